From an optimization exercise on the open Yosys and OpenROAD flow, aimed at a short achievable clock period and few clock cycles per item; shortcuts taken in it are not production practice.
At most, simulation tests tie the RTL to the original design; equivalence was not proved.
Order is by start time. A run may have started before the one above it ended, and the first run may already hold edits.
Not every run is shown, and edits may drop behaviour that the tests do not exercise.
For run 5, only the layout was checked, not whether the RTL still works.
Power is estimated from default activity; no workload was simulated.

### flow/design.v
`timescale 1ns / 1ps
module alu(a,b,aluctrl,o_p,zero,shift_amt,flag,shift_ctrl);
input [31:0] a,b;
input [4:0] shift_amt;
input [3:0] aluctrl;
input shift_ctrl;
output reg [31:0]o_p;
output reg zero;
output reg flag;
always@(*)
begin
flag = 1'b0;
case(aluctrl)
default :begin
o_p = 32'b0;
zero = 1'b0;
end 
4'b0000 : begin
{flag,o_p} = a + b;
zero = (o_p==32'b0);
end
4'b0001 : begin
o_p = a-b;
zero = (o_p==32'b0);
end
4'b0010 : begin
o_p = a & b;
end
4'b0011 : begin
o_p = a | b;
end
4'b0100 : begin
if(shift_ctrl==1'b0)
begin
o_p = ($signed(b)>>>shift_amt);
end
else
begin
o_p = ($signed(b)>>>a);
end
end
4'b0101 : begin
o_p = ~(a | b);
end
4'b0110 : begin 
o_p = a^b;
end
4'b0111 : begin
if(shift_ctrl==1'b0)
begin
o_p = (b<<shift_amt);
end
else
begin
o_p = (b<<a);
end
end 
4'b1000 : begin
if(shift_ctrl==1'b0)
begin
o_p = (b>>shift_amt);
end
else
begin
o_p = (b>>a);
end
end
4'b1001 : begin
o_p = ($signed(a) > $signed(b));
end
4'b1010 : begin
o_p= ($signed(a) < $signed(b));
end
4'b1011 : begin
o_p= (a==b);
end
4'b1100 : begin
o_p= (a!=b);
end
4'b1101 : begin
o_p= (a<b);
end
4'b1110 : begin
o_p= ($signed(a) <= $signed(b));
end
endcase
if(o_p==32'b0)
begin
zero = 1'b1;
end
else
begin
zero=1'b0;
end
end
endmodule
`timescale 1ns / 1ps
module decode(instr,immi,rs,rt,rd,aluselect,regdest,memwrite,regwrite,memtoreg,branch,jump,aluctrl,shift,targ_addr,offset,shift_ctrl,immidiate);
input [31:0] instr;
output reg [31:0] immi;
output reg [4:0] rs,rt,rd;
output  reg [4:0] shift;
output reg  [25:0] targ_addr;
output  reg aluselect,regdest,memwrite,regwrite,memtoreg;
output  reg [3:0] aluctrl;
output  reg branch,jump;
output reg [15:0] offset;
output reg shift_ctrl,immidiate;
always@(instr)
begin
 rs = instr[25:21];
 rt =instr[20:16];
 rd =instr[15:11];
 shift=instr[10:6];
targ_addr=instr[25:0];
immi=32'h0000;
branch = 0;
jump=0;
aluselect=1'b0;
regdest=1'b0;
memwrite=0;
regwrite=0;
memtoreg=1'b0;
aluctrl=4'b0000;
immidiate=0;
shift_ctrl=0;
offset=instr[15:0];
if(instr[15]==1)
begin
 immi={16'hFFFF,instr[15:0]};
end
else if(instr[15]==0)
begin
immi={16'h0000,instr[15:0]};
end
if(instr[31:26]==6'b000000)   
begin
branch = 0;
jump=0;
aluselect=0;
regdest=1;
memwrite=0;
regwrite=1;
memtoreg=0;
if(instr[5:0]==6'b100000)	 
begin
aluctrl=4'b0000;
end
else if(instr[5:0]==6'b100010)  
begin
aluctrl=4'b0001;
end
else if(instr[5:0]==6'b101010)  
begin
aluctrl=4'b1010;
end
else if(instr[5:0]==6'b101011)  
begin
aluctrl=4'b1101;
end
else if(instr[5:0]==6'b100100)	 
begin
aluctrl = 4'b0010;
immidiate=1;
end
else if(instr[5:0]==6'b100101)	 
begin
aluctrl = 4'b0011;
immidiate=1;
end
else if(instr[5:0]==6'b100111)		 
begin
aluctrl = 4'b0101;
end
else if(instr[5:0]==6'b100110)		 
begin
aluctrl = 4'b0110;
immidiate=1;
end
else if(instr[5:0]==6'b000000)		 
begin
if(instr[10:6]==5'b00000)				
begin
shift_ctrl=1'b1;
end
aluctrl = 4'b0111;
end
else if(instr[5:0]==6'b000010)		 
begin
if(instr[10:6]==5'b00000)
begin
shift_ctrl=1'b1;
end
aluctrl = 4'b1000;
end
else if(instr[5:0]==6'b000011)		 
begin
if(instr[10:6]==5'b00000)
begin
shift_ctrl=1'b1;
end
aluctrl = 4'b0100;
end
end
else if (instr[31:26]==6'b001000)   
begin
branch=0;
jump=0;
aluctrl=4'b0000;
aluselect=1;
regdest=0;
memwrite=0;
regwrite=1;
memtoreg=0;
end
else if(instr[31:26]==6'b001100)  
begin
branch=0;
jump=0;
aluctrl=4'b0010;
aluselect=1;
regdest=0;
memwrite=0;
regwrite=1;
memtoreg=0;
immidiate=1;
end
else if(instr[31:26]==6'b001101)  
begin
branch=0;
jump=0;
aluctrl=4'b0011;
aluselect=1;
regdest=0;
memwrite=0;
regwrite=1;
memtoreg=0;
immidiate=1;
end
else if(instr[31:26]==6'b001110)  
begin
branch=0;
jump=0;
aluctrl=4'b0110;
aluselect=1;
regdest=0;
memwrite=0;
regwrite=1;
memtoreg=0;
immidiate=1;
end
else if(instr[31:26]==6'b001010)  
begin
branch=0;
jump=0;
aluctrl=4'b1010;
aluselect=1;
regdest=0;
memwrite=0;
regwrite=1;
memtoreg=0;
end
else if(instr[31:26]==6'b001011)  
begin
branch=0;
jump=0;
aluctrl=4'b1101;
aluselect=1;
regdest=0;
memwrite=0;
regwrite=1;
memtoreg=0;
immidiate=1;
end
else if(instr[31:26]==6'b100011)  
begin
branch=0;
jump=0;
aluctrl=4'b0000;
aluselect=1;
regdest=0;
memwrite=0;
regwrite=1;
memtoreg=1;
end
else if(instr[31:26]==6'b101011)  
begin
branch=0;
jump=0;
aluctrl=4'b0000;
aluselect=1;
regdest=0;
memwrite=1;
regwrite=0;
memtoreg=0;
end
else if(instr[31:26]==6'b000100)  
begin
branch=1;
jump=0;
aluctrl=4'b0001;
aluselect=0;
regdest=0;
memwrite=0;
regwrite=0;
memtoreg=0;
end
else if(instr[31:26]==6'b000101)  
begin
branch=1;
jump=0;
aluctrl=4'b1011;
aluselect=0;
regdest=0;
memwrite=0;
regwrite=0;
memtoreg=0;
end
else if(instr[31:26]==6'b000110)  
begin
branch=1;
jump=0;
aluselect=0;
regdest=0;
memwrite=0;
regwrite=0;
memtoreg=0;
aluctrl=4'b1001;
end
else if(instr[31:26]==6'b000111)  
begin
branch=1;
jump=0;
aluselect=0;
regdest=0;
memwrite=0;
regwrite=0;
memtoreg=0;
aluctrl=4'b1110;
end
else if(instr[31:26]==6'b000010)  
begin
branch=0;
jump=1;
aluctrl=4'b0000;
aluselect=0;
regdest=0;
memwrite=0;
regwrite=0;
memtoreg=0;
end
end
endmodule
`timescale 1ns / 1ps
module exe(clk,rst,o_p,instr,retire,imem_addr,imem_data,dmem_addr,dmem_wdata,dmem_we,dmem_re,dmem_rdata);
input clk;
input rst;
output [31:0] instr;
output retire;
output reg [31:0] o_p;
output [31:0] imem_addr;
input [31:0] imem_data;
output [31:0] dmem_addr;
output [31:0] dmem_wdata;
output dmem_we;
output dmem_re;
input [31:0] dmem_rdata;
  wire branch,jump,flag,zero;
 wire [31:0] immi;
 wire [4:0] rs,rt,rd;
  wire [4:0] shift;
 wire  [25:0] targ_addr;
  wire aluselect,regdest,memwrite,regwrite,memtoreg,shift_ctrl,immidiate;
  wire [3:0] aluctrl;
 wire [15:0] offset;
reg [4:0] Rd;
wire [31:0] A;
wire [31:0] o_p_alu,o_p_mem;
wire [31:0] reg_B;
reg [31:0] B;
reg [31:0] reg_file[1:31];    
reg [31:0] pc;
wire [29:0] PC_add;
wire [29:0] PC_jump;
reg [29:0] PC_1;
reg [29:0] PC_2;
reg [31:0] instr_out;
reg valid;      
assign PC_jump = {pc[31:28],targ_addr[25:0]};
assign PC_add = pc[31:2] + 30'd1;
always@(*)
begin
if(branch == 1'b1 & zero == 1'b1)
begin
PC_1 = PC_add + {{14{offset[15]}},offset[15:0]}-1;
end
else
begin
PC_1 = PC_add;
end
end
always@(*)
begin
if(jump == 1'b1)
begin
PC_2 = PC_jump;
end
else
begin
PC_2 = PC_1;
end
end
always@(posedge clk)
begin
if(rst)
begin
instr_out <= 32'b0;
pc <= 32'b0;
valid <= 1'b0;
end
else
begin
instr_out <= imem_data;
valid <= 1'b1;
pc[31:0] <= {PC_2,{2{1'b0}}};
end
end
assign imem_addr = pc;
assign instr = instr_out;
assign retire = valid & ~rst;
decode modu(instr,immi,rs,rt,rd,aluselect,regdest,memwrite,regwrite,memtoreg,branch,jump,aluctrl,shift,targ_addr,offset,shift_ctrl,immidiate);
assign A = (rs == 5'd0) ? 32'b0 : reg_file[rs];
assign reg_B = (rt == 5'd0) ? 32'b0 : reg_file[rt];
always@(*)
begin
if(regdest==1)
begin
Rd=rd;
end
else
begin
Rd=rt;
end
if(aluselect==1)
begin
if(immidiate==0)
begin
B=immi;
end
else
begin
B={16'b0,offset};
end
end
else
begin
B=reg_B;
end
end
alu g1(A,B,aluctrl,o_p_alu,zero,shift,flag,shift_ctrl);
assign o_p_mem = dmem_rdata;
assign dmem_addr = o_p_alu;
assign dmem_wdata = reg_B;
assign dmem_we = memwrite & ~rst;
assign dmem_re = regwrite & memtoreg & ~rst;
always@(posedge clk)
begin
if(rst)
begin
o_p <= 32'b0;
end
else
begin
if(regwrite==1 && memtoreg==0)
begin
o_p <= o_p_alu;
end
if(regwrite==1 && memtoreg==1)
begin
o_p <= o_p_mem;
end
if(memwrite==1)
begin
o_p <= reg_B;
end
end
end
always@(posedge clk)
begin
if(!rst && regwrite==1 && Rd != 5'd0)
begin
if(memtoreg==0)
reg_file[Rd] <= o_p_alu;
else
reg_file[Rd] <= o_p_mem;
end
end
endmodule
### flow/run.sh
#!/bin/bash
# synth_recipe.tcl (not shown) runs the flow's synth.tcl, then flattens the netlist and writes it again
# the make line also repeats each setting of config.mk as NAME=value (left out here)
make -C /OpenROAD-flow-scripts/flow DESIGN_CONFIG=/design/flow/config.mk WORK_HOME=/design/flow/orfs CLKGATE_MAP_FILE= SYNTH_SCRIPT=/design/flow/synth_recipe.tcl finish
### flow/config.mk
export PLATFORM = sky130hd
export DESIGN_NAME = exe
export DESIGN_NICKNAME = exe
export VERILOG_FILES = /design/flow/design.v
export SDC_FILE = /design/flow/constraint.sdc
export NUM_CORES = 8
export LEC_CHECK = 0
export CAP_MARGIN = 20
export CORE_MARGIN = 2
export CORE_UTILIZATION = 40
export SETUP_SLACK_MARGIN = 2.0
export SLEW_MARGIN = 20
### flow/constraint.sdc
create_clock -name core_clock -period 8.5 [get_ports {clk}]
set_input_delay 1.7000 -clock core_clock [delete_from_list [all_inputs] [get_ports {clk}]]
set_output_delay 1.7000 -clock core_clock [all_outputs]
set_load 0.01 [all_outputs]
==> summary.json, run 1 <==
{
  "power": {"value": 18.5, "unit": "mW"},
  "setup.worst_path.class": {"value": "flip-flop to output pin"},
  "cts.clk_slew.worst_paths": {"value": 60, "unit": "ps"},
  "dpl-instance-area": {"value": 74200, "unit": "µm²"},
  "final.period_utilization": {"value": 94.6, "unit": "%"},
  "detail_route.wl_per_cell": {"value": 38.9, "unit": "µm"},
  "areaGrowthSynthToFinish": {"value": 29.8, "unit": "%"},
  "gr_ovfl_total": {"value": 0},
  "mux_share_of_post_synthesis_cell_area": {"value": 19.2, "unit": "%"},
  "nNetsFinal": {"value": 6380},
  "ys_seq_elements": {"value": 1087},
  "finalClockSkew": {"value": 60.9, "unit": "ps"},
  "post_drt_via_cell_ratio": {"value": 6.72},
  "startpoint_class": {"value": "flip-flop"},
  "dp.cells": {"value": 7939},
  "htreeDepth": {"value": 3},
  "status": {"value": "complete, no violations"},
  "fmaxAchievable": {"value": 0.124, "unit": "GHz"},
  "yosys.area.top_type": {"value": "sky130_fd_sc_hd__edfxtp_1"},
  "setup_total_negative_slack": {"value": 0, "unit": "ps"},
  "worst_slew_margin_rel": {"value": 9.48, "unit": "%"},
  "worst_pin_slew": {"value": 1350, "unit": "ps"},
  "die-area": {"value": 165000, "unit": "µm²"},
  "synth_area": {"value": 64600, "unit": "µm²"},
  "final-max-slew-violation-count": {"value": 0},
  "post_synth_xor_area_fraction": {"value": 0.827, "unit": "%"},
  "syn-instance-count": {"value": 5223},
  "place_hpwl": {"value": 228000, "unit": "µm"},
  "fillerInstances": {"value": 13700},
  "cts_buffers": {"value": 116},
  "cts-hold-fix-buffers": {"value": 0},
  "grt_first_pass_wirelength": {"value": 439000, "unit": "µm"},
  "grt_antenna_before_repair": {"value": 16},
  "placement.io_buffers": {"value": 226},
  "synth_simple_gate_area_share": {"value": 8.65, "unit": "%"},
  "critPathMaxStageDelay": {"value": 460, "unit": "ps"},
  "ys.warnings.count": {"value": 3},
  "proportion_of_netlist_area_held_by_the_largest_area_contributor": {"value": 46.1, "unit": "%"},
  "cts_sinks": {"value": 1087},
  "worstHoldPathType": {"value": "flip-flop to flip-flop"},
  "final_weighted_congestion_in_routability_driven_placement": {"value": 1.06},
  "drt-total-wl": {"value": 328000, "unit": "µm"},
  "period_minus_slack": {"value": 8040, "unit": "ps"},
  "drcViolationCount": {"value": 0},
  "top_level_ports": {"value": 229},
  "synth_compound_area_share": {"value": 14.7, "unit": "%"},
  "track_usage": {"value": 38.6, "unit": "%"},
  "clk_latency": {"value": 780, "unit": "ps"},
  "layout.cells.most_common_list": {"value": "sky130_fd_sc_hd__edfxtp_1 (992), sky130_fd_sc_hd__buf_4 (787), sky130_fd_sc_hd__mux2i_1 (383), sky130_fd_sc_hd__mux4_2 (298), sky130_fd_sc_hd__nor2_1 (283)"},
  "detailroute.via_count": {"value": 56600},
  "clock_tree_from_tritoncts": {"value": "yes"},
  "worst_setup_path_end_kind": {"value": "output pin"},
  "largest_net_degree_at_the_start_of_global_routing": {"value": 60},
  "ff_latch_area": {"value": 31700, "unit": "µm²"},
  "post_synth_fa_ha_maj_area_fraction": {"value": 3.08, "unit": "%"},
  "asyncSetResetFlopFracSynth": {"value": 0, "unit": "%"},
  "static-leakage-power": {"value": 29.6, "unit": "nW"},
  "row_count": {"value": 147},
  "die_h": {"value": 406, "unit": "µm"},
  "post_route_cells_drive_above_1_share": {"value": 34.7, "unit": "%"},
  "synth_ff_type": {"value": "sky130_fd_sc_hd__edfxtp_1"},
  "detail-route-antenna-nets": {"value": 0},
  "finalHoldWorstSlack": {"value": 511, "unit": "ps"},
  "cp_data_required_time": {"value": 6800, "unit": "ps"},
  "root_buf_cell": {"value": "sky130_fd_sc_hd__clkbuf_16"},
  "detail_route.first_pass.iterations": {"value": 9},
  "avgSynthCellArea": {"value": 12.4, "unit": "µm²"},
  "finalNonFillerCells": {"value": 8431},
  "initial_utilization": {"value": 40.3, "unit": "%"},
  "critical_path_arrival": {"value": 6340, "unit": "ps"},
  "layout_commonest_cell": {"value": "sky130_fd_sc_hd__edfxtp_1"},
  "worst_path_dominant_cell_family": {"value": "compound AO/OA/AOI/OAI gates"},
  "cell_variety_after_synth": {"value": 115},
  "synth-edff-count": {"value": 992},
  "clockBufferDepth": {"value": 3},
  "design.core.area": {"value": 160000, "unit": "µm²"},
  "die_x": {"value": 406, "unit": "µm"},
  "fin_util": {"value": 52.3, "unit": "%"},
  "timing_hold_violations_final": {"value": 0},
  "layout.cell_area.non_filler": {"value": 83800, "unit": "µm²"},
  "synth.area.top_cells": {"value": "sky130_fd_sc_hd__edfxtp_1 (46%), sky130_fd_sc_hd__mux4_2 (10%), sky130_fd_sc_hd__mux2i_1 (6.1%)"},
  "detailedRoute.firstIterationViolations": {"value": 8489},
  "critical-path-top-cell-by-count": {"value": "sky130_fd_sc_hd__buf_4"},
  "critPathBufInv": {"value": 10},
  "preCtsSetupSlack": {"value": 113, "unit": "ps"},
  "worst-path-max-fanout": {"value": 19},
  "rsz_0062_raised_after_global_routing": {"value": "yes"},
  "power_per_cell_area": {"value": 220, "unit": "nW/µm²"},
  "cpMaxStageDelayCell": {"value": "sky130_fd_sc_hd__dfxtp_2"},
  "setup_violations": {"value": 0},
  "vdd_ir_drop_max": {"value": 0.000181, "unit": "V"},
  "via_count_of_the_first_global_routing_pass": {"value": 54000},
  "dominant_combinational_cell_family_by_area_after_synthesis": {"value": "multiplexers"},
  "timing.max_cap.violations": {"value": 0},
  "multi_input_comb_area": {"value": 33100, "unit": "µm²"},
  "seq_area_frac_synth": {"value": 49.1, "unit": "%"},
  "worst_slack": {"value": 463, "unit": "ps"}
}
[worst paths after layout]
| check | slack (ps) | endpoint | cells past startpoint | from |
|---|---|---|---|---|
| max | 460 | dmem_addr[28] | 26 | instr_out[19] |
| min | 510 | o_p[17] | 2 | o_p[17] |
| max reg2reg | 990 | pc[25] | 34 | instr_out[19] |
| min reg2reg | 510 | o_p[17] | 2 | o_p[17] |
[power breakdown]
group          switching [mW]  internal [mW]  leakage [nW]
Sequential             0.0683           6.59          9.73
Combinational            4.01           2.40          17.9
Clock                    2.28           3.13          1.97
[final cells by class]
type	instances	area share, %
sequential	1087	37.8
inverter	198	0.904
clock inverter	76	1.10
antenna	12	0.0358
clock buffer	144	3.72
tap	2160	3.22
timing repair buffer	1201	13.7
multi-input combinational	3553	39.5
[what timing repair did]
action                                 4_1_cts  5_1_grt
setup endpoints to repair                  701      335
gates cloned                                19        6
resized for setup                          419      385
endpoints found under the hold margin        0        0
buffers inserted                           153       81
pin swaps                                  107      125
[cell usage after synthesis (86+ instances only)]
| cell type | number |
|---|---|
| sky130_fd_sc_hd__edfxtp_1 | 992 |
| sky130_fd_sc_hd__mux2i_1 | 393 |
| sky130_fd_sc_hd__nor2_1 | 336 |
| sky130_fd_sc_hd__mux4_2 | 298 |
| sky130_fd_sc_hd__nand2_1 | 246 |
| sky130_fd_sc_hd__a21oi_1 | 238 |
| sky130_fd_sc_hd__o21ai_0 | 194 |
| sky130_fd_sc_hd__inv_1 | 191 |
| sky130_fd_sc_hd__clkbuf_1 | 163 |
| sky130_fd_sc_hd__ha_1 | 154 |
| sky130_fd_sc_hd__mux2_2 | 138 |
| sky130_fd_sc_hd__o211ai_1 | 112 |
| sky130_fd_sc_hd__buf_2 | 109 |
| sky130_fd_sc_hd__o22ai_1 | 105 |
| sky130_fd_sc_hd__a22oi_1 | 103 |
| sky130_fd_sc_hd__dfxtp_1 | 95 |
| sky130_fd_sc_hd__nand3_1 | 94 |
| sky130_fd_sc_hd__a211oi_1 | 89 |
| sky130_fd_sc_hd__nor3_1 | 87 |
| sky130_fd_sc_hd__a221oi_1 | 86 |
[cells by family after synthesis]
family | Yosys count
AOI/OAI and AO/OA | 1360
xor gates and xnor gates | 61
adders and majority gates | 157
buffers and inverters | 588
DFF | 1087
muxes | 845
other | 1
and+or+nand+nor | 1124
[state kept, by name, summed over array words and instances (netlist names)]
register / flops
instr_out: 32
o_p: 32
valid: 1
reg_file: 992
pc: 30
[metal layers]
| metal | GRT usage [%] | wire length, µm | vias to the layer above |
|---|---|---|---|
| met2 | 58.8 | 143000 | 4297 |
| met4 | 29.9 | 31200 | 10 |
| met3 | 9.79 | 39700 | 1229 |
| met1 | 46.8 | 114000 | 28400 |
| li1 | - | - | 22800 |
| met5 | 0 | 103 | - |
[worst min-delay path, stage by stage (launching register included)]
cell and delay [ps]:
sky130_fd_sc_hd__dfxtp_1 330, sky130_fd_sc_hd__a221oi_1 70, sky130_fd_sc_hd__nor2_1 70
Testbench counts, summed over its fixed seeds: cycles 33,831, instrs 33,735.
==> run 2: changes to the inputs <==
==> flow/design.v (replaced) <==
`timescale 1ns / 1ps
module alu(a, b, sh, sh_reg, op_add, op_sub, op_slt, op_sltu, op_and, op_or, op_xor, op_nor,
           op_sll, op_srl, op_sra, y);
input  [31:0] a, b;
input  [4:0]  sh;
input         sh_reg;
input         op_add, op_sub, op_slt, op_sltu, op_and, op_or, op_xor, op_nor;
input         op_sll, op_srl, op_sra;
output [31:0] y;
wire [31:0] sum  = a + b;
wire [32:0] diff = {1'b0, a} - {1'b0, b};
wire        ltu  = diff[32];
wire        lt   = (a[31] ^ b[31]) ? a[31] : diff[31];
wire [4:0]  amt  = sh_reg ? a[4:0] : sh;
wire        big  = sh_reg & (|a[31:5]);
wire [31:0] sll  = big ? 32'h0 : (b << amt);
wire [31:0] srl  = big ? 32'h0 : (b >> amt);
wire signed [31:0] sb = b;
wire [31:0] sra_r = sb >>> amt;
wire [31:0] sra  = big ? {32{b[31]}} : sra_r;
assign y = ({32{op_add}}  & sum)
         | ({32{op_sub}}  & diff[31:0])
         | ({32{op_slt}}  & {31'h0, lt})
         | ({32{op_sltu}} & {31'h0, ltu})
         | ({32{op_and}}  & (a & b))
         | ({32{op_or}}   & (a | b))
         | ({32{op_xor}}  & (a ^ b))
         | ({32{op_nor}}  & ~(a | b))
         | ({32{op_sll}}  & sll)
         | ({32{op_srl}}  & srl)
         | ({32{op_sra}}  & sra);
endmodule
`timescale 1ns / 1ps
module decode(instr, b_imm, imm, wr, dst, ld, st, beq, bne, ble, bgt, jmp,
              op_add, op_sub, op_slt, op_sltu, op_and, op_or, op_xor, op_nor,
              op_sll, op_srl, op_sra, sh_reg);
input  [31:0] instr;
output reg        b_imm;      
output reg [31:0] imm;        
output reg        wr;         
output reg [4:0]  dst;        
output reg        ld, st, beq, bne, ble, bgt, jmp;
output reg        op_add, op_sub, op_slt, op_sltu, op_and, op_or, op_xor, op_nor;
output reg        op_sll, op_srl, op_sra, sh_reg;
wire [5:0] opc = instr[31:26];
wire [5:0] fn  = instr[5:0];
always @(*) begin
  b_imm = 1'b0; imm = {{16{instr[15]}}, instr[15:0]};
  wr = 1'b0; dst = instr[20:16];
  ld = 1'b0; st = 1'b0; beq = 1'b0; bne = 1'b0; ble = 1'b0; bgt = 1'b0; jmp = 1'b0;
  op_add = 1'b0; op_sub = 1'b0; op_slt = 1'b0; op_sltu = 1'b0;
  op_and = 1'b0; op_or = 1'b0; op_xor = 1'b0; op_nor = 1'b0;
  op_sll = 1'b0; op_srl = 1'b0; op_sra = 1'b0;
  sh_reg = (instr[10:6] == 5'd0);
  case (opc)
    6'b000000: begin
      wr = 1'b1; dst = instr[15:11];
      case (fn)
        6'b100010: op_sub = 1'b1;
        6'b101010: op_slt = 1'b1;
        6'b101011: op_sltu = 1'b1;
        6'b100100: op_and = 1'b1;
        6'b100101: op_or = 1'b1;
        6'b100111: op_nor = 1'b1;
        6'b100110: op_xor = 1'b1;
        6'b000000: op_sll = 1'b1;
        6'b000010: op_srl = 1'b1;
        6'b000011: op_sra = 1'b1;
        default:   op_add = 1'b1;
      endcase
    end
    6'b001000: begin wr = 1'b1; b_imm = 1'b1; op_add = 1'b1; end
    6'b001100: begin wr = 1'b1; b_imm = 1'b1; op_and = 1'b1; imm = {16'h0, instr[15:0]}; end
    6'b001101: begin wr = 1'b1; b_imm = 1'b1; op_or  = 1'b1; imm = {16'h0, instr[15:0]}; end
    6'b001110: begin wr = 1'b1; b_imm = 1'b1; op_xor = 1'b1; imm = {16'h0, instr[15:0]}; end
    6'b001010: begin wr = 1'b1; b_imm = 1'b1; op_slt = 1'b1; end
    6'b001011: begin wr = 1'b1; b_imm = 1'b1; op_sltu = 1'b1; imm = {16'h0, instr[15:0]}; end
    6'b100011: begin wr = 1'b1; b_imm = 1'b1; ld = 1'b1; end
    6'b101011: begin b_imm = 1'b1; st = 1'b1; end
    6'b000100: beq = 1'b1;
    6'b000101: bne = 1'b1;
    6'b000110: ble = 1'b1;
    6'b000111: bgt = 1'b1;
    6'b000010: jmp = 1'b1;
    default: ;
  endcase
end
endmodule
`timescale 1ns / 1ps
module exe(clk,rst,o_p,instr,retire,imem_addr,imem_data,dmem_addr,dmem_wdata,dmem_we,dmem_re,dmem_rdata);
input clk;
input rst;
output [31:0] instr;
output retire;
output reg [31:0] o_p;
output [31:0] imem_addr;
input [31:0] imem_data;
output [31:0] dmem_addr;
output [31:0] dmem_wdata;
output dmem_we;
output dmem_re;
input [31:0] dmem_rdata;
reg [31:0] rf [1:31];
reg [29:0] pc_f;
assign imem_addr = {pc_f, 2'b00};
wire [31:0] fi = imem_data;
wire [4:0]  f_rs = fi[25:21];
wire [4:0]  f_rt = fi[20:16];
wire        d_b_imm, d_wr, d_ld, d_st, d_beq, d_bne, d_ble, d_bgt, d_jmp;
wire [31:0] d_imm;
wire [4:0]  d_dst;
wire        d_add, d_sub, d_slt, d_sltu, d_and, d_or, d_xor, d_nor, d_sll, d_srl, d_sra, d_shr;
decode dec(.instr(fi), .b_imm(d_b_imm), .imm(d_imm), .wr(d_wr), .dst(d_dst),
           .ld(d_ld), .st(d_st), .beq(d_beq), .bne(d_bne), .ble(d_ble), .bgt(d_bgt), .jmp(d_jmp),
           .op_add(d_add), .op_sub(d_sub), .op_slt(d_slt), .op_sltu(d_sltu),
           .op_and(d_and), .op_or(d_or), .op_xor(d_xor), .op_nor(d_nor),
           .op_sll(d_sll), .op_srl(d_srl), .op_sra(d_sra), .sh_reg(d_shr));
reg         ld_m, st_m, opw_m, rfw_m, v_m;
reg  [4:0]  dst_m;
reg  [31:0] res_m, addr_m, ir_m;
wire [31:0] m_res = ld_m ? dmem_rdata : res_m;
reg         v_x, rfw_x, opw_x, ld_x, st_x, beq_x, bne_x, ble_x, bgt_x, jmp_x;
reg  [4:0]  dst_x;
reg  [31:0] ir_x, a_x, b_x, t_x;
reg         fa, fb, ft;
reg         add_x, sub_x, slt_x, sltu_x, and_x, or_x, xor_x, nor_x, sll_x, srl_x, sra_x, shr_x;
wire [31:0] rf_a = (f_rs == 5'd0) ? 32'h0 : rf[f_rs];
wire [31:0] rf_t = (f_rt == 5'd0) ? 32'h0 : rf[f_rt];
wire        fwd_ma = rfw_m & (dst_m == f_rs);
wire        fwd_mt = rfw_m & (dst_m == f_rt);
wire [31:0] f_a = fwd_ma ? m_res : rf_a;
wire [31:0] f_t = fwd_mt ? m_res : rf_t;
wire        f_rfw = d_wr & (d_dst != 5'd0);
always @(posedge clk) begin
  ir_x <= fi;
  a_x  <= f_a;
  t_x  <= f_t;
  b_x  <= d_b_imm ? d_imm : f_t;
  dst_x <= d_dst;
  fa <= rfw_x & (dst_x == f_rs);
  ft <= rfw_x & (dst_x == f_rt);
  fb <= rfw_x & (dst_x == f_rt) & ~d_b_imm;
  add_x <= d_add; sub_x <= d_sub; slt_x <= d_slt; sltu_x <= d_sltu;
  and_x <= d_and; or_x <= d_or; xor_x <= d_xor; nor_x <= d_nor;
  sll_x <= d_sll; srl_x <= d_srl; sra_x <= d_sra; shr_x <= d_shr;
  if (rst) begin
    v_x <= 1'b0; rfw_x <= 1'b0; opw_x <= 1'b0; ld_x <= 1'b0; st_x <= 1'b0;
    beq_x <= 1'b0; bne_x <= 1'b0; ble_x <= 1'b0; bgt_x <= 1'b0; jmp_x <= 1'b0;
  end else begin
    v_x <= 1'b1; rfw_x <= f_rfw; opw_x <= d_wr | d_st; ld_x <= d_ld; st_x <= d_st;
    beq_x <= d_beq; bne_x <= d_bne; ble_x <= d_ble; bgt_x <= d_bgt; jmp_x <= d_jmp;
  end
end
wire [31:0] xa = fa ? m_res : a_x;
wire [31:0] xb = fb ? m_res : b_x;
wire [31:0] xt = ft ? m_res : t_x;
wire [31:0] alu_y;
alu g1(.a(xa), .b(xb), .sh(ir_x[10:6]), .sh_reg(shr_x),
       .op_add(add_x), .op_sub(sub_x), .op_slt(slt_x), .op_sltu(sltu_x),
       .op_and(and_x), .op_or(or_x), .op_xor(xor_x), .op_nor(nor_x),
       .op_sll(sll_x), .op_srl(srl_x), .op_sra(sra_x), .y(alu_y));
wire [31:0] x_addr = xa + xb;
wire eq  = (xa == xt);
wire lts = $signed(xa) < $signed(xt);
wire taken = (beq_x & eq) | (bne_x & ~eq) | (ble_x & (lts | eq)) | (bgt_x & ~(lts | eq));
wire [29:0] pc_seq = pc_f + 30'd1;
wire [29:0] pc_br  = pc_f + {{14{ir_x[15]}}, ir_x[15:0]};
wire [29:0] pc_j   = {pc_f[29:26], ir_x[25:0]};
always @(posedge clk) begin
  if (rst) pc_f <= 30'd0;
  else if (jmp_x) pc_f <= pc_j;
  else if (taken) pc_f <= pc_br;
  else pc_f <= pc_seq;
end
always @(posedge clk) begin
  ir_m   <= ir_x;
  dst_m  <= dst_x;
  addr_m <= x_addr;
  res_m  <= st_x ? xt : alu_y;
  if (rst) begin
    v_m <= 1'b0; ld_m <= 1'b0; st_m <= 1'b0; opw_m <= 1'b0; rfw_m <= 1'b0;
  end else begin
    v_m <= v_x; ld_m <= ld_x; st_m <= st_x; opw_m <= opw_x; rfw_m <= rfw_x;
  end
end
assign dmem_addr  = addr_m;
assign dmem_wdata = res_m;
assign dmem_we    = st_m;
assign dmem_re    = ld_m;
assign instr      = ir_m;
assign retire     = v_m & ~rst;
always @(posedge clk) begin
  if (rst) o_p <= 32'h0;
  else if (opw_m) o_p <= m_res;
end
always @(posedge clk) begin
  if (rfw_m & ~rst) rf[dst_m] <= m_res;
end
endmodule
==> summary.json, run 2 <==
{
  "layout_commonest_cell": {"value": "sky130_fd_sc_hd__edfxtp_1", "change": "unchanged"},
  "final-max-slew-violation-count": {"value": 0, "change": "unchanged"},
  "setup_violations": {"value": 0, "change": "unchanged"},
  "worst_slack": {"value": 2110, "unit": "ps", "change": "was 463 ps"},
  "yosys.cell_count.top_type": {"value": "sky130_fd_sc_hd__edfxtp_1", "change": "unchanged"},
  "post_drt_via_cell_ratio": {"value": 6.31, "change": "was 6.72"},
  "timing.max_cap.violations": {"value": 0, "change": "unchanged"},
  "final_weighted_congestion_in_routability_driven_placement": {"value": 1.01, "change": "was 1.06"},
  "worst_setup_path_end_kind": {"value": "flip-flop", "change": "was output pin"},
  "final.period_utilization": {"value": 75.1, "unit": "%", "change": "was 94.6%"},
  "cp_data_required_time": {"value": 9240, "unit": "ps", "change": "was 6800 ps"},
  "number_of_flip_flops_under_the_largest_register_name": {"value": 992, "change": "unchanged"},
  "gr_ovfl_total": {"value": 0, "change": "unchanged"},
  "placement.io_buffers": {"value": 226, "change": "unchanged"},
  "row_count": {"value": 151, "change": "was 147"},
  "vdd_ir_drop_max": {"value": 0.000202, "unit": "V", "change": "was 0.000181 V"},
  "setup_total_negative_slack": {"value": 0, "unit": "ps", "change": "unchanged"},
  "root_buf_cell": {"value": "sky130_fd_sc_hd__clkbuf_16", "change": "unchanged"},
  "worstHoldPathType": {"value": "flip-flop to flip-flop", "change": "unchanged"},
  "detailedRoute.firstIterationViolations": {"value": 5808, "change": "was 8489"},
  "combPwrFrac": {"value": 19.5, "unit": "%", "change": "was 34.7%"},
  "drcViolationCount": {"value": 0, "change": "unchanged"},
  "avgSynthCellArea": {"value": 13.5, "unit": "µm²", "change": "was 12.4 µm²"},
  "clk_latency": {"value": 840, "unit": "ps", "change": "was 780 ps"},
  "fmaxAchievable": {"value": 0.157, "unit": "GHz", "change": "was 0.124 GHz"},
  "layout.cell_area.non_filler": {"value": 80100, "unit": "µm²", "change": "was 83800 µm²"},
  "clock_tree_from_tritoncts": {"value": "yes", "change": "unchanged"},
  "synth-edff-count": {"value": 992, "change": "unchanged"},
  "dpl-instance-area": {"value": 73600, "unit": "µm²", "change": "was 74200 µm²"},
  "htreeDepth": {"value": 4, "change": "was 3"},
  "top_level_ports": {"value": 229, "change": "unchanged"},
  "die-area": {"value": 173000, "unit": "µm²", "change": "was 165000 µm²"},
  "cpMaxStageDelayCell": {"value": "sky130_fd_sc_hd__or4_1", "change": "was sky130_fd_sc_hd__dfxtp_2"},
  "layout.cells.most_common_list": {"value": "sky130_fd_sc_hd__edfxtp_1 (992), sky130_fd_sc_hd__mux4_2 (478), sky130_fd_sc_hd__mux2i_1 (386), sky130_fd_sc_hd__nor2_1 (366), sky130_fd_sc_hd__dfxtp_1 (319)", "change": "was sky130_fd_sc_hd__edfxtp_1 (992), sky130_fd_sc_hd__buf_4 (787), sky130_fd_sc_hd__mux2i_1 (383), sky130_fd_sc_hd__mux4_2 (298), sky130_fd_sc_hd__nor2_1 (283)"},
  "detail_route.first_pass.iterations": {"value": 7, "change": "was 9"},
  "post_route_cells_drive_above_1_share": {"value": 23.9, "unit": "%", "change": "was 34.7%"},
  "synth_ff_type": {"value": "sky130_fd_sc_hd__edfxtp_1", "change": "unchanged"},
  "preCtsSetupSlack": {"value": 660, "unit": "ps", "change": "was 113 ps"},
  "die_x": {"value": 416, "unit": "µm", "change": "was 406 µm"},
  "power_per_cell_area": {"value": 208, "unit": "nW/µm²", "change": "was 220 nW/µm²"},
  "nNetsFinal": {"value": 5590, "change": "was 6380"},
  "finalHoldWorstSlack": {"value": 327, "unit": "ps", "change": "was 511 ps"},
  "cts.clk_slew.worst_paths": {"value": 60, "unit": "ps", "change": "about the same"},
  "die_h": {"value": 416, "unit": "µm", "change": "was 406 µm"},
  "p_sw": {"value": 4.76, "unit": "mW", "change": "was 6.35 mW"},
  "initial_utilization": {"value": 40.2, "unit": "%", "change": "was 40.3%"},
  "syn-instance-count": {"value": 5039, "change": "was 5223"},
  "period_minus_slack": {"value": 6390, "unit": "ps", "change": "was 8040 ps"},
  "worst-path-max-fanout": {"value": 4, "change": "was 19"},
  "synth.area.top_cells": {"value": "sky130_fd_sc_hd__edfxtp_1 (44%), sky130_fd_sc_hd__mux4_2 (16%), sky130_fd_sc_hd__dfxtp_1 (9.6%)", "change": "was sky130_fd_sc_hd__edfxtp_1 (46%), sky130_fd_sc_hd__mux4_2 (10%), sky130_fd_sc_hd__mux2i_1 (6.1%)"},
  "timing_hold_violations_final": {"value": 0, "change": "unchanged"},
  "seq_area_frac_synth": {"value": 53.4, "unit": "%", "change": "was 49.1%"},
  "p_sw_share": {"value": 28.6, "unit": "%", "change": "was 34.4%"},
  "setup.worst_path.class": {"value": "input port to flip-flop", "change": "was flip-flop to output pin"},
  "grt_first_pass_wirelength": {"value": 349000, "unit": "µm", "change": "was 439000 µm"},
  "grt_antenna_before_repair": {"value": 14, "change": "was 16"},
  "place_hpwl": {"value": 163000, "unit": "µm", "change": "was 228000 µm"},
  "detail-route-antenna-nets": {"value": 0, "change": "unchanged"},
  "worst_slew_margin_rel": {"value": 26.3, "unit": "%", "change": "was 9.48%"},
  "cts-hold-fix-buffers": {"value": 0, "change": "unchanged"},
  "cts_sinks": {"value": 1318, "change": "was 1087"},
  "ys.warnings.count": {"value": 2, "change": "was 3"},
  "detailroute.via_count": {"value": 48600, "change": "was 56600"},
  "clockBufferDepth": {"value": 3, "change": "unchanged"},
  "drt-total-wl": {"value": 248000, "unit": "µm", "change": "was 328000 µm"},
  "clkPwrFrac": {"value": 37.0, "unit": "%", "change": "was 29.3%"},
  "asyncSetResetFlopFracSynth": {"value": 0, "unit": "%", "change": "unchanged"},
  "yosys.area.top_type": {"value": "sky130_fd_sc_hd__edfxtp_1", "change": "unchanged"},
  "proportion_of_netlist_area_held_by_the_largest_area_contributor": {"value": 43.8, "unit": "%", "change": "was 46.1%"},
  "fin_util": {"value": 47.3, "unit": "%", "change": "was 52.3%"},
  "detail_route.wl_per_cell": {"value": 32.2, "unit": "µm", "change": "was 38.9 µm"},
  "static-leakage-power": {"value": 28.6, "unit": "nW", "change": "was 29.6 nW"},
  "status": {"value": "complete, no violations", "change": "unchanged"},
  "worst_pin_slew": {"value": 1100, "unit": "ps", "change": "was 1350 ps"},
  "ys_seq_elements": {"value": 1318, "change": "was 1087"},
  "finalClockSkew": {"value": 44.7, "unit": "ps", "change": "was 60.9 ps"},
  "synth_area": {"value": 68100, "unit": "µm²", "change": "was 64600 µm²"},
  "rsz_0062_raised_after_global_routing": {"value": "yes", "change": "unchanged"},
  "p_seq_share": {"value": 43.5, "unit": "%", "change": "was 36.0%"},
  "track_usage": {"value": 28.0, "unit": "%", "change": "was 38.6%"},
  "critPathMaxStageDelay": {"value": 510, "unit": "ps", "change": "was 460 ps"},
  "via_count_of_the_first_global_routing_pass": {"value": 46900, "change": "was 54000"},
  "power_internal": {"value": 11.9, "unit": "mW", "change": "was 12.1 mW"},
  "netlist_top_cells_count": {"value": "sky130_fd_sc_hd__edfxtp_1 (992), sky130_fd_sc_hd__mux4_2 (478), sky130_fd_sc_hd__nor2_1 (401)", "change": "was sky130_fd_sc_hd__edfxtp_1 (992), sky130_fd_sc_hd__mux2i_1 (393), sky130_fd_sc_hd__nor2_1 (336)"},
  "largest_net_degree_at_the_start_of_global_routing": {"value": 123, "change": "was 60"},
  "cell_variety_after_synth": {"value": 95, "change": "was 115"},
  "startpoint_class": {"value": "input port", "change": "was flip-flop"},
  "areaGrowthSynthToFinish": {"value": 17.6, "unit": "%", "change": "was 29.8%"},
  "cts_buffers": {"value": 141, "change": "was 116"},
  "critical_path_arrival": {"value": 7130, "unit": "ps", "change": "was 6340 ps"},
  "registers.top_by_ff_count": {"value": "rf", "change": "was reg_file"},
  "design.core.area": {"value": 169000, "unit": "µm²", "change": "was 160000 µm²"}
}
==> run 2: per-stage QoR <==
step                      total power [mW]  instances
final                                 16.6       7702
after global routing                  17.1       7698
after CTS                             16.5       7638
after detailed placement              10.4       7320
after global placement                10.4       7319
after floorplan                       9.12       5040
==> run 2: area by class of cell <==
class,instances,area [µm²]
multi-input combinational,3207,30900
tap,2218,2780
antenna,7,17.5
inverter,149,559
clock inverter,80,733
clock buffer,177,3810
fill,14700,89200
sequential,1318,36300
timing repair buffer,546,4930
==> run 2: power groups by stage <==
stage               Combinational [mW]  Sequential (mW)  Clock, mW
finish                            3.25             7.23       6.15
global route                      3.41             7.25       6.47
CTS                               3.07             7.23       6.23
detailed placement                3.00             7.36          0
global placement                  3.01             7.36          0
floorplan                         1.74             7.37          0
==> run 2: logic make-up after synthesis <==
| group | after synthesis | synth area share (%) |
|---|---|---|
| other cells | 1 | 0.00551 |
| flops | 1318 | 53.4 |
| simple gates | 1000 | 6.56 |
| fa+ha+maj | 161 | 3.00 |
| mux | 935 | 23.0 |
| xor+xnor | 92 | 1.18 |
| compound gates | 1017 | 9.78 |
| buf+inv | 515 | 3.10 |
==> run 2: worst paths after layout <==
kind	depth (start not counted)	startpoint	end	slack (ps)
max	27	dmem_rdata[11]	pc_f[28]	2110
min	0	ir_x[28]	ir_m[28]	330
max reg2reg	27	res_m[31]	pc_f[28]	2270
min reg2reg	0	ir_x[28]	ir_m[28]	330
==> run 2: metal layers <==
layer	share of wire, %	up-vias	global-route usage [%]
met5	0.017	-	0
met3	8.4	550	5.11
met2	48	2552	45.9
met1	39	25000	36.3
met4	5.2	6	12.6
li1	-	20500	-
==> run 2: timing repair <==
action                     in CTS  in global routing
setup endpoints to repair      16                 20
gates resized for setup        98                160
buffers inserted               61                 56
pin swaps                      30                 46
==> run 2: worst max-delay path: cells and delay by family <==
family	cells	cell delay (ps)
multiplexers	1	230
adder cells (fa/ha/maj)	3	710
buffers and inverters	2	320
AO/OA/AOI/OAI	11	2400
AND/OR/NAND/NOR	10	1770
Testbench counts for the RTL of run 2, summed over its fixed seeds: cycles 33,927, instrs 33,735.
==> run 3: changes to the inputs <==
--- a/flow/config.mk
+++ b/flow/config.mk
@@ -8,5 +8,5 @@
 export CAP_MARGIN = 20
 export CORE_MARGIN = 2
 export CORE_UTILIZATION = 40
-export SETUP_SLACK_MARGIN = 2.0
+export SETUP_SLACK_MARGIN = 5
 export SLEW_MARGIN = 20
==> summary.json, run 3 <==
{
  "avgSynthCellArea": {"value": 13.5, "unit": "µm²", "change": "unchanged"},
  "fmaxAchievable": {"value": 0.156, "unit": "GHz", "change": "was 0.157 GHz"},
  "worst_slew_margin_rel": {"value": 27.3, "unit": "%", "change": "was 26.3%"},
  "largest_net_degree_at_the_start_of_global_routing": {"value": 72, "change": "was 123"},
  "synth_simple_gate_area_share": {"value": 6.56, "unit": "%", "change": "unchanged"},
  "placement.io_buffers": {"value": 226, "change": "unchanged"},
  "yosys.area.top_type": {"value": "sky130_fd_sc_hd__edfxtp_1", "change": "unchanged"},
  "final_weighted_congestion_in_routability_driven_placement": {"value": 0.993, "change": "was 1.01"},
  "critical_path_arrival": {"value": 7120, "unit": "ps", "change": "was 7130 ps"},
  "die_h": {"value": 416, "unit": "µm", "change": "unchanged"},
  "power": {"value": 17.5, "unit": "mW", "change": "was 16.6 mW"},
  "timing.max_cap.violations": {"value": 0, "change": "unchanged"},
  "seq_area_frac_synth": {"value": 53.4, "unit": "%", "change": "unchanged"},
  "detail-route-antenna-nets": {"value": 0, "change": "unchanged"},
  "period_minus_slack": {"value": 6400, "unit": "ps", "change": "was 6390 ps"},
  "finalHoldWorstSlack": {"value": 324, "unit": "ps", "change": "was 327 ps"},
  "clk_latency": {"value": 820, "unit": "ps", "change": "was 840 ps"},
  "static-leakage-power": {"value": 30.8, "unit": "nW", "change": "was 28.6 nW"},
  "worst_setup_path_end_kind": {"value": "flip-flop", "change": "unchanged"},
  "detail_route.first_pass.iterations": {"value": 6, "change": "was 7"},
  "post_synth_fa_ha_maj_area_fraction": {"value": 3.00, "unit": "%", "change": "unchanged"},
  "detail_route.wl_per_cell": {"value": 33.9, "unit": "µm", "change": "was 32.2 µm"},
  "grt_antenna_before_repair": {"value": 14, "change": "unchanged"},
  "rsz_0062_raised_after_global_routing": {"value": "yes", "change": "unchanged"},
  "post_drt_via_cell_ratio": {"value": 6.39, "change": "was 6.31"},
  "cts-hold-fix-buffers": {"value": 0, "change": "unchanged"},
  "dominant_combinational_cell_family_by_area_after_synthesis": {"value": "multiplexers", "change": "unchanged"},
  "drt-total-wl": {"value": 268000, "unit": "µm", "change": "was 248000 µm"},
  "drcViolationCount": {"value": 0, "change": "unchanged"},
  "ys.warnings.count": {"value": 2, "change": "unchanged"},
  "die-area": {"value": 173000, "unit": "µm²", "change": "unchanged"},
  "setup_total_negative_slack": {"value": 0, "unit": "ps", "change": "unchanged"},
  "final-max-slew-violation-count": {"value": 0, "change": "unchanged"},
  "top_level_ports": {"value": 229, "change": "unchanged"},
  "worst-path-max-fanout": {"value": 13, "change": "was 4"},
  "synth_compound_area_share": {"value": 9.78, "unit": "%", "change": "unchanged"},
  "timing_hold_violations_final": {"value": 0, "change": "unchanged"},
  "initial_utilization": {"value": 40.2, "unit": "%", "change": "unchanged"},
  "fin_util": {"value": 50.6, "unit": "%", "change": "was 47.3%"},
  "finalClockSkew": {"value": 39.2, "unit": "ps", "change": "was 44.7 ps"},
  "synth_area": {"value": 68100, "unit": "µm²", "change": "unchanged"},
  "detailroute.via_count": {"value": 50500, "change": "was 48600"},
  "die_x": {"value": 416, "unit": "µm", "change": "unchanged"},
  "setup.worst_path.class": {"value": "input port to flip-flop", "change": "unchanged"},
  "mux_share_of_post_synthesis_cell_area": {"value": 23.0, "unit": "%", "change": "unchanged"},
  "startpoint_class": {"value": "input port", "change": "unchanged"},
  "cts_sinks": {"value": 1318, "change": "unchanged"},
  "htreeDepth": {"value": 4, "change": "unchanged"},
  "worst_pin_slew": {"value": 1090, "unit": "ps", "change": "was 1100 ps"},
  "synth-edff-count": {"value": 992, "change": "unchanged"},
  "finalNonFillerCells": {"value": 7908, "change": "was 7702"},
  "registers.top_by_ff_count": {"value": "rf", "change": "unchanged"},
  "asyncSetResetFlopFracSynth": {"value": 0, "unit": "%", "change": "unchanged"},
  "cts.clk_slew.worst_paths": {"value": 60, "unit": "ps", "change": "about the same"},
  "worstHoldPathType": {"value": "flip-flop to flip-flop", "change": "unchanged"},
  "power_per_cell_area": {"value": 204, "unit": "nW/µm²", "change": "was 208 nW/µm²"},
  "netlist_top_cells_count": {"value": "sky130_fd_sc_hd__edfxtp_1 (992), sky130_fd_sc_hd__mux4_2 (478), sky130_fd_sc_hd__nor2_1 (401)", "change": "unchanged"},
  "cp_data_required_time": {"value": 9220, "unit": "ps", "change": "was 9240 ps"},
  "layout.cells.most_common_list": {"value": "sky130_fd_sc_hd__edfxtp_1 (992), sky130_fd_sc_hd__mux4_2 (478), sky130_fd_sc_hd__mux2i_1 (364), sky130_fd_sc_hd__nor2_1 (359), sky130_fd_sc_hd__buf_4 (356)", "change": "was sky130_fd_sc_hd__edfxtp_1 (992), sky130_fd_sc_hd__mux4_2 (478), sky130_fd_sc_hd__mux2i_1 (386), sky130_fd_sc_hd__nor2_1 (366), sky130_fd_sc_hd__dfxtp_1 (319)"},
  "nNetsFinal": {"value": 5796, "change": "was 5590"},
  "root_buf_cell": {"value": "sky130_fd_sc_hd__clkbuf_16", "change": "unchanged"},
  "clock_tree_from_tritoncts": {"value": "yes", "change": "unchanged"},
  "post_synth_xor_area_fraction": {"value": 1.18, "unit": "%", "change": "unchanged"},
  "design.core.area": {"value": 169000, "unit": "µm²", "change": "unchanged"},
  "vdd_ir_drop_max": {"value": 0.000178, "unit": "V", "change": "was 0.000202 V"},
  "post_route_cells_drive_above_1_share": {"value": 33.0, "unit": "%", "change": "was 23.9%"},
  "dp.cells": {"value": 7279, "change": "was 7320"},
  "syn-instance-count": {"value": 5039, "change": "unchanged"},
  "cell_variety_after_synth": {"value": 95, "change": "unchanged"},
  "yosys.cell_count.top_type": {"value": "sky130_fd_sc_hd__edfxtp_1", "change": "unchanged"},
  "setup_violations": {"value": 0, "change": "unchanged"},
  "gr_ovfl_total": {"value": 0, "change": "unchanged"},
  "grt_first_pass_wirelength": {"value": 372000, "unit": "µm", "change": "was 349000 µm"},
  "fillerInstances": {"value": 14200, "change": "was 14700"},
  "synth_ff_type": {"value": "sky130_fd_sc_hd__edfxtp_1", "change": "unchanged"},
  "cts_buffers": {"value": 143, "change": "was 141"},
  "final.period_utilization": {"value": 75.3, "unit": "%", "change": "was 75.1%"},
  "detailedRoute.firstIterationViolations": {"value": 6432, "change": "was 5808"},
  "layout_commonest_cell": {"value": "sky130_fd_sc_hd__edfxtp_1", "change": "unchanged"},
  "track_usage": {"value": 30.0, "unit": "%", "change": "was 28.0%"},
  "via_count_of_the_first_global_routing_pass": {"value": 49200, "change": "was 46900"},
  "place_hpwl": {"value": 160000, "unit": "µm", "change": "was 163000 µm"},
  "row_count": {"value": 151, "change": "unchanged"},
  "number_of_flip_flops_under_the_largest_register_name": {"value": 992, "change": "unchanged"},
  "synth.area.top_cells": {"value": "sky130_fd_sc_hd__edfxtp_1 (44%), sky130_fd_sc_hd__mux4_2 (16%), sky130_fd_sc_hd__dfxtp_1 (9.6%)", "change": "unchanged"},
  "areaGrowthSynthToFinish": {"value": 25.8, "unit": "%", "change": "was 17.6%"},
  "status": {"value": "complete, no violations", "change": "unchanged"},
  "proportion_of_netlist_area_held_by_the_largest_area_contributor": {"value": 43.8, "unit": "%", "change": "unchanged"},
  "clockBufferDepth": {"value": 3, "change": "unchanged"},
  "ys_seq_elements": {"value": 1318, "change": "unchanged"}
}
[run 3: cell counts after synthesis]
No cell type changed its count.
[run 3: logic make-up (layout without fill, tap and decap cells)]
family	Yosys count	in the layout
other cells	1	7
compound gates	1017	1018
buf+inv	515	1157
flops	1318	1318
fa+ha+maj	161	161
simple gates	1000	1001
mux	935	936
xor+xnor	92	92
[run 3: critical path, stage by stage]
cell	delay (ps)
sky130_fd_sc_hd__dlygate4sd2_1	270
sky130_fd_sc_hd__mux2i_4	260
sky130_fd_sc_hd__a21o_1	230
sky130_fd_sc_hd__inv_2	80
sky130_fd_sc_hd__ha_4	280
sky130_fd_sc_hd__and4_4	250
sky130_fd_sc_hd__nand4_1	200
sky130_fd_sc_hd__nor2_1	160
sky130_fd_sc_hd__buf_4	170
sky130_fd_sc_hd__o41a_1	180
sky130_fd_sc_hd__buf_4	130
sky130_fd_sc_hd__o21ai_4	70
sky130_fd_sc_hd__and3_4	190
sky130_fd_sc_hd__a211o_1	270
sky130_fd_sc_hd__buf_6	160
sky130_fd_sc_hd__and3_1	200
sky130_fd_sc_hd__ha_4	310
sky130_fd_sc_hd__nand2_1	90
sky130_fd_sc_hd__nor2_2	150
sky130_fd_sc_hd__buf_4	180
sky130_fd_sc_hd__o311ai_2	110
sky130_fd_sc_hd__a21oi_1	180
sky130_fd_sc_hd__o211ai_1	160
sky130_fd_sc_hd__o211ai_1	250
sky130_fd_sc_hd__a31oi_1	130
sky130_fd_sc_hd__o21a_1	150
sky130_fd_sc_hd__or4_4	480
sky130_fd_sc_hd__a21oi_2	110
[run 3: layout make-up]
| cell class | count | area [µm²] | area share [%] |
|---|---|---|---|
| Sequential cell | 1318 | 36400 | 42.5 |
| Tap cell | 2218 | 2780 | 3.24 |
| Multi-Input combinational cell | 3210 | 33600 | 39.2 |
| Clock buffer | 184 | 3880 | 4.53 |
| Antenna cell | 5 | 12.5 | 0.0146 |
| Inverter | 149 | 574 | 0.671 |
| Clock inverter | 77 | 777 | 0.907 |
| Timing Repair Buffer | 747 | 7670 | 8.95 |
[run 3: final timing paths]
kind / start / endpoint / slack [ps] / cells after the start
setup / recovery: dmem_rdata[30] / pc_f[29] / 2100 / 28
hold / removal: ir_x[26] / ir_m[26] / 320 / 0
setup reg to reg: ld_m / pc_f[29] / 2240 / 27
hold reg to reg: ir_x[26] / ir_m[26] / 320 / 0
[run 3: timing repair]
| item | 4_1_cts | 5_1_grt |
|---|---|---|
| buffers inserted | 274 | 61 |
| gates cloned | 23 | 5 |
| setup endpoints to repair | 382 | 147 |
| gates resized for setup | 769 | 171 |
| pin swaps | 191 | 108 |
[run 3: where the power goes]
part,switching [mW],internal [mW],leakage [nW],total (mW)
clock,2.67,3.61,2.27,6.28
sequential,0.100,7.13,11.8,7.23
combinational,2.28,1.67,16.8,3.95
[run 3: per-layer routing]
layer  track usage, %  wire, µm
met1             38.5    102000
met2             49.2    128000
met3             5.17     22600
met4             15.1     15800
met5                0        27
[run 3: through the flow]
stage	instance area, µm²	setup slack, ps
after floorplan	69500	1940
after global placement	73800	85.6
after detailed placement	73900	200
after CTS	84300	2340
after global routing	85600	1910
final	85600	2100
==> run 4: changes to the inputs <==
--- a/flow/config.mk
+++ b/flow/config.mk
@@ -5,6 +5,7 @@
 export SDC_FILE = /design/flow/constraint.sdc
 export NUM_CORES = 8
 export LEC_CHECK = 0
+export ABC_CLOCK_PERIOD_IN_PS = 2500
 export CAP_MARGIN = 20
 export CORE_MARGIN = 2
 export CORE_UTILIZATION = 40
==> summary.json, run 4 <==
{
  "die_h": {"value": 416, "unit": "µm", "change": "unchanged"},
  "via_count_of_the_first_global_routing_pass": {"value": 49200, "change": "unchanged"},
  "worst_pin_slew": {"value": 1090, "unit": "ps", "change": "unchanged"},
  "ys.warnings.count": {"value": 2, "change": "unchanged"},
  "htreeDepth": {"value": 4, "change": "unchanged"},
  "number_of_flip_flops_under_the_largest_register_name": {"value": 992, "change": "unchanged"},
  "post_route_cells_drive_above_1_share": {"value": 33.0, "unit": "%", "change": "unchanged"},
  "avgSynthCellArea": {"value": 13.5, "unit": "µm²", "change": "unchanged"},
  "worstSetupStartpoint": {"value": "dmem_rdata[30]", "change": "unchanged"},
  "nNetsFinal": {"value": 5796, "change": "unchanged"},
  "design.core.area": {"value": 169000, "unit": "µm²", "change": "unchanged"},
  "worst_slack": {"value": 2100, "unit": "ps", "change": "unchanged"},
  "proportion_of_netlist_area_held_by_the_largest_area_contributor": {"value": 43.8, "unit": "%", "change": "unchanged"},
  "ys_seq_elements": {"value": 1318, "change": "unchanged"},
  "yosys.cell_count.top_type": {"value": "sky130_fd_sc_hd__edfxtp_1", "change": "unchanged"},
  "setup_total_negative_slack": {"value": 0, "unit": "ps", "change": "unchanged"},
  "cts_sinks": {"value": 1318, "change": "unchanged"},
  "combPwrFrac": {"value": 22.6, "unit": "%", "change": "about the same"},
  "finalClockSkew": {"value": 39.2, "unit": "ps", "change": "unchanged"},
  "worst-path-max-fanout": {"value": 13, "change": "unchanged"},
  "fmaxAchievable": {"value": 0.156, "unit": "GHz", "change": "unchanged"},
  "preCtsSetupSlack": {"value": 200, "unit": "ps", "change": "unchanged"},
  "worst_setup_path_end_kind": {"value": "flip-flop", "change": "unchanged"},
  "power_internal": {"value": 12.4, "unit": "mW", "change": "unchanged"},
  "startpoint_class": {"value": "input port", "change": "unchanged"},
  "worstHoldPathType": {"value": "flip-flop to flip-flop", "change": "unchanged"},
  "synth_area": {"value": 68100, "unit": "µm²", "change": "unchanged"},
  "p_seq_share": {"value": 41.4, "unit": "%", "change": "about the same"},
  "detailroute.via_count": {"value": 50500, "change": "unchanged"},
  "root_buf_cell": {"value": "sky130_fd_sc_hd__clkbuf_16", "change": "unchanged"},
  "registers.top_by_ff_count": {"value": "rf", "change": "unchanged"},
  "largest_net_degree_at_the_start_of_global_routing": {"value": 72, "change": "unchanged"},
  "timing_hold_violations_final": {"value": 0, "change": "unchanged"},
  "detail-route-antenna-nets": {"value": 0, "change": "unchanged"},
  "p_sw": {"value": 5.05, "unit": "mW", "change": "unchanged"},
  "synth-edff-count": {"value": 992, "change": "unchanged"},
  "static-leakage-power": {"value": 30.8, "unit": "nW", "change": "unchanged"},
  "worst_slew_margin_rel": {"value": 27.3, "unit": "%", "change": "unchanged"},
  "track_usage": {"value": 30.0, "unit": "%", "change": "unchanged"},
  "cell_variety_after_synth": {"value": 95, "change": "unchanged"},
  "status": {"value": "complete, no violations", "change": "unchanged"},
  "clk_latency": {"value": 820, "unit": "ps", "change": "about the same"},
  "syn-instance-count": {"value": 5039, "change": "unchanged"},
  "clock_tree_from_tritoncts": {"value": "yes", "change": "unchanged"},
  "clockBufferDepth": {"value": 3, "change": "unchanged"},
  "row_count": {"value": 151, "change": "unchanged"},
  "drt-total-wl": {"value": 268000, "unit": "µm", "change": "unchanged"},
  "synth_ff_type": {"value": "sky130_fd_sc_hd__edfxtp_1", "change": "unchanged"},
  "r2r-start": {"value": "ld_m", "change": "unchanged"},
  "cp_data_required_time": {"value": 9220, "unit": "ps", "change": "about the same"},
  "power": {"value": 17.5, "unit": "mW", "change": "unchanged"},
  "synth.area.top_cells": {"value": "sky130_fd_sc_hd__edfxtp_1 (44%), sky130_fd_sc_hd__mux4_2 (16%), sky130_fd_sc_hd__dfxtp_1 (9.6%)", "change": "unchanged"},
  "setup_violations": {"value": 0, "change": "unchanged"},
  "grt_antenna_before_repair": {"value": 14, "change": "unchanged"},
  "netlist_top_cells_count": {"value": "sky130_fd_sc_hd__edfxtp_1 (992), sky130_fd_sc_hd__mux4_2 (478), sky130_fd_sc_hd__nor2_1 (401)", "change": "unchanged"},
  "timing.max_cap.violations": {"value": 0, "change": "unchanged"},
  "period_minus_slack": {"value": 6400, "unit": "ps", "change": "unchanged"},
  "layout_commonest_cell": {"value": "sky130_fd_sc_hd__edfxtp_1", "change": "unchanged"},
  "initial_utilization": {"value": 40.2, "unit": "%", "change": "unchanged"},
  "cts_buffers": {"value": 143, "change": "unchanged"},
  "detailedRoute.firstIterationViolations": {"value": 6432, "change": "unchanged"},
  "die-area": {"value": 173000, "unit": "µm²", "change": "unchanged"},
  "final-max-slew-violation-count": {"value": 0, "change": "unchanged"},
  "yosys.area.top_type": {"value": "sky130_fd_sc_hd__edfxtp_1", "change": "unchanged"},
  "rsz_0062_raised_after_global_routing": {"value": "yes", "change": "unchanged"},
  "final_weighted_congestion_in_routability_driven_placement": {"value": 0.993, "change": "unchanged"},
  "final.period_utilization": {"value": 75.3, "unit": "%", "change": "unchanged"},
  "hold_start": {"value": "ir_x[26]", "change": "unchanged"},
  "power_per_cell_area": {"value": 204, "unit": "nW/µm²", "change": "unchanged"},
  "reg2reg_slack": {"value": 2240, "unit": "ps", "change": "about the same"},
  "grt_first_pass_wirelength": {"value": 372000, "unit": "µm", "change": "unchanged"},
  "clkPwrFrac": {"value": 36.0, "unit": "%", "change": "about the same"},
  "dpl-instance-area": {"value": 73900, "unit": "µm²", "change": "unchanged"},
  "top_level_ports": {"value": 229, "change": "unchanged"},
  "vdd_ir_drop_max": {"value": 0.000178, "unit": "V", "change": "unchanged"},
  "layout.cells.most_common_list": {"value": "sky130_fd_sc_hd__edfxtp_1 (992), sky130_fd_sc_hd__mux4_2 (478), sky130_fd_sc_hd__mux2i_1 (364), sky130_fd_sc_hd__nor2_1 (359), sky130_fd_sc_hd__buf_4 (356)", "change": "unchanged"},
  "gr_ovfl_total": {"value": 0, "change": "unchanged"},
  "p_sw_share": {"value": 28.9, "unit": "%", "change": "unchanged"},
  "critical_path_arrival": {"value": 7120, "unit": "ps", "change": "about the same"},
  "seq_area_frac_synth": {"value": 53.4, "unit": "%", "change": "unchanged"},
  "drcViolationCount": {"value": 0, "change": "unchanged"},
  "setup.worst_path.class": {"value": "input port to flip-flop", "change": "unchanged"},
  "layout.cell_area.non_filler": {"value": 85600, "unit": "µm²", "change": "unchanged"},
  "detail_route.first_pass.iterations": {"value": 6, "change": "unchanged"},
  "cts.clk_slew.worst_paths": {"value": 60, "unit": "ps", "change": "about the same"},
  "asyncSetResetFlopFracSynth": {"value": 0, "unit": "%", "change": "unchanged"},
  "post_drt_via_cell_ratio": {"value": 6.39, "change": "unchanged"},
  "die_x": {"value": 416, "unit": "µm", "change": "unchanged"},
  "detail_route.wl_per_cell": {"value": 33.9, "unit": "µm", "change": "unchanged"},
  "areaGrowthSynthToFinish": {"value": 25.8, "unit": "%", "change": "unchanged"},
  "place_hpwl": {"value": 160000, "unit": "µm", "change": "unchanged"},
  "placement.io_buffers": {"value": 226, "change": "unchanged"}
}
## run 4: layer usage
layer | vias to the layer above | GRT usage [%] | part of all wire [%]
li1 | 20900 | - | -
met1 | 26100 | 38.5 | 38
met2 | 2808 | 49.2 | 48
met3 | 680 | 5.17 | 8.4
met4 | 4 | 15.1 | 5.9
met5 | - | 0 | 0.010
## run 4: critical path, cell delays in order
cell and delay, ps:
sky130_fd_sc_hd__dlygate4sd2_1 270, sky130_fd_sc_hd__mux2i_4 260, sky130_fd_sc_hd__a21o_1 230, sky130_fd_sc_hd__inv_2 80, sky130_fd_sc_hd__ha_4 280, sky130_fd_sc_hd__and4_4 250
sky130_fd_sc_hd__nand4_1 200, sky130_fd_sc_hd__nor2_1 160, sky130_fd_sc_hd__buf_4 170, sky130_fd_sc_hd__o41a_1 180, sky130_fd_sc_hd__buf_4 130, sky130_fd_sc_hd__o21ai_4 70
sky130_fd_sc_hd__and3_4 190, sky130_fd_sc_hd__a211o_1 270, sky130_fd_sc_hd__buf_6 160, sky130_fd_sc_hd__and3_1 200, sky130_fd_sc_hd__ha_4 310, sky130_fd_sc_hd__nand2_1 90
sky130_fd_sc_hd__nor2_2 150, sky130_fd_sc_hd__buf_4 180, sky130_fd_sc_hd__o311ai_2 110, sky130_fd_sc_hd__a21oi_1 180, sky130_fd_sc_hd__o211ai_1 160, sky130_fd_sc_hd__o211ai_1 250
sky130_fd_sc_hd__a31oi_1 130, sky130_fd_sc_hd__o21a_1 150, sky130_fd_sc_hd__or4_4 480, sky130_fd_sc_hd__a21oi_2 110
## run 4: cell type report
class | count | area, µm²
tap | 2218 | 2780
clock buffer | 184 | 3880
antenna | 5 | 12.5
sequential | 1318 | 36400
fill | 14200 | 83600
timing repair buffer | 747 | 7670
multi-input combinational | 3210 | 33600
inverter | 149 | 574
clock inverter | 77 | 777
## run 4: metrics by stage
step                hold WS (ps)  utilization, %  cells
global placement             311            43.6   7275
finish                       324            50.6   7908
detailed placement           312            43.7   7279
global route                 326            50.6   7904
CTS                          322            49.8   7837
floorplan                    310               -   5040
## run 4: cells by family after synthesis
kind of cell / count (synthesis) / share of synthesized area, %
flip-flops: 1318 / 53.4
buffers and inverters: 515 / 3.10
adder cells (fa/ha/maj): 161 / 3.00
XOR/XNOR: 92 / 1.18
other: 1 / 0.00551
multiplexers: 935 / 23.0
AO/OA/AOI/OAI: 1017 / 9.78
AND/OR/NAND/NOR: 1000 / 6.56
## run 4: power by group through the flow
| stage | Sequential (mW) | Clock, mW | Combinational, mW |
|---|---|---|---|
| after detailed placement | 7.36 | 0 | 3.05 |
| after global routing | 7.24 | 6.58 | 4.12 |
| after global placement | 7.36 | 0 | 3.05 |
| final | 7.23 | 6.28 | 3.95 |
| after CTS | 7.23 | 6.34 | 3.67 |
| after floorplan | 7.38 | 0 | 1.87 |
## run 4: path summary, 6_finish.rpt
path	endpoint	depth (start not counted)
max reg2reg	pc_f[29]	27
min	ir_m[26]	0
min reg2reg	ir_m[26]	0
max	pc_f[29]	28
## run 4: timing repair
action,in CTS,in global routing
setup endpoints to repair,382,147
pin swaps,191,108
gates cloned,23,5
hold endpoints to repair,0,0
resized for setup,769,171
buffers inserted,274,61
hold buffers,0,0
==> run 5: changes to the inputs <==
--- a/flow/design.v
+++ b/flow/design.v
@@ -101,7 +101,10 @@
 output dmem_re;
 input [31:0] dmem_rdata;
 reg [31:0] rf [1:31];
-reg [29:0] pc_f;
+reg [29:0] pc_seq, pc_br;
+reg [25:0] pc_j;
+reg        sel_br, sel_j;
+wire [29:0] pc_f = sel_br ? pc_br : sel_j ? {pc_seq[29:26], pc_j} : pc_seq;
 assign imem_addr = {pc_f, 2'b00};
 wire [31:0] fi = imem_data;
 wire [4:0]  f_rs = fi[25:21];
@@ -122,7 +125,7 @@
 reg         v_x, rfw_x, opw_x, ld_x, st_x, beq_x, bne_x, ble_x, bgt_x, jmp_x;
 reg  [4:0]  dst_x;
 reg  [31:0] ir_x, a_x, b_x, t_x;
-reg         fa, fb, ft;
+reg         fa_r, fa_l, fb_r, fb_l, ft_r, ft_l;
 reg         add_x, sub_x, slt_x, sltu_x, and_x, or_x, xor_x, nor_x, sll_x, srl_x, sra_x, shr_x;
 wire [31:0] rf_a = (f_rs == 5'd0) ? 32'h0 : rf[f_rs];
 wire [31:0] rf_t = (f_rt == 5'd0) ? 32'h0 : rf[f_rt];
@@ -131,15 +134,20 @@
 wire [31:0] f_a = fwd_ma ? m_res : rf_a;
 wire [31:0] f_t = fwd_mt ? m_res : rf_t;
 wire        f_rfw = d_wr & (d_dst != 5'd0);
+wire        hit_a = rfw_x & (dst_x == f_rs);
+wire        hit_t = rfw_x & (dst_x == f_rt);
 always @(posedge clk) begin
   ir_x <= fi;
   a_x  <= f_a;
   t_x  <= f_t;
   b_x  <= d_b_imm ? d_imm : f_t;
   dst_x <= d_dst;
-  fa <= rfw_x & (dst_x == f_rs);
-  ft <= rfw_x & (dst_x == f_rt);
-  fb <= rfw_x & (dst_x == f_rt) & ~d_b_imm;
+  fa_r <= hit_a & ~ld_x;
+  fa_l <= hit_a & ld_x;
+  ft_r <= hit_t & ~ld_x;
+  ft_l <= hit_t & ld_x;
+  fb_r <= hit_t & ~ld_x & ~d_b_imm;
+  fb_l <= hit_t & ld_x & ~d_b_imm;
   add_x <= d_add; sub_x <= d_sub; slt_x <= d_slt; sltu_x <= d_sltu;
   and_x <= d_and; or_x <= d_or; xor_x <= d_xor; nor_x <= d_nor;
   sll_x <= d_sll; srl_x <= d_srl; sra_x <= d_sra; shr_x <= d_shr;
@@ -151,9 +159,12 @@
     beq_x <= d_beq; bne_x <= d_bne; ble_x <= d_ble; bgt_x <= d_bgt; jmp_x <= d_jmp;
   end
 end
-wire [31:0] xa = fa ? m_res : a_x;
-wire [31:0] xb = fb ? m_res : b_x;
-wire [31:0] xt = ft ? m_res : t_x;
+wire [31:0] xa_r = fa_r ? res_m : a_x;
+wire [31:0] xb_r = fb_r ? res_m : b_x;
+wire [31:0] xt_r = ft_r ? res_m : t_x;
+wire [31:0] xa = fa_l ? dmem_rdata : xa_r;
+wire [31:0] xb = fb_l ? dmem_rdata : xb_r;
+wire [31:0] xt = ft_l ? dmem_rdata : xt_r;
 wire [31:0] alu_y;
 alu g1(.a(xa), .b(xb), .sh(ir_x[10:6]), .sh_reg(shr_x),
        .op_add(add_x), .op_sub(sub_x), .op_slt(slt_x), .op_sltu(sltu_x),
@@ -163,14 +174,14 @@
 wire eq  = (xa == xt);
 wire lts = $signed(xa) < $signed(xt);
 wire taken = (beq_x & eq) | (bne_x & ~eq) | (ble_x & (lts | eq)) | (bgt_x & ~(lts | eq));
-wire [29:0] pc_seq = pc_f + 30'd1;
-wire [29:0] pc_br  = pc_f + {{14{ir_x[15]}}, ir_x[15:0]};
-wire [29:0] pc_j   = {pc_f[29:26], ir_x[25:0]};
-always @(posedge clk) begin
-  if (rst) pc_f <= 30'd0;
-  else if (jmp_x) pc_f <= pc_j;
-  else if (taken) pc_f <= pc_br;
-  else pc_f <= pc_seq;
+always @(posedge clk) begin
+  pc_br <= pc_f + {{14{ir_x[15]}}, ir_x[15:0]};
+  pc_j  <= ir_x[25:0];
+  if (rst) begin
+    pc_seq <= 30'd0; sel_br <= 1'b0; sel_j <= 1'b0;
+  end else begin
+    pc_seq <= pc_f + 30'd1; sel_br <= taken; sel_j <= jmp_x;
+  end
 end
 always @(posedge clk) begin
   ir_m   <= ir_x;
@@ -189,11 +200,12 @@
 assign dmem_re    = ld_m;
 assign instr      = ir_m;
 assign retire     = v_m & ~rst;
+wire [31:0] wb = ld_m ? dmem_rdata : res_m;
 always @(posedge clk) begin
   if (rst) o_p <= 32'h0;
-  else if (opw_m) o_p <= m_res;
-end
-always @(posedge clk) begin
-  if (rfw_m & ~rst) rf[dst_m] <= m_res;
+  else if (opw_m) o_p <= wb;
+end
+always @(posedge clk) begin
+  if (rfw_m & ~rst) rf[dst_m] <= wb;
 end
 endmodule
==> flow/flow/run.sh (new file) <==
#!/bin/bash
# Own layout flow: the ORFS flow with these changes:
#  - synthesis leaves adders to ABC (no fixed full/half-adder cells) and gives ABC a tight
#    delay target; registers are the same as in the standard synthesis;
#  - port buffers are plain buffers, and the resizer may swap any cell footprint;
# Each tool's output is kept in the ORFS log folder (orfs/logs) and in make_*.log here.
set -euo pipefail
W=$PWD
source "$W/flow/knobs.sh"
make -C "$FLOW_HOME" DESIGN_CONFIG="$W/config.mk" WORK_HOME="$W/orfs" CLKGATE_MAP_FILE= \
  SYNTH_SCRIPT="$W/synth_recipe.tcl" "${KNOBS[@]}" finish > "$W/make_finish.log" 2>&1
R="$W/orfs/results/$FLOW_PLATFORM/exe/base"
: # left out here: write the final layout as DEF
==> flow/flow/knobs.sh (new file) <==
KNOBS=(
  ADDER_MAP_FILE=
  MATCH_CELL_FOOTPRINT=0
  "BUFFER_PORTS_ARGS=-buffer_cell sky130_fd_sc_hd__buf_4"
)
==> flow/standard.sh (new file) <==
#!/bin/bash
# synth_recipe.tcl (not shown) runs the flow's synth.tcl, then flattens the netlist and writes it again
# the make line also repeats each setting of config.mk as NAME=value (left out here)
make -C /OpenROAD-flow-scripts/flow DESIGN_CONFIG=/design/flow/config.mk WORK_HOME=/design/flow/orfs CLKGATE_MAP_FILE= SYNTH_SCRIPT=/design/flow/synth_recipe.tcl "${@:-finish}"
==> flow/config.mk (replaced) <==
export PLATFORM = sky130hd
export DESIGN_NAME = exe
export DESIGN_NICKNAME = exe
export VERILOG_FILES = /design/flow/design.v
export SDC_FILE = /design/flow/constraint.sdc
export NUM_CORES = 8
export LEC_CHECK = 0
export ABC_CLOCK_PERIOD_IN_PS = 2000
export CAP_MARGIN = 20
export CORE_MARGIN = 2
export CORE_UTILIZATION = 40
export SETUP_SLACK_MARGIN = 4.9
export SLEW_MARGIN = 20
removed: flow/run.sh
==> summary.json, run 5 <==
{
  "status": {"value": "complete, no violations", "change": "unchanged"},
  "worst_hold_path.endpoint": {"value": "pc_j[16]", "change": "was ir_m[26]"},
  "vdd_ir_drop_max": {"value": 0.000240, "unit": "V", "change": "was 0.000178 V"},
  "htreeDepth": {"value": 4, "change": "unchanged"},
  "proportion_of_netlist_area_held_by_the_largest_area_contributor": {"value": 42.8, "unit": "%", "change": "was 43.8%"},
  "cp_data_required_time": {"value": 9240, "unit": "ps", "change": "was 9220 ps"},
  "synth.area.top_cells": {"value": "sky130_fd_sc_hd__edfxtp_1 (43%), sky130_fd_sc_hd__mux4_2 (15%), sky130_fd_sc_hd__dfxtp_1 (10%)", "change": "was sky130_fd_sc_hd__edfxtp_1 (44%), sky130_fd_sc_hd__mux4_2 (16%), sky130_fd_sc_hd__dfxtp_1 (9.6%)"},
  "finalHoldWorstSlack": {"value": 321, "unit": "ps", "change": "was 324 ps"},
  "layout.cells.most_common_list": {"value": "sky130_fd_sc_hd__edfxtp_1 (992), sky130_fd_sc_hd__buf_4 (555), sky130_fd_sc_hd__mux4_2 (479), sky130_fd_sc_hd__nor2_1 (391), sky130_fd_sc_hd__nand2_1 (359)", "change": "was sky130_fd_sc_hd__edfxtp_1 (992), sky130_fd_sc_hd__mux4_2 (478), sky130_fd_sc_hd__mux2i_1 (364), sky130_fd_sc_hd__nor2_1 (359), sky130_fd_sc_hd__buf_4 (356)"},
  "drt-total-wl": {"value": 276000, "unit": "µm", "change": "was 268000 µm"},
  "detail_route.wl_per_cell": {"value": 33.1, "unit": "µm", "change": "was 33.9 µm"},
  "avgSynthCellArea": {"value": 13.0, "unit": "µm²", "change": "was 13.5 µm²"},
  "via_count_of_the_first_global_routing_pass": {"value": 51900, "change": "was 49200"},
  "syn-instance-count": {"value": 5371, "change": "was 5039"},
  "final_weighted_congestion_in_routability_driven_placement": {"value": 1.01, "change": "was 0.993"},
  "layout_commonest_cell": {"value": "sky130_fd_sc_hd__edfxtp_1", "change": "unchanged"},
  "period_minus_slack": {"value": 4030, "unit": "ps", "change": "was 6400 ps"},
  "preCtsSetupSlack": {"value": 2310, "unit": "ps", "change": "was 200 ps"},
  "netlist_top_cells_count": {"value": "sky130_fd_sc_hd__edfxtp_1 (992), sky130_fd_sc_hd__mux4_2 (479), sky130_fd_sc_hd__nor2_1 (451)", "change": "was sky130_fd_sc_hd__edfxtp_1 (992), sky130_fd_sc_hd__mux4_2 (478), sky130_fd_sc_hd__nor2_1 (401)"},
  "cts.clk_slew.worst_paths": {"value": 70, "unit": "ps", "change": "was 60 ps"},
  "min_delay_path_depth": {"value": 0, "change": "unchanged"},
  "die-area": {"value": 177000, "unit": "µm²", "change": "was 173000 µm²"},
  "startpoint_class": {"value": "input port", "change": "unchanged"},
  "power_per_cell_area": {"value": 209, "unit": "nW/µm²", "change": "was 204 nW/µm²"},
  "initial_utilization": {"value": 40.2, "unit": "%", "change": "about the same"},
  "design.core.area": {"value": 173000, "unit": "µm²", "change": "was 169000 µm²"},
  "detail-route-antenna-nets": {"value": 0, "change": "unchanged"},
  "track_usage": {"value": 29.9, "unit": "%", "change": "was 30.0%"},
  "cts-hold-fix-buffers": {"value": 0, "change": "unchanged"},
  "ys_seq_elements": {"value": 1353, "change": "was 1318"},
  "multi_input_comb_area": {"value": 34300, "unit": "µm²", "change": "was 33600 µm²"},
  "fillerInstances": {"value": 14800, "change": "was 14200"},
  "worstHoldPathType": {"value": "flip-flop to flip-flop", "change": "unchanged"},
  "seq_area_frac_synth": {"value": 53.2, "unit": "%", "change": "was 53.4%"},
  "die_x": {"value": 421, "unit": "µm", "change": "was 416 µm"},
  "root_buf_cell": {"value": "sky130_fd_sc_hd__clkbuf_16", "change": "unchanged"},
  "worstRegToRegCells": {"value": 18, "change": "was 27"},
  "setup_total_negative_slack": {"value": 0, "unit": "ps", "change": "unchanged"},
  "nNetsFinal": {"value": 5973, "change": "was 5796"},
  "yosys.cell_count.top_type": {"value": "sky130_fd_sc_hd__edfxtp_1", "change": "unchanged"},
  "clock_tree_from_tritoncts": {"value": "yes", "change": "unchanged"},
  "rsz_0062_raised_after_global_routing": {"value": "yes", "change": "unchanged"},
  "r2r-start": {"value": "fb_r", "change": "was ld_m"},
  "reg2reg_slack": {"value": 4500, "unit": "ps", "change": "was 2240 ps"},
  "synth-edff-count": {"value": 992, "change": "unchanged"},
  "fmaxAchievable": {"value": 0.248, "unit": "GHz", "change": "was 0.156 GHz"},
  "post_drt_via_cell_ratio": {"value": 6.39, "change": "about the same"},
  "place_hpwl": {"value": 168000, "unit": "µm", "change": "was 160000 µm"},
  "ff_latch_area": {"value": 37000, "unit": "µm²", "change": "was 36400 µm²"},
  "setup_violations": {"value": 0, "change": "unchanged"},
  "ys.warnings.count": {"value": 2, "change": "unchanged"},
  "final.period_utilization": {"value": 47.4, "unit": "%", "change": "was 75.3%"},
  "post_route_cells_drive_above_1_share": {"value": 35.3, "unit": "%", "change": "was 33.0%"},
  "clk_latency": {"value": 830, "unit": "ps", "change": "was 820 ps"},
  "detailedRoute.firstIterationViolations": {"value": 6943, "change": "was 6432"},
  "worst_slew_margin_rel": {"value": 18.1, "unit": "%", "change": "was 27.3%"},
  "top_level_ports": {"value": 229, "change": "unchanged"},
  "synth_ff_type": {"value": "sky130_fd_sc_hd__edfxtp_1", "change": "unchanged"},
  "grt_antenna_before_repair": {"value": 10, "change": "was 14"},
  "largest_net_degree_at_the_start_of_global_routing": {"value": 101, "change": "was 72"},
  "number_of_flip_flops_under_the_largest_register_name": {"value": 992, "change": "unchanged"},
  "worst_slack": {"value": 4470, "unit": "ps", "change": "was 2100 ps"},
  "cts_buffers": {"value": 148, "change": "was 143"},
  "detail_route.first_pass.iterations": {"value": 8, "change": "was 6"},
  "static-leakage-power": {"value": 30.1, "unit": "nW", "change": "was 30.8 nW"},
  "asyncSetResetFlopFracSynth": {"value": 0, "unit": "%", "change": "unchanged"},
  "areaGrowthSynthToFinish": {"value": 25.1, "unit": "%", "change": "was 25.8%"},
  "placement.io_buffers": {"value": 226, "change": "unchanged"},
  "finalClockSkew": {"value": 36.1, "unit": "ps", "change": "was 39.2 ps"},
  "gr_ovfl_total": {"value": 0, "change": "unchanged"},
  "worst-path-max-fanout": {"value": 5, "change": "was 13"},
  "hold_start": {"value": "ir_x[16]", "change": "was ir_x[26]"},
  "yosys.area.top_type": {"value": "sky130_fd_sc_hd__edfxtp_1", "change": "unchanged"},
  "timing_hold_violations_final": {"value": 0, "change": "unchanged"},
  "grt_first_pass_wirelength": {"value": 384000, "unit": "µm", "change": "was 372000 µm"},
  "synth_area": {"value": 69600, "unit": "µm²", "change": "was 68100 µm²"},
  "critical_path_arrival": {"value": 4760, "unit": "ps", "change": "was 7120 ps"},
  "row_count": {"value": 153, "change": "was 151"},
  "die_h": {"value": 421, "unit": "µm", "change": "was 416 µm"},
  "detailroute.via_count": {"value": 53400, "change": "was 50500"},
  "timing.max_cap.violations": {"value": 0, "change": "unchanged"},
  "clockBufferDepth": {"value": 3, "change": "unchanged"},
  "crit-reg2reg-capture": {"value": "res_m[30]", "change": "was pc_f[29]"},
  "worst_pin_slew": {"value": 1220, "unit": "ps", "change": "was 1090 ps"},
  "registers.top_by_ff_count": {"value": "rf", "change": "unchanged"},
  "cts_sinks": {"value": 1353, "change": "was 1318"},
  "setup.worst_path.class": {"value": "input port to flip-flop", "change": "unchanged"},
  "final-max-slew-violation-count": {"value": 0, "change": "unchanged"},
  "cell_variety_after_synth": {"value": 108, "change": "was 95"},
  "worst_setup_path_end_kind": {"value": "flip-flop", "change": "unchanged"},
  "drcViolationCount": {"value": 0, "change": "unchanged"}
}
-- run 5: power by group --
group	internal, mW	total [mW]	switching [mW]
Sequential	7.46	7.65	0.182
Combinational	1.60	4.02	2.43
Clock	3.71	6.50	2.80
-- run 5: routing by layer --
layer | GRT usage (%) | wire length [µm] | vias up
met5 | 0 | 40 | -
met2 | 47.6 | 129000 | 3048
li1 | - | - | 22100
met3 | 5.97 | 23800 | 767
met1 | 38.2 | 105000 | 27500
met4 | 17.1 | 18900 | 6
-- run 5: per-stage QoR --
stage	instances	util [%]	area (µm²)	total power, mW
2_1_floorplan	5372	-	70600	9.68
3_3_place_gp	7660	43.0	74500	11.0
3_5_place_dp	7660	43.0	74500	11.0
4_1_cts	8245	49.0	85000	17.9
5_1_grt	8353	50.2	87100	18.7
6_report	8355	50.2	87100	18.2
-- run 5: cells by family (layout without fill, tap and decap cells) --
family | count (synthesis) | in the layout | synth area share (%)
AO/OA/AOI/OAI | 1174 | 1177 | 10.9
XOR/XNOR | 194 | 194 | 2.49
adder cells (fa/ha/maj) | 53 | 53 | 0.778
buffers and inverters | 475 | 1123 | 2.85
flip-flops | 1353 | 1353 | 53.2
multiplexers | 947 | 951 | 22.4
other | 1 | 5 | 0.00538
AND/OR/NAND/NOR | 1174 | 1174 | 7.44
-- run 5: worst max path at each step --
stage	startpoint	end	depth (start not counted)
after floorplan	dmem_rdata[1]	res_m[24]	14
after global placement	dmem_rdata[30]	res_m[0]	13
after detailed placement	dmem_rdata[30]	res_m[0]	13
after CTS	dmem_rdata[25]	res_m[0]	13
after global routing	sel_j	pc_br[27]	17
final	dmem_rdata[0]	res_m[30]	17
-- run 5: cell type report --
type / count / share of cell area [%]
clock inverter: 76 / 0.905
multi-input combinational: 3551 / 39.4
tap: 2325 / 3.34
timing repair buffer: 781 / 8.82
sequential: 1353 / 42.5
inverter: 72 / 0.323
antenna: 3 / 0.00862
clock buffer: 194 / 4.67
-- run 5: critical path: stages --
cell and delay [ps]:
sky130_fd_sc_hd__buf_12 110, sky130_fd_sc_hd__buf_12 120, sky130_fd_sc_hd__mux2i_4 170, sky130_fd_sc_hd__o21ai_2 90, sky130_fd_sc_hd__a211oi_4 340, sky130_fd_sc_hd__a2111oi_2 70
sky130_fd_sc_hd__or3_4 420, sky130_fd_sc_hd__o41ai_4 370, sky130_fd_sc_hd__buf_6 190, sky130_fd_sc_hd__o21ba_4 250, sky130_fd_sc_hd__buf_6 140, sky130_fd_sc_hd__buf_6 90
sky130_fd_sc_hd__o211ai_1 110, sky130_fd_sc_hd__o2111ai_2 130, sky130_fd_sc_hd__and3_4 230, sky130_fd_sc_hd__o21ai_2 60, sky130_fd_sc_hd__a22oi_1 150
-- run 5: repair_timing --
action	in CTS	in global routing
endpoints found under the setup margin	565	199
pin swaps	153	154
gates resized for setup	621	270
buffers inserted	286	98
cloned	29	9

[static timing again, ports no longer ideal]
The results above use ideal ports. As a check the final layouts listed here were re-extracted and re-timed, cells and wires unchanged.
Step 1: set_driving_cell puts a clkbuf_16 on clk and a buf_2 on each other input, an assumption about the parent block.
Step 2 moves the port delays by t, midway between the first and last clock arrival at a register: inputs arrive t later, outputs are due t later. That takes back most of the time a late clock gives input paths.
Slacks: ideal / step 1 / step 2; pairs: ideal / step 1.
| run | shift t [ns] | slack for setup (ns) | latest minus earliest clock arrival (ns) |
|---|---|---|---|
| run 1 | 0.838 | 0.463 / 0.375 / 0.993 | 0.061 / 0.061 |
| run 2 | 0.903 | 2.114 / 2.181 / 1.277 | 0.046 / 0.047 |
| run 3 | 0.891 | 2.096 / 2.155 / 1.264 | 0.039 / 0.039 |
| run 4 | 0.891 | 2.096 / 2.155 / 1.264 | 0.039 / 0.039 |
| run 5 | 0.889 | 4.473 / 4.498 / 3.608 | 0.038 / 0.037 |
After both steps every run listed still meets setup and hold. The setup slack of run 5, which loses most, moves by +0.025 ns with the drivers and by -0.865 ns with both steps.
